From an optimization exercise on the open Yosys and OpenROAD flow, aimed at small area and a short achievable clock period; shortcuts taken in it are not production practice.
Where RTL was checked, it was by simulation tests only, not by an equivalence proof against the original.
The runs stand in the order in which they began. Some may have run side by side, so a run need not build on the results above it, and the first need not be the original design.
The series may have gaps, and a smaller design here may also do less where the tests do not look.
The RTL of runs 1 and 2 was laid out without a check of its function.
Power figures rest on the tool's default switching activity, not on a simulated workload.

<file path="design/flow/design.v">
`timescale 1ns / 1ps
module cla_4bit_aug(
input [3:0]a,
input [3:0]b,
input cin,
output [3:0] sum,
output P,G);
wire [2:0]c;
wire [3:0]p,g;
assign p=a^b; 
assign g=a&b;  
assign c[0]= g[0]|(p[0]&cin);
assign c[1]= g[1] | (p[1]&g[0]) | p[1]&p[0]&cin;
assign c[2]= g[2] | (p[2]&g[1]) | p[2]&p[1]&g[0] | p[2]&p[1]&p[0]&cin;
assign P=p[0]&p[1]&p[2]&p[3];
assign G=g[3] | (p[3]&g[2]) | p[3]&p[2]&g[1] | p[3]&p[2]&p[1]&g[0];
xor x5(sum[0],p[0],cin),           
		 x6(sum[1],p[1],c[0]),
		 x7(sum[2],p[2],c[1]),
		 x8(sum[3],p[3],c[2]);
endmodule
`timescale 1ns / 1ps
module LCU(
input [3:0]p,
input [3:0]g,
input cin,
output [3:0]c
    );
assign c[0]= g[0]|(p[0]&cin);
assign c[1]= g[1] | (p[1]&g[0]) | p[1]&p[0]&cin;
assign c[2]= g[2] | (p[2]&g[1]) | p[2]&p[1]&g[0] | p[2]&p[1]&p[0]&cin;
assign c[3]=g[3] | (p[3]&g[2]) | p[3]&p[2]&g[1] | p[3]&p[2]&p[1]&g[0] | p[3]&p[2]&p[1]&p[0]&cin;
endmodule
`timescale 1ns / 1ps
module cla_16_bit(
    input [15:0] a,
    input [15:0] b,
    input cin,
    output [15:0] sum,
    output cout
    );
	wire [3:0]P,G;                            
	wire [3:0]c;
	LCU l1(P,G,cin,c);
	cla_4bit_aug c0(a[3:0],b[3:0],cin,sum[3:0],P[0],G[0]),
	 c1(a[7:4],b[7:4],c[0],sum[7:4],P[1],G[1]),
	 c2(a[11:8],b[11:8],c[1],sum[11:8],P[2],G[2]),
	 c3(a[15:12],b[15:12],c[2],sum[15:12],P[3],G[3]);
	assign cout=c[3];
endmodule
`timescale 1ns / 1ps
module cla_32_bit(
	 input [31:0] a,
    input [31:0] b,
    input cin,
    output [31:0] sum,
    output cout
    );
	wire carry1;
	cla_16_bit c1(a[15:0],b[15:0],cin,sum[15:0],carry1),
	c2(a[31:16],b[31:16],carry1,sum[31:16],cout);
endmodule
module ALU(
		input signed[31:0]reg1,
		input signed[31:0]reg2,
		input [2:0]x,
		input branch,
		input rst,
		input clk,
		output reg [1:0]sign,
		output reg cout,
		output reg [31:0]result
    );
	 wire [31:0]sum;
	 wire carry;
	 cla_32_bit add(reg1,reg2,1'b0,sum,carry);
	 always@(posedge rst or posedge clk)
		 begin
			if(rst) begin cout<=0;
			end
			else begin
				if(((~x[1])&(~x[0])&(~branch))) 
					begin 
					cout <=carry;
					end
			end
		 end
	 always@* begin
	 	if(~x[2]) begin
			if((~x[1])&(~x[0]))begin
				if(~branch) 
				begin
					result = sum;
				end else result=reg2;
				sign[1]=(reg1==0);
				sign[0]=(reg1[31]==1);
			end else if((~x[1])&(x[0]))
			begin
				result = ~reg2+1;
				sign[1]=(reg1==0);
				sign[0]=(reg1[31]==1);
			end else if((x[1])&(~x[0]))
			begin
				result = reg1&reg2;
				sign[1]=(reg1==0);
				sign[0]=(reg1[31]==1);
			end else
			begin
				 result=reg1^reg2;
				sign[1]=(reg1==0);
				sign[0]=(reg1[31]==1);
			end 
		end else begin 
			if((~x[1])&(x[0])) begin
				result = (reg1<<reg2);
				sign[1]=(reg1==0);
				sign[0]=(reg1[31]==1);
			end else if((x[1])&(x[0])) begin
				result = (reg1>>reg2);
				sign[1]=(reg1==0);
				sign[0]=(reg1[31]==1);
			end else begin
				result = (reg1>>>reg2);
				sign[1]=(reg1==0);
				sign[0]=(reg1[31]==1);
			end
		end
	end
endmodule
`timescale 1ns / 1ps
module alucontrol(
		input [3:0]funcode,
		input [3:0] aluop,
		output reg [5:0]control
    );
	 	 always@(*)
	 begin
		case(aluop)
				4'b0000:
				begin
						if(funcode==4'b0000) begin
								control=6'b000000;
						end else if (funcode==4'b0001)begin
								control=6'b001000;
						end else if(funcode==4'b0010) begin
								control=6'b010000;
						end else if(funcode==4'b0011) begin
								control=6'b011000;
						end else if(funcode==4'b0100) begin
									control=6'b101000;
						end else if(funcode==4'b0101) begin
									control=6'b111000;
						end else begin
									control=6'b110000;
							end
				end
				4'b0001:
				begin
						if(funcode==4'b0000) begin
								control=6'b000000;
						end else if (funcode==4'b0001) begin
								control=6'b001000;
						end else if (funcode==4'b0010) begin
								control=6'b101000;
						end else if (funcode==4'b0011) begin
								control=6'b111000;
						end else begin
									control=6'b110000;
							end
				end
				4'b0100:
				begin
						if(funcode==4'b0000) begin
								control=6'b000110;
						end else if(funcode==4'b0001) begin
								control=6'b000110;
						end else if(funcode==4'b0011) begin
								control=6'b000010;
						end else begin
								control=6'b000001;
							end
				end
				4'b0101:
				begin
						control=6'b000110;
				end
				4'b0110:
				begin
						if(funcode==4'b0000) begin
								control=6'b000011;
						end else if(funcode==4'b0001) begin
								control=6'b000100;
						end else if(funcode==4'b0010)	begin
								control=6'b000101;
						end else begin
								control=6'b000000;
							end
				end
				default:control=6'b000000;
			endcase
	 end
	endmodule
`timescale 1ns / 1ps
module branchlogic(
	input	[2:0]x,
	input carry,
	input [1:0]sign,
	output reg branch
    );
	 always @*
	 begin
			if(x==3'b110)
	 		begin
	 		branch=1;
			end else if(x==3'b001 &carry==1)
			begin
			branch=1;
			end else if(x==3'b010 &carry==0)
			begin
			branch=1;
			end else if(x==3'b011 &sign==2'b01)
			begin
			branch=1;
			end else if(x==3'b100 &sign==2'b10)
			begin
			branch=1;
			end else if(x==3'b101 & ~(sign==2'b10))
			begin
			branch=1;
			end else 
			begin
			branch=0;
			end
	 end
endmodule
`timescale 1ns / 1ps
module control(
	 input [3:0] opcode,
    output reg RegWrite, 
    output reg MemRead, 
    output reg MemWrite,
    output reg MemtoReg,  
	 output reg regbranch,
	 output reg AluSrc,
    output reg RegDst
    );
	 always@(*)
		begin
			MemWrite=((~opcode[2])&opcode[1]&opcode[0]);
			MemRead = (~opcode[2]) & (opcode[1]) & (~opcode[0])&(~opcode[3]);
			RegWrite = (~opcode[2]) & (~opcode[1] | (~opcode[0]));
			MemtoReg = (~opcode[2]) & (opcode[1]) & (~opcode[0]);
			RegDst = (~opcode[0])&opcode[1]&(~opcode[2]);
			regbranch = opcode[2];
			AluSrc = (opcode[2] | opcode[1] | opcode[0]);
		end
endmodule
`timescale 1ns / 1ps
module datamemory(
		input  memread,
		input  memwrite,
		input  clk,
		input  rst,
		input	 [31:0]writedata,
		input	 [31:0]address,
		output [31:0]readdata
    );
	integer i;
	reg[31:0]memreg[0:63];
assign readdata=memread?memreg[address[5:0]]:32'b0;	
always @(posedge clk or posedge rst) 
	begin
		if(rst)
		begin
			for(i=0;i<64;i=i+1)
				begin
					memreg[i]<=0;
				end
		end else begin 
			if(memwrite)
			begin
				memreg[address[5:0]]<=writedata;
			end
		end
	end
endmodule
`timescale 1ns / 1ps
module instructiondec(
		input [31:0]instr,
		output reg [3:0]opcode,
		output reg [4:0]reg1,
		output reg [4:0]reg2,
		output reg [15:0]imm,
		output reg [3:0]funcode
    );
	 wire [3:0]opc;
	 assign opc=instr[31:28];
	 always @*
	 begin
		if(opc==0000)
		begin
			reg1=instr[27:23];
			reg2=instr[22:18];
			 opcode=instr[31:28];
			funcode=instr[17:14];
			imm=0;
		end else if(opc==4'b0001)
		begin
			reg1=instr[27:23];
			reg2=0;
			 opcode=instr[31:28];
			imm=instr[22:7];
			funcode=instr[6:3];
		end else if(opc==4'b0010)
		begin
			reg2=instr[27:23];
			reg1=instr[22:18];
			imm=instr[17:2];
			 opcode=instr[31:28];
			funcode=0;
		end else if(opc==4'b0011)
		begin
			reg2=instr[27:23];
			reg1=instr[22:18];		
			imm=instr[17:2];
			 opcode=instr[31:28];
			funcode=0;
		end else if(opc==4'b0100)
		begin
			imm=instr[27:12];
			reg1=0;
			reg2=0;
			 opcode=instr[31:28];
			funcode=instr[11:8];
		end else if(opc==4'b0101)
		begin
			reg1=instr[27:23];
			imm=0;
			reg2=0;
			 opcode=instr[31:28];
			funcode=0;
		end else if(opc==4'b0110)
		begin
			reg1=instr[27:23];
			reg2=0;
			imm=instr[22:7];
			 opcode=instr[31:28];
			funcode=instr[6:3];
		end
		else 
		begin
			reg1=0;
			imm=0;
			reg2=0;
			funcode=0;
			 opcode=instr[31:28];
		end
	end
endmodule
`timescale 1ns / 1ps
module linker(
	input [3:0]opcode,
	input [3:0]funcode,
	output flag
    );
 assign flag=(opcode==4'b0100 & (funcode==0001));
endmodule
`timescale 1ns / 1ps
module mux_2_1_32bit(
	input switch,
	input [31:0]A, 
	input [31:0]B,
	output [31:0]out
    );
assign out=switch?B:A;
endmodule
`timescale 1ns / 1ps
module mux_2_1_5bit(
	input regdst,
	input [4:0]addreg1, 
	input [4:0]addreg2,
	output [4:0]writeaddress
    );
assign writeaddress=regdst?addreg2:addreg1;
endmodule
`timescale 1ns / 1ps
module program_counter(
    input clk,
    input rst,
    input Branch,
    input [31:0] L,
    output reg [31:0] pc
    );
	always @(posedge clk or posedge rst) 
	begin
		if(rst) begin
			pc<=32'd0;
		end
		else begin
			if(Branch)
				pc<=L; 
			else
				pc<=pc+4'b0100; 
		end
	end
endmodule
`timescale 1ns / 1ps
module reg_file(
  input clk,
  input write,
  input rst,
  input [4:0]writeaddress,
  input [4:0]addreg1,
  input [4:0]addreg2,
  input [31:0]dinreg,
  output [31:0]doutreg1,
  output [31:0]doutreg2
);
reg signed [31:0]register[31:0];
integer i;
	assign doutreg1=rst?32'b0:register[addreg1];
	assign doutreg2=rst?32'b0:register[addreg2];
	always @(posedge clk or posedge rst) 
	begin
		if(rst)
		begin
			for(i=0;i<32;i=i+1)
				begin
					register[i]<=0;
				end
		end else begin 
			if(write)
			begin
			register[writeaddress]<=dinreg;
			end 
		end
	end
endmodule
`timescale 1ns / 1ps
module sign16extn(
	input [15:0] imm,
	output [31:0]eimm
    );
assign eimm={{16{imm[15]}},imm};
endmodule
`timescale 1ns / 1ps
module Datapath(
	input clk,
	input rst,
	input [31:0]instr_in,
	output [31:0]pc_out,
	output MemRead,
	output MemWrite,
	output MemtoReg,
	output [3:0]opcode,
	output regwrite,
	output branchfinal,
	output [4:0]reg1,
	output [4:0]reg2,
	output [3:0]funcode,
	output [31:0]instru,
	output [31:0]doutreg1,
	output [31:0]doutreg2,
	output [31:0]result
    );
	 wire [1:0]sign;
	 wire cout;
	 wire [31:0]dinreg;
	 wire branch;
	 wire [5:0] control;
	 wire [31:0]pc;
	 wire [2:0]AluOp;
	 wire RegDst;
	 wire flag;
	 wire [4:0]finalwriteaddress;
	 wire [31:0]out;
	 wire [31:0]extimm;
	 wire [15:0]imm;
	 wire finalregwrite;
	 wire [31:0]readdata;
	 wire [31:0]writedata;
	 wire [4:0]writeaddress;
	program_counter p1(.clk(clk),.rst(rst),.Branch(branchfinal),.L(dinreg),.pc(pc));
	assign instru=instr_in;
	assign pc_out=pc;
	instructiondec dec1(instru,opcode,reg1,reg2,imm,funcode);
	mux_2_1_32bit m4(flag,dinreg,pc+4,writedata);
	mux_2_1_5bit m5(flag,writeaddress,5'b11111,finalwriteaddress);
	linker l1(opcode,funcode,flag);
	sign16extn ext1(imm,extimm);
	or(finalregwrite,regwrite,flag);
	control c1(opcode, regwrite, MemRead,  MemWrite,MemtoReg,branch,AluSrc, RegDst);
	alucontrol aluc1(funcode,opcode,control);
	mux_2_1_5bit m1(RegDst,reg1,reg2,writeaddress);
	mux_2_1_32bit m2(	AluSrc,doutreg2,extimm,out);
	mux_2_1_32bit m3(MemtoReg,result,readdata,dinreg);
	reg_file r1(clk,finalregwrite,rst,finalwriteaddress,reg1,reg2,writedata,doutreg1,doutreg2);
	ALU alu1(doutreg1,out,control[5:3],branch,rst,clk,sign,cout,result);
	branchlogic bl1(control[2:0],cout,sign,branchfinal);
	datamemory dm1(MemRead,MemWrite,clk,rst,doutreg2,result,readdata);
endmodule
</file>
<file path="design/flow/run.sh">
#!/bin/bash
# synth_recipe.tcl (not shown) runs the flow's synth.tcl, then flattens the netlist and writes it again
# the make line also repeats each setting of config.mk as NAME=value (left out here)
make -C /OpenROAD-flow-scripts/flow DESIGN_CONFIG=/design/flow/config.mk WORK_HOME=/design/flow/orfs CLKGATE_MAP_FILE= SYNTH_SCRIPT=/design/flow/synth_recipe.tcl finish
</file>
<file path="design/flow/config.mk">
export PLATFORM = sky130hd
export DESIGN_NAME = Datapath
export DESIGN_NICKNAME = Datapath
export VERILOG_FILES = /design/flow/design.v
export SDC_FILE = /design/flow/constraint.sdc
export NUM_CORES = 4
export LEC_CHECK = 0
export CAP_MARGIN = 20
export CORE_MARGIN = 2
export CORE_UTILIZATION = 25
export PLACE_DENSITY = 0.45
export SETUP_SLACK_MARGIN = 0.5
export SLEW_MARGIN = 20
</file>
<file path="design/flow/constraint.sdc">
create_clock -name core_clock -period 16.0 [get_ports {clk}]
set_input_delay 3.2000 -clock core_clock [delete_from_list [all_inputs] [get_ports {clk}]]
set_output_delay 3.2000 -clock core_clock [all_outputs]
set_load 0.01 [all_outputs]
</file>
==> metrics.md, run 1 <==
| Metric | Value |
|---|---|
| ANT nets after route | 0 |
| Sw power | 0.00827 W |
| First-pass GRT wire length | 1510 mm |
| Max frequency | 64.5 MHz |
| Async set-or-reset flop fraction in the synthesized netlist | 1.00 |
| Vias after detailed routing | 154694 |
| Final-report max-slew violation count | 0 |
| Via-per-instance ratio | 5.92 |
| Clk buf depth | 4 |
| Endpoints failing setup | 0 |
| Initial core utilization | 0.251 |
| #FFs+latches synth | 3105 |
| P per Cell Area | 122 mW/mm² |
| Most Crowded Layer GR | met2 |
| Seq pwr share | 0.413 |
| H-tree depth | 5 |
| Grt total ovfl | 0 |
| Syn_area_per_cell | 8.98 µm² |
| Worst Path Buf+Inv | 9 |
| Comb pwr share | 0.202 |
| Max_cap viols | 0 |
| Crit-path max FO | 22 |
| Share of layout cells above drive strength 1 | 0.177 |
| Post-layout util | 0.313 |
| CP arrival | 12.30 ns |
| Minimum clock period | 15.50 ns |
| Status | no timing/DRC/antenna violations |
| Fin crit share | 0.969 |
| Clock Skew | 0.0809 ns |
| Delay of the slowest critical-path stage | 1.00 ns |
| Worst min path class | register to register |
| Initial drt markers | 21899 |
| Placeable Area | 0.606 mm² |
| Largest net degree at the start of global routing | 160 |
| Fillers | 63915 |
| TritonCTS Buffers | 366 |
| Gr usage total | 0.369 |
| Crit start category | input port |
| Overall Power | 0.0231 W |
| DP Area | 0.177 mm² |
| Mapped Area | 0.152 mm² |
| Fin. Hold Viols | 0 |
| Leak | 82.1 nW |
| Area grow syn2layout | 24.9% |
| Final instance area | 0.190 mm² |
| Max VDD drop | 0.0915 mV |
| Height of the chip | 783 µm |
| Wire per inst | 44.6 µm |
| Ys Warns | 11 |
| Nets | 17767 |
| Vias in the first global route | 143101 |
| Slowest stage cell on the critical path | a2111oi_1 |
| HPWL Detailed | 859 mm |
| Worst Setup Slack post-DPL | -0.659 ns |
| Rows | 286 |
| WP data required | 12.80 ns |
| Clk pwr share | 0.385 |
| I/O pin total | 217 |
| Chip Width | 783 µm |
| Slew @ Worst Pin | 1.33 ns |
| Port bufs | 212 |
| Met1 Use GR | 0.472 |
| Number of synthesized flops with an enable pin | 0 |
| Synth unique cells | 129 |
| Register area share after synthesis | 0.512 |
| Grt met3 use | 0.0952 |
| Detailed Routing Iterations Pass 1 | 7 |
| Root buf cell | clkbuf_16 |
| Cells after synthesis | 16907 |
| Synthesized net count | 16983 |
| Worst setup margin | 0.499 ns |
| Clock edge transition at the registers on the reported setup and hold paths | 0.06 ns |
| Skew-Pair Late Insertion Delay | 1.08 ns |
| Final GP Congestion | 1.09 |
| Sink count of the clock tree | 3105 |
| CP Class | input port to primary output |
| CTS tree | done |
| Critical path's top delay family | compound AO/OA/AOI/OAI gates |
| Crit. End Element | primary output |
| CP dominant cell by count | buf_4 |
| Total internal power | 0.0148 W |
| Routed wire length | 1170 mm |
| RSZ-0062 raised after global routing | false |
| Initial antenna violation count | 173 |
| Sw Share | 0.358 |
| CTS Hold Buffers Added | 0 |
| Met2 usage | 0.542 |
| Die area | 0.613 mm² |
| Slew headroom | 0.107 |
| Final routed DRC violation total | 0 |
| Main synth FF type | dfrtp_1 |
-- kinds of logic (layout without fill, tap and decap cells) --
logic type / count (synthesis) / after routing / share of synthesized area
AND/OR/NAND/NOR: 6008 / 6008 / 0.182
AO/OA/AOI/OAI: 5434 / 5434 / 0.223
flip-flops: 3105 / 3105 / 0.512
buffers and inverters: 1962 / 3037 / 0.0549
multiplexers: 281 / 281 / 0.0200
XOR/XNOR: 75 / 75 / 0.00433
adder cells (fa/ha/maj): 42 / 42 / 0.00386
other: 0 / 94 / 0
-- cell usage after synthesis (238+ instances only) --
| cell | instances | share of area |
|---|---|---|
| nand2_1 | 3505 | 0.087 |
| dfrtp_1 | 3105 | 0.51 |
| o21ai_0 | 2878 | 0.095 |
| clkbuf_1 | 1183 | 0.029 |
| a22oi_1 | 784 | 0.039 |
| nand3_1 | 684 | 0.023 |
| nand4_1 | 540 | 0.022 |
| and3_1 | 340 | 0.014 |
| buf_2 | 296 | 0.0098 |
| nor2_1 | 296 | 0.0073 |
| a21oi_1 | 274 | 0.0090 |
| o21ai_1 | 261 | 0.0086 |
| inv_1 | 238 | 0.0059 |
-- worst paths after layout --
| path | startpoint | end | slack (ns) | depth (start not counted) |
|---|---|---|---|---|
| min in group asynchronous | rst | p1.pc[18] | 2.21 | 2 |
| min reg2reg | dm1.memreg[8][0] | dm1.memreg[8][0] | 0.47 | 2 |
| max | instr_in[24] | result[22] | 0.50 | 27 |
| max reg2reg | r1.register[5][23] | r1.register[26][19] | 5.39 | 33 |
| max in group asynchronous | rst | dm1.memreg[38][23] | 7.34 | 11 |
| min | dm1.memreg[8][0] | dm1.memreg[8][0] | 0.47 | 2 |
-- registers in the layout (all words and copies together), names as in the netlist --
signal,flops
dm1.memreg,2048
r1.register,1024
p1.pc,32
alu1.cout,1
-- layer usage --
| metal | share of wire | wire length (µm) |
|---|---|---|
| met1 | 0.40 | 469000 |
| met2 | 0.42 | 489000 |
| met3 | 0.092 | 107000 |
| met4 | 0.087 | 101000 |
| met5 | 0.00034 | 400 |
-- cells in the final DEF (no fill, tap or decap), types with 78 or more instances in the layout --
cell type	n
nand3_1	667
nor2_1	279
nor4_1	115
a22o_1	186
and3_1	325
dfrtp_1	3105
a221oi_1	111
o2111ai_1	176
buf_12	259
nand2_1	3407
clkdlybuf4s50_1	199
clkbuf_8	88
inv_1	233
o21ai_0	2872
nor3_1	100
mux2_2	178
clkbuf_1	78
a22oi_1	781
nand4_1	540
clkbuf_16	370
mux2i_1	101
diode_2	94
o21ai_1	260
a21oi_1	259
buf_4	1644
-- power groups by stage --
stage | combinational, W | clock (W) | sequential (W)
floorplan | 0.00178 | 0 | 0.00896
global placement | 0.00445 | 0 | 0.00959
detailed placement | 0.00446 | 0 | 0.00957
CTS | 0.00448 | 0.00898 | 0.00944
global route | 0.00473 | 0.00928 | 0.00950
finish | 0.00466 | 0.00889 | 0.00954
-- stage by stage --
step           setup TNS (ns)  hold WS (ns)  instances
5_1_grt                     0         0.492      26075
2_1_floorplan               0         0.442      16907
3_3_place_gp            -3.38         0.453      25369
6_report                    0         0.471      26140
3_5_place_dp            -2.36         0.462      25374
4_1_cts                     0         0.475      26044
-- final cells by class --
type | instances | area [µm²] | share of cell area
inverter | 257 | 1020 | 0.00537
tap | 8064 | 10100 | 0.0532
antenna | 94 | 235 | 0.00124
multi-input combinational | 11840 | 68400 | 0.361
sequential | 3105 | 77700 | 0.410
timing repair buffer | 2121 | 19700 | 0.104
clock inverter | 123 | 1680 | 0.00887
clock buffer | 536 | 10800 | 0.0568
-- worst min-delay path: cells and delay by family, from the launching register on --
kind	cells	cell delay (ns)
AOI/OAI and AO/OA	1	0.06
DFF	1	0.33
and+or+nand+nor	1	0.04
-- repair_timing --
item,4_1_cts,5_1_grt
setup buffers,11,0
pin swaps,11,0
endpoints found under the setup margin,13,5
resized for setup,45,8
==> run 2: changes to the inputs <==
==> design/flow/design.v (replaced) <==
`timescale 1ns / 1ps
module Datapath(
	input clk,
	input rst,
	input [31:0]instr_in,
	output [31:0]pc_out,
	output MemRead,
	output MemWrite,
	output MemtoReg,
	output [3:0]opcode,
	output regwrite,
	output branchfinal,
	output [4:0]reg1,
	output [4:0]reg2,
	output [3:0]funcode,
	output [31:0]instru,
	output [31:0]doutreg1,
	output [31:0]doutreg2,
	output [31:0]result
    );
	wire [31:0] i = instr_in;
	wire [3:0] op = i[31:28];
	wire op0 = (op == 4'd0);
	wire op1 = (op == 4'd1);
	wire op2 = (op == 4'd2);
	wire op3 = (op == 4'd3);
	wire op4 = (op == 4'd4);
	wire op5 = (op == 4'd5);
	wire op6 = (op == 4'd6);
	wire op8 = (op == 4'd8);
	wire op11 = (op == 4'd11);
	wire op23 = op2 | op3;
	assign instru = i;
	assign opcode = op;
	assign MemRead = op2;
	assign MemWrite = ~op[2] & op[1] & op[0];
	assign MemtoReg = ~op[2] & op[1] & ~op[0];
	assign regwrite = ~op[2] & ~(op[1] & op[0]);
	wire rsel_a = op0 | op1 | op5 | op6;      
	assign reg1 = rsel_a ? i[27:23] : op23 ? i[22:18] : 5'd0;
	assign reg2 = op0 ? i[22:18] : op23 ? i[27:23] : 5'd0;
	assign funcode = op0 ? i[17:14] : (op1 | op6) ? i[6:3] : op4 ? i[11:8] : 4'd0;
	reg [31:0] pc;
	reg carry;
	reg [31:0] rf [0:31];
	reg [31:0] rf_v;
	reg [31:0] dm [0:63];
	reg [63:0] dm_v;
	assign pc_out = pc;
	wire [4:0] ra = i[27:23];
	wire [4:0] rb = i[22:18];
	reg [31:0] A, B;
	integer k;
	always @* begin
		A = 32'd0;
		B = 32'd0;
		for (k = 0; k < 32; k = k + 1) begin
			A = A | ({32{(ra == k) & rf_v[k]}} & rf[k]);
			B = B | ({32{(rb == k) & rf_v[k]}} & rf[k]);
		end
	end
	wire [31:0] R0 = {32{rf_v[0]}} & rf[0];
	assign doutreg1 = rsel_a ? A : op23 ? B : R0;
	assign doutreg2 = op0 ? B : op23 ? A : R0;
	wire [31:0] imm1 = {{16{i[22]}}, i[22:7]};    
	wire [31:0] imm2 = {{16{i[17]}}, i[17:2]};    
	wire [31:0] imm4 = {{16{i[27]}}, i[27:12]};   
	wire [31:0] extimm = (op1 | op6) ? imm1 : op23 ? imm2 : op4 ? imm4 : 32'd0;
	wire [31:0] opa = doutreg1;
	wire [31:0] opb = (op0 | op8) ? doutreg2 : extimm;
	wire [32:0] sum = {1'b0, opa} + {1'b0, opb};
	wire [3:0] f = op0 ? i[17:14] : i[6:3];
	reg [2:0] fn;
	always @* begin
		if (op0) begin
			case (f)
				4'd0: fn = 3'd0;
				4'd1: fn = 3'd1;
				4'd2: fn = 3'd2;
				4'd3: fn = 3'd3;
				4'd4: fn = 3'd4;
				4'd5: fn = 3'd5;
				default: fn = 3'd6;
			endcase
		end else if (op1) begin
			case (f)
				4'd0: fn = 3'd0;
				4'd1: fn = 3'd1;
				4'd2: fn = 3'd4;
				4'd3: fn = 3'd5;
				default: fn = 3'd6;
			endcase
		end else
			fn = 3'd0;
	end
	reg [31:0] alu;
	always @* begin
		case (fn)
			3'd0: alu = sum[31:0];
			3'd1: alu = ~opb + 32'd1;
			3'd2: alu = opa & opb;
			3'd3: alu = opa ^ opb;
			3'd4: alu = opa << opb;
			3'd5: alu = opa >> opb;
			default: alu = $signed(opa) >>> opb;
		endcase
	end
	assign result = op[2] ? extimm : alu;
	wire carry_we = ~op[2] & (fn == 3'd0);
	wire [3:0] bf4 = i[11:8];
	wire [3:0] bf6 = i[6:3];
	assign branchfinal =
		(op4 & ((bf4 == 4'd0) | (bf4 == 4'd1) | ((bf4 == 4'd3) ? ~carry : carry))) |
		op5 |
		(op6 & (((bf6 == 4'd0) & A[31]) | ((bf6 == 4'd1) & (A == 32'd0)) | ((bf6 == 4'd2) & (A != 32'd0))));
	wire [31:0] pc4 = pc + 32'd4;
	wire [5:0] maddr = result[5:0];
	reg [31:0] rdata;
	always @* begin
		rdata = 32'd0;
		for (k = 0; k < 64; k = k + 1)
			rdata = rdata | ({32{(maddr == k) & dm_v[k]}} & dm[k]);
	end
	wire mwe = MemWrite;
	wire link = op4 & (bf4 == 4'd1);
	wire rwe = regwrite | link;
	wire [4:0] wa = link ? 5'd31 : (op0 | op1 | op2) ? i[27:23] : 5'd0;
	wire [31:0] wd = link ? pc4 : op2 ? rdata : MemtoReg ? 32'd0 : result;
	always @(posedge clk or posedge rst) begin
		if (rst) begin
			pc <= 32'd0;
			carry <= 1'b0;
			rf_v <= 32'd0;
			dm_v <= 64'd0;
		end else begin
			pc <= branchfinal ? result : pc4;
			if (carry_we) carry <= sum[32];
			if (rwe) rf_v[wa] <= 1'b1;
			if (mwe) dm_v[maddr] <= 1'b1;
		end
	end
	always @(posedge clk) begin
		if (rwe) rf[wa] <= wd;
		if (mwe) dm[maddr] <= doutreg2;
	end
endmodule
--- a/design/flow/config.mk
+++ b/design/flow/config.mk
@@ -7,7 +7,7 @@
 export LEC_CHECK = 0
 export CAP_MARGIN = 20
 export CORE_MARGIN = 2
-export CORE_UTILIZATION = 25
-export PLACE_DENSITY = 0.45
-export SETUP_SLACK_MARGIN = 0.5
+export CORE_UTILIZATION = 45
+export PLACE_DENSITY = 0.6
+export SETUP_SLACK_MARGIN = 4
 export SLEW_MARGIN = 20
==> metrics.md, run 2 <==
| Metric | Value |
|---|---|
| Status | no timing/DRC/antenna violations |
| Rows | 205 |
| Critical path's top delay family | compound AO/OA/AOI/OAI gates |
| Endpoints failing setup | 0 |
| Clock edge transition at the registers on the reported setup and hold paths | 0.06 ns |
| Initial antenna violation count | 155 |
| Post-layout util | 0.582 |
| Final-report max-slew violation count | 0 |
| Leak | 61.4 nW |
| Area share of the largest cell type after synthesis | 0.655 |
| Synth unique cells | 107 |
| Vias after detailed routing | 142752 |
| Initial core utilization | 0.452 |
| ANT nets after route | 0 |
| Synth Area in XOR/XNOR | 0.00460 |
| Root buf cell | clkbuf_16 |
| Final routed DRC violation total | 0 |
| Top flop regs | dm (2048), rf (1024), dm_v (64) |
| Area grow syn2layout | 28.9% |
| Largest family of logic cells by synthesized area | compound AO/OA/AOI/OAI gates |
| Multi-input logic area | 0.0461 mm² |
| Overall Power | 0.0221 W |
| Nets | 12401 |
| HPWL Detailed | 648 mm |
| Skew-Pair Late Insertion Delay | 1.05 ns |
| Largest register by flop count | dm |
| Slowest stage cell on the critical path | a22oi_2 |
| H-tree depth | 5 |
| Clock Skew | 0.149 ns |
| Most frequent cells after synthesis | edfxtp_1 (3072), nand2_1 (1216), nand4_1 (674) |
| Cells after synthesis | 10727 |
| Slew headroom | 0.0327 |
| Largest net degree at the start of global routing | 70 |
| Wire per inst | 58.2 µm |
| Commonest cells after routing, fill and taps aside | edfxtp_1 (3072), buf_4 (1406), nand2_1 (1156) |
| First-pass GRT wire length | 1240 mm |
| Crit-path max FO | 31 |
| Minimum clock period | 12.86 ns |
| #FFs+latches synth | 3201 |
| Number of synthesized flops with an enable pin | 3072 |
| Gr usage total | 0.602 |
| Area leader, netlist | edfxtp_1 |
| Port bufs | 212 |
| Crit start category | input port |
| RSZ-0062 raised after global routing | true |
| CP arrival | 9.66 ns |
| Grt total ovfl | 0 |
| Register area | 0.0955 mm² |
| Area share of fa/ha/maj cells after synthesis | 0.00388 |
| WP data required | 12.80 ns |
| I/O pin total | 217 |
| Worst setup margin | 3.14 ns |
| Worst Path Buf+Inv | 7 |
| Max VDD drop | 0.158 mV |
| Detailed Routing Iterations Pass 1 | 15 |
| Max_cap viols | 0 |
| Syn_area_per_cell | 13.1 µm² |
| CTS tree | done |
| Max FFs per register | 2048 |
| TritonCTS Buffers | 336 |
| CP dominant cell by count | o21ai_2 |
| Clk buf depth | 4 |
| Async set-or-reset flop fraction in the synthesized netlist | 0.0403 |
| Register area share after synthesis | 0.678 |
| Synth area leaders | edfxtp_1 (66%), nand2_1 (3.2%), nand4_1 (3.0%), dfrtp_1 (2.3%), a22oi_1 (2.2%) |
| Mapped Area | 0.141 mm² |
| Synth Area in Compound Gates | 0.142 |
| Final GP Congestion | 1.16 |
| Most frequent cell after synthesis | edfxtp_1 |
| P per Cell Area | 122 mW/mm² |
| CP Class | input port to primary output |
| Commonest non-fill, non-tap cell in the layout | edfxtp_1 |
| Slew @ Worst Pin | 1.45 ns |
| Worst Setup Slack post-DPL | 0.970 ns |
| Main synth FF type | edfxtp_1 |
| Crit. End Element | primary output |
| Fin. Hold Viols | 0 |
| Synthesized net count | 10804 |
| Chip Width | 563 µm |
| Via-per-instance ratio | 8.42 |
| Initial drt markers | 35827 |
| Fillers | 24508 |
| Hold Worst Slack | 0.453 ns |
| Share of layout cells above drive strength 1 | 0.263 |
| Delay of the slowest critical-path stage | 0.51 ns |
| Post-Synth Simple-Gate Area | 0.135 |
| Ys Warns | 1 |
| Height of the chip | 563 µm |
| Routed wire length | 988 mm |
| Vias in the first global route | 124374 |
| Fin crit share | 0.804 |
| Worst min path class | register to register |
| Post-synthesis mux area share | 0.00540 |
| Die area | 0.317 mm² |
| Placeable Area | 0.312 mm² |
| Sink count of the clock tree | 3201 |
| Max frequency | 77.7 MHz |
run 2: cell types whose count changed after synthesis, sizes merged, moves of 191 or more:
cell    delta
nor3     +191
a22oi    -375
nand2   -2287
dfrtp   -2976
nand3    -411
and3     -255
clkbuf   -675
or3      +246
edfxtp  +3072
o22ai    +256
o21ai   -2947
run 2: timing repair:
| action | CTS | global route |
|---|---|---|
| resized for setup | 798 | 318 |
| setup endpoints to repair | 1639 | 948 |
| cloned | 14 | 7 |
| hold endpoints to repair | 0 | 0 |
| pin swaps | 139 | 125 |
| hold buffers | 0 | 0 |
| buffers inserted | 230 | 124 |
run 2: path summary, 6_finish.rpt:
kind | start | to | slack [ns] | cells past startpoint
hold reg to reg | dm_v[48] | dm_v[48] | 0.45 | 1
setup reg to reg | rf_v[6] | rf[26][15] | 5.14 | 34
hold / removal | dm_v[48] | dm_v[48] | 0.45 | 1
max in group asynchronous | rst | rf_v[2] | 11.44 | 3
min in group asynchronous | rst | dm_v[36] | 2.85 | 2
setup / recovery | instr_in[18] | result[30] | 3.14 | 31
run 2: layout make-up:
type | count | share of cell area
sequential | 3201 | 0.527
multi-input combinational | 6517 | 0.254
antenna | 219 | 0.00302
timing repair buffer | 2153 | 0.124
inverter | 115 | 0.00252
tap | 4140 | 0.0286
clock inverter | 190 | 0.0118
clock buffer | 424 | 0.0499
run 2: where the power goes:
group / internal, W / switching (W) / total (W)
logic: 0.00115 / 0.00307 / 0.00421
registers: 0.00953 / 0.000192 / 0.00973
clock network: 0.00460 / 0.00357 / 0.00817
run 2: cell families after synthesis:
family | count (synthesis)
buffers and inverters | 1014
and+or+nand+nor | 3684
DFF | 3201
muxes | 75
xor gates and xnor gates | 73
adders and majority gates | 43
AOI/OAI and AO/OA | 2637
run 2: per-layer routing:
metal | global-route usage | wire length, µm
met5 | 0.0890 | 5940
met1 | 0.698 | 316000
met3 | 0.425 | 207000
met4 | 0.483 | 107000
met2 | 0.734 | 351000
run 2: stage by stage:
step | std cells | setup TNS, ns | cell area, µm²
after floorplan | 10727 | 0 | 141000
after global placement | 15735 | -17.08 | 161000
after detailed placement | 15746 | 0 | 162000
after CTS | 16604 | 0 | 178000
after global routing | 16787 | 0 | 181000
final | 16959 | 0 | 181000
==> run 3: changes to the inputs <==
==> design/flow/design.v (replaced) <==
`timescale 1ns / 1ps
module Datapath(
	input clk,
	input rst,
	input [31:0]instr_in,
	output [31:0]pc_out,
	output MemRead,
	output MemWrite,
	output MemtoReg,
	output [3:0]opcode,
	output regwrite,
	output branchfinal,
	output [4:0]reg1,
	output [4:0]reg2,
	output [3:0]funcode,
	output [31:0]instru,
	output [31:0]doutreg1,
	output [31:0]doutreg2,
	output [31:0]result
    );
	wire [31:0] i = instr_in;
	wire [3:0] op = i[31:28];
	wire op0 = (op == 4'd0);
	wire op1 = (op == 4'd1);
	wire op2 = (op == 4'd2);
	wire op3 = (op == 4'd3);
	wire op4 = (op == 4'd4);
	wire op5 = (op == 4'd5);
	wire op6 = (op == 4'd6);
	wire op8 = (op == 4'd8);
	wire op10 = (op == 4'd10);
	wire op23 = op2 | op3;
	assign instru = i;
	assign opcode = op;
	assign MemRead = op2;
	assign MemWrite = ~op[2] & op[1] & op[0];
	assign MemtoReg = ~op[2] & op[1] & ~op[0];
	assign regwrite = ~op[2] & ~(op[1] & op[0]);
	wire rsel_a = op0 | op1 | op5 | op6;      
	assign reg1 = rsel_a ? i[27:23] : op23 ? i[22:18] : 5'd0;
	assign reg2 = op0 ? i[22:18] : op23 ? i[27:23] : 5'd0;
	assign funcode = op0 ? i[17:14] : (op1 | op6) ? i[6:3] : op4 ? i[11:8] : 4'd0;
	reg [31:0] pc;
	reg carry;
	reg [31:0] rf_v;
	reg [63:0] dm_v;
	wire [1023:0] rf;     
	wire [2047:0] dm;
	assign pc_out = pc;
	function [31:0] rd32;
		input [4:0] a;
		input [1023:0] m;
		reg [511:0] l1;
		reg [255:0] l2;
		reg [127:0] l3;
		reg [63:0] l4;
		integer j;
		begin
			for (j = 0; j < 16; j = j + 1) l1[j*32 +: 32] = a[0] ? m[(2*j+1)*32 +: 32] : m[(2*j)*32 +: 32];
			for (j = 0; j < 8; j = j + 1) l2[j*32 +: 32] = a[1] ? l1[(2*j+1)*32 +: 32] : l1[(2*j)*32 +: 32];
			for (j = 0; j < 4; j = j + 1) l3[j*32 +: 32] = a[2] ? l2[(2*j+1)*32 +: 32] : l2[(2*j)*32 +: 32];
			for (j = 0; j < 2; j = j + 1) l4[j*32 +: 32] = a[3] ? l3[(2*j+1)*32 +: 32] : l3[(2*j)*32 +: 32];
			rd32 = a[4] ? l4[63:32] : l4[31:0];
		end
	endfunction
	wire [4:0] ra = i[27:23];
	wire [4:0] rb = i[22:18];
	wire [31:0] A = rd32(ra, rf) & {32{rf_v[ra]}};
	wire [31:0] B = rd32(rb, rf) & {32{rf_v[rb]}};
	wire [31:0] R0 = rf[31:0] & {32{rf_v[0]}};
	assign doutreg1 = rsel_a ? A : op23 ? B : R0;
	assign doutreg2 = op0 ? B : op23 ? A : R0;
	wire [31:0] imm1 = {{16{i[22]}}, i[22:7]};    
	wire [31:0] imm2 = {{16{i[17]}}, i[17:2]};    
	wire [31:0] imm4 = {{16{i[27]}}, i[27:12]};   
	wire [31:0] extimm = (op1 | op6) ? imm1 : op23 ? imm2 : op4 ? imm4 : 32'd0;
	wire [3:0] f0 = i[17:14];
	wire [3:0] f1 = i[6:3];
	wire fn_add = (op0 & (f0 == 4'd0)) | (op1 & (f1 == 4'd0)) | (~op[2] & ~op0 & ~op1);
	wire fn_neg = (op0 & (f0 == 4'd1)) | (op1 & (f1 == 4'd1));
	wire fn_and = op0 & (f0 == 4'd2);
	wire fn_xor = op0 & (f0 == 4'd3);
	wire fn_shl = (op0 & (f0 == 4'd4)) | (op1 & (f1 == 4'd2));
	wire fn_shr = (op0 & (f0 == 4'd5)) | (op1 & (f1 == 4'd3));
	wire fn_sra = (op0 & (f0 > 4'd5)) | (op1 & (f1 > 4'd3));
	wire fn_sh = fn_shl | fn_shr | fn_sra;
	wire fn_imm = op[2];
	wire [31:0] ax = op23 ? B : (op0 | op1) ? A : R0;
	wire [31:0] ay = op0 ? B : op8 ? R0 : op1 ? imm1 : op23 ? imm2 : 32'd0;
	wire [32:0] sum;
	ks_add32 add0(.a(ax), .b(ay), .s(sum));
	wire [31:0] sb = op0 ? B : imm1;
	wire [31:0] neg = ~sb + 32'd1;
	reg [31:0] a_r;
	integer n;
	always @* for (n = 0; n < 32; n = n + 1) a_r[n] = A[31 - n];
	wire [31:0] s0 = fn_shl ? a_r : A;
	wire fill = fn_sra & A[31];
	wire big = op0 ? (|B[31:5]) : (|i[22:12]);
	wire [31:0] s1 = sb[0] ? {fill, s0[31:1]} : s0;
	wire [31:0] s2 = sb[1] ? {{2{fill}}, s1[31:2]} : s1;
	wire [31:0] s3 = sb[2] ? {{4{fill}}, s2[31:4]} : s2;
	wire [31:0] s4 = sb[3] ? {{8{fill}}, s3[31:8]} : s3;
	wire [31:0] s5 = sb[4] ? {{16{fill}}, s4[31:16]} : s4;
	wire [31:0] s6 = big ? {32{fill}} : s5;
	reg [31:0] s6_r;
	always @* for (n = 0; n < 32; n = n + 1) s6_r[n] = s6[31 - n];
	wire [31:0] shres = fn_shl ? s6_r : s6;
	assign result = ({32{fn_add}} & sum[31:0]) |
	                ({32{fn_neg}} & neg) |
	                ({32{fn_and}} & (A & B)) |
	                ({32{fn_xor}} & (A ^ B)) |
	                ({32{fn_sh}}  & shres) |
	                ({32{fn_imm}} & extimm);
	wire [3:0] bf4 = i[11:8];
	wire [3:0] bf6 = i[6:3];
	assign branchfinal =
		(op4 & ((bf4 == 4'd0) | (bf4 == 4'd1) | ((bf4 == 4'd3) ? ~carry : carry))) |
		op5 |
		(op6 & (((bf6 == 4'd0) & A[31]) | ((bf6 == 4'd1) & (A == 32'd0)) | ((bf6 == 4'd2) & (A != 32'd0))));
	wire [31:0] pc4 = pc + 32'd4;
	wire [5:0] maddr = op[3] ? R0[5:0] : (B[5:0] + i[7:2]);
	wire [31:0] mwd = op[3] ? R0 : A;
	wire mwe = MemWrite;
	reg [31:0] rdata;
	integer k;
	always @* begin
		rdata = 32'd0;
		for (k = 0; k < 64; k = k + 1)
			rdata = rdata | ({32{maddr == k}} & dm[k*32 +: 32]);
		rdata = rdata & {32{dm_v[maddr]}};
	end
	wire link = op4 & (bf4 == 4'd1);
	wire rwe = regwrite | link;
	wire [4:0] wa = link ? 5'd31 : (op0 | op1 | op2) ? i[27:23] : 5'd0;
	wire [31:0] wd = link ? pc4 : op2 ? rdata : op10 ? 32'd0 : result;
	always @(posedge clk or posedge rst) begin
		if (rst) begin
			pc <= 32'd0;
			carry <= 1'b0;
			rf_v <= 32'd0;
			dm_v <= 64'd0;
		end else begin
			pc <= branchfinal ? extimm : pc4;
			if (fn_add) carry <= sum[32];
			if (rwe) rf_v[wa] <= 1'b1;
			if (mwe) dm_v[maddr] <= 1'b1;
		end
	end
	genvar g;
	generate
		for (g = 0; g < 32; g = g + 1) begin : rfw
			reg [31:0] q;
			always @(posedge clk) if (rwe & (wa == g)) q <= wd;
			assign rf[g*32 +: 32] = q;
		end
		for (g = 0; g < 64; g = g + 1) begin : dmw
			reg [31:0] q;
			always @(posedge clk) if (mwe & (maddr == g)) q <= mwd;
			assign dm[g*32 +: 32] = q;
		end
	endgenerate
endmodule
module ks_add32(
	input [31:0] a,
	input [31:0] b,
	output [32:0] s
    );
	wire [31:0] p0 = a ^ b;
	wire [31:0] g0 = a & b;
	wire [31:0] g1, p1, g2, p2, g3, p3, g4, p4, g5;
	genvar n;
	generate
		for (n = 0; n < 32; n = n + 1) begin : lv
			if (n >= 1) begin
				assign g1[n] = g0[n] | (p0[n] & g0[n-1]);
				assign p1[n] = p0[n] & p0[n-1];
			end else begin
				assign g1[n] = g0[n];
				assign p1[n] = p0[n];
			end
			if (n >= 2) begin
				assign g2[n] = g1[n] | (p1[n] & g1[n-2]);
				assign p2[n] = p1[n] & p1[n-2];
			end else begin
				assign g2[n] = g1[n];
				assign p2[n] = p1[n];
			end
			if (n >= 4) begin
				assign g3[n] = g2[n] | (p2[n] & g2[n-4]);
				assign p3[n] = p2[n] & p2[n-4];
			end else begin
				assign g3[n] = g2[n];
				assign p3[n] = p2[n];
			end
			if (n >= 8) begin
				assign g4[n] = g3[n] | (p3[n] & g3[n-8]);
				assign p4[n] = p3[n] & p3[n-8];
			end else begin
				assign g4[n] = g3[n];
				assign p4[n] = p3[n];
			end
			if (n >= 16)
				assign g5[n] = g4[n] | (p4[n] & g4[n-16]);
			else
				assign g5[n] = g4[n];
		end
	endgenerate
	assign s[0] = p0[0];
	assign s[31:1] = p0[31:1] ^ g5[30:0];
	assign s[32] = g5[31];
endmodule
--- a/design/flow/config.mk
+++ b/design/flow/config.mk
@@ -7,7 +7,10 @@
 export LEC_CHECK = 0
 export CAP_MARGIN = 20
 export CORE_MARGIN = 2
-export CORE_UTILIZATION = 45
-export PLACE_DENSITY = 0.6
+export CORE_UTILIZATION = 30
+export CTS_BUF_LIST = sky130_fd_sc_hd__clkbuf_8 sky130_fd_sc_hd__clkbuf_16
+export CTS_CLUSTER_DIAMETER = 80
+export CTS_CLUSTER_SIZE = 20
+export PLACE_DENSITY = 0.5
 export SETUP_SLACK_MARGIN = 4
 export SLEW_MARGIN = 20
==> metrics.md, run 3 <==
| Metric | Value |
|---|---|
| Status | no timing/DRC/antenna violations |
| Mapped Area | 0.141 mm² |
| CTS Hold Buffers Added | 0 |
| Slew headroom | 0.136 |
| Setup_tns | 0 ns |
| Fin. Hold Viols | 0 |
| CTS tree | done |
| Routed wire length | 718 mm |
| Hold_sp | dm_v[24] |
| First-pass GRT wire length | 933 mm |
| Launching element of the worst setup path | instr_in[25] |
| Vias after detailed routing | 103992 |
| Height of the chip | 689 µm |
| Port bufs | 212 |
| Largest net degree at the start of global routing | 92 |
| Nets | 9969 |
| Vias in the first global route | 97125 |
| Final GP Congestion | 1.01 |
| Routed length on met2 | 307 mm |
| Max VDD drop | 0.100 mV |
| Synth unique cells | 108 |
| Max FFs per register | 2048 |
| I/O pin total | 217 |
| Synth area leaders | edfxtp_1 (65%), mux2i_1 (4.9%), mux4_2 (3.9%), a22oi_1 (3.8%), dfrtp_1 (2.3%) |
| Root buf cell | clkbuf_16 |
| Metal-1 WL | 276 mm |
| Max layer used | met5 |
| Grt total ovfl | 0 |
| Max_cap viols | 0 |
| Worst R2R Setup Slack | 6.25 ns |
| Final-report max-slew violation count | 0 |
| Main synth FF type | edfxtp_1 |
| Worst Setup Slack post-DPL | 1.63 ns |
| Most frequent cell after synthesis | edfxtp_1 |
| Area grow syn2layout | 15.9% |
| Number of synthesized flops with an enable pin | 3072 |
| H-tree depth | 4 |
| Most frequent cells after synthesis | edfxtp_1 (3072), a22oi_1 (714), nand2_1 (701) |
| #FFs+latches synth | 3201 |
| Commonest non-fill, non-tap cell in the layout | edfxtp_1 |
| Initial antenna violation count | 65 |
| Via-per-instance ratio | 6.43 |
| Share of layout cells above drive strength 1 | 0.176 |
| Clock edge transition at the registers on the reported setup and hold paths | 0.09 ns |
| Clock Skew | 0.151 ns |
| CP dominant cell by count | o22ai_1 |
| Crit. End Element | primary output |
| P per Cell Area | 111 mW/mm² |
| Top flop regs | dmw.q (2048), rfw.q (1024), dm_v (64) |
| CP Class | input port to primary output |
| Delay of the slowest critical-path stage | 0.90 ns |
| Worst setup margin | 3.79 ns |
| Critical path, cell by cell | buf_8, buf_12, nand4b_1, buf_4, buf_4, buf_12, o22ai_1, nor4_2, nand3_1, o22ai_1, o32ai_1, a22oi_1, o22ai_1, nor2_1, nor2_1, o22a_1, a221o_1, clkdlybuf4s50_1 |
| Die area | 0.475 mm² |
| Wire per inst | 44.4 µm |
| Syn_area_per_cell | 14.8 µm² |
| TritonCTS Buffers | 194 |
| Async set-or-reset flop fraction in the synthesized netlist | 0.0403 |
| Slew @ Worst Pin | 1.29 ns |
| Leak | 53.7 nW |
| Metal3 WL | 83.3 mm |
| HPWL Detailed | 435 mm |
| Final routed DRC violation total | 0 |
| Skew-Pair Late Insertion Delay | 1.06 ns |
| Chip Width | 689 µm |
| Cells after synthesis | 9497 |
| Crit-path max FO | 15 |
| RSZ-0062 raised after global routing | true |
| Sink count of the clock tree | 3201 |
| Rows | 251 |
| Area share of the largest cell type after synthesis | 0.655 |
| Fillers | 44380 |
| Gr usage total | 0.292 |
| Register area share after synthesis | 0.677 |
| Minimum clock period | 12.21 ns |
| Overall Power | 0.0182 W |
| Worst r2r src | rf_v[0] |
| Placeable Area | 0.468 mm² |
| Ys Warns | 1 |
| Clk buf depth | 4 |
| Synthesized net count | 9608 |
| CP arrival | 9.01 ns |
| Largest register by flop count | dmw.q |
| Detailed Routing Iterations Pass 1 | 9 |
| WP data required | 12.80 ns |
| Area leader, netlist | edfxtp_1 |
| Fin crit share | 0.763 |
| Initial core utilization | 0.301 |
| Max frequency | 81.9 MHz |
| Hold Worst Slack | 0.478 ns |
| Slowest stage cell on the critical path | o22ai_1 |
| Crit start category | input port |
| Initial drt markers | 19126 |
| Worst min path class | register to register |
| ANT nets after route | 0 |
| Endpoints failing setup | 0 |
| Commonest cells after routing, fill and taps aside | edfxtp_1 (3072), a22oi_1 (704), nand2_1 (676), mux2i_1 (676), buf_4 (533) |
run 3: changes by cell type after synthesis, moves of 160 or more:
cell / previous run / this run
a22o_1: 292 / 132
mux4_2: 0 / 245
nor3_1: 321 / 94
a22oi_1: 409 / 714
mux2i_1: 67 / 684
o2111ai_1: 179 / 10
nand2_1: 1216 / 701
or3_1: 261 / 17
nand4_1: 674 / 111
run 3: worst paths after layout:
kind                       cells past startpoint       endpoint
max                                           18      result[0]
min                                            1       dm_v[24]
max reg2reg                                   25  rfw[31].q[27]
min reg2reg                                    1       dm_v[24]
max in group asynchronous                      3       dm_v[28]
min in group asynchronous                      2          carry
run 3: kinds of logic after synthesis:
family | synth area share
buf+inv | 0.0256
mux | 0.0906
fa+ha+maj | 0.00697
flops | 0.677
compound gates | 0.134
xor+xnor | 0.00497
simple gates | 0.0606
run 3: what timing repair did:
action / CTS / global route
pin swaps: 53 / 42
setup endpoints to repair: 33 / 29
gates resized for setup: 357 / 112
buffers inserted: 119 / 29
gates cloned: 25 / 7
run 3: power breakdown:
| group | leakage (nW) | switching, W | internal (W) |
|---|---|---|---|
| Sequential | 29.8 | 0.000134 | 0.00951 |
| Clock | 2.86 | 0.00296 | 0.00232 |
| Combinational | 21.0 | 0.00232 | 0.000958 |
| Total | 53.7 | 0.00541 | 0.0128 |
run 3: layer usage:
| layer | vias up | global-route usage |
|---|---|---|
| met5 | - | 0 |
| met3 | 1640 | 0.0729 |
| met1 | 55077 | 0.387 |
| met4 | 16 | 0.165 |
| met2 | 7885 | 0.435 |
| li1 | 39374 | - |
run 3: stage by stage:
step                      utilization  instance area (µm²)  cells
final                           0.349               163000  16161
after floorplan                     -               141000   9497
after CTS                       0.347               162000  16097
after global routing            0.349               163000  16137
after global placement          0.327               153000  15669
after detailed placement        0.328               153000  15678
run 3: critical path: cells and delay by family:
family / cells / cell delay, ns
AOI/OAI and AO/OA: 7 / 2.70
and+or+nand+nor: 5 / 1.51
buffers and inverters: 6 / 1.47
run 3: final cells by class:
type                       instances  area, µm²  area share
clock buffer                     197       4910      0.0300
antenna                           26       65.1    0.000398
sequential                      3201      95500       0.585
timing repair buffer             895       9250      0.0566
clock inverter                    78        772     0.00473
multi-input combinational       5494      44800       0.274
tap                             6198       7750      0.0475
inverter                          72        283     0.00173
==> run 4: changes to the inputs <==
==> design/flow/flow/run.sh (new file) <==
#!/bin/bash
set -euo pipefail
export BUFFER_PORTS_ARGS="-buffer_cell sky130_fd_sc_hd__buf_4"
bash standard.sh > standard_flow.log 2>&1
grep -h "input buffers\|output buffers" orfs/logs/*/Datapath/base/3_3_place_gp.log > port_buffers.log || true
==> design/flow/standard.sh (new file) <==
#!/bin/bash
# synth_recipe.tcl (not shown) runs the flow's synth.tcl, then flattens the netlist and writes it again
# the make line also repeats each setting of config.mk as NAME=value (left out here)
make -C /OpenROAD-flow-scripts/flow DESIGN_CONFIG=/design/flow/config.mk WORK_HOME=/design/flow/orfs CLKGATE_MAP_FILE= SYNTH_SCRIPT=/design/flow/synth_recipe.tcl "${@:-finish}"
removed: design/flow/run.sh
==> metrics.md, run 4 <==
| Metric | Value |
|---|---|
| Register area share after synthesis | 0.677 |
| Top flop regs | dmw.q (2048), rfw.q (1024), dm_v (64) |
| Cells after synthesis | 9497 |
| Area grow syn2layout | 15.3% |
| Number of synthesized flops with an enable pin | 3072 |
| Main synth FF type | edfxtp_1 |
| HPWL Detailed | 434 mm |
| Max VDD drop | 0.0903 mV |
| CP arrival | 8.95 ns |
| Gr usage total | 0.292 |
| Via-per-instance ratio | 6.44 |
| Vias in the first global route | 96351 |
| Final-report max-slew violation count | 0 |
| I/O pin total | 217 |
| Commonest cells after routing, fill and taps aside | edfxtp_1 (3072), a22oi_1 (705), mux2i_1 (678) |
| Ys Warns | 1 |
| Nets | 9914 |
| Setup_tns | 0 ns |
| Worst min path class | register to register |
| Synthesized net count | 9608 |
| H-tree depth | 4 |
| Initial core utilization | 0.301 |
| P per Cell Area | 112 mW/mm² |
| Max FFs per register | 2048 |
| Rows | 251 |
| Chip Width | 689 µm |
| TritonCTS Buffers | 191 |
| ANT nets after route | 0 |
| Minimum clock period | 12.15 ns |
| Crit-path max FO | 14 |
| Max frequency | 82.3 MHz |
| Grt total ovfl | 0 |
| Slew @ Worst Pin | 1.31 ns |
| Largest net degree at the start of global routing | 87 |
| Most frequent cell after synthesis | edfxtp_1 |
| Slew headroom | 0.125 |
| Final instance area | 0.162 mm² |
| Crit. End Element | primary output |
| Detailed Routing Iterations Pass 1 | 9 |
| Sink count of the clock tree | 3201 |
| Fin crit share | 0.759 |
| Share of layout cells above drive strength 1 | 0.189 |
| Vias after detailed routing | 103754 |
| Area leader, netlist | edfxtp_1 |
| RSZ-0062 raised after global routing | true |
| Final GP Congestion | 1.02 |
| Syn_area_per_cell | 14.8 µm² |
| Final routed DRC violation total | 0 |
| Area share of the largest cell type after synthesis | 0.655 |
| CTS tree | done |
| Die area | 0.475 mm² |
| Mapped Area | 0.141 mm² |
| DP Area | 0.153 mm² |
| Wire per inst | 44.8 µm |
| Crit start category | input port |
| Clock edge transition at the registers on the reported setup and hold paths | 0.09 ns |
| Routed wire length | 722 mm |
| Async set-or-reset flop fraction in the synthesized netlist | 0.0403 |
| Skew-Pair Late Insertion Delay | 0.99 ns |
| Placeable Area | 0.468 mm² |
| Commonest non-fill, non-tap cell in the layout | edfxtp_1 |
| Root buf cell | clkbuf_16 |
| Clock Skew | 0.106 ns |
| Synth unique cells | 108 |
| Initial drt markers | 18907 |
| Port bufs | 212 |
| Fin. Hold Viols | 0 |
| #FFs+latches synth | 3201 |
| First-pass GRT wire length | 933 mm |
| Status | no timing/DRC/antenna violations |
| Max_cap viols | 0 |
| CP Class | input port to primary output |
| Initial antenna violation count | 50 |
| Clk buf depth | 4 |
| Most frequent cells after synthesis | edfxtp_1 (3072), a22oi_1 (714), nand2_1 (701) |
| Height of the chip | 689 µm |
| Leak | 53.6 nW |
| WP data required | 12.80 ns |
| Endpoints failing setup | 0 |
| Synth area leaders | edfxtp_1 (65%), mux2i_1 (4.9%), mux4_2 (3.9%), a22oi_1 (3.8%), dfrtp_1 (2.3%) |
| Largest register by flop count | dmw.q |
==> run 4: cell counts after synthesis <==
Identical to the previous run, type by type.
==> run 4: cells by family after synthesis <==
family,synth area share
XOR/XNOR,0.00497
multiplexers,0.0906
AND/OR/NAND/NOR,0.0606
adder cells (fa/ha/maj),0.00697
buffers and inverters,0.0256
flip-flops,0.677
AO/OA/AOI/OAI,0.134
==> run 4: power by group <==
part	total (W)	internal [W]	switching, W
Clock	0.00525	0.00234	0.00291
Sequential	0.00966	0.00951	0.000144
Combinational	0.00325	0.000923	0.00232
Total	0.0182	0.0128	0.00538
==> run 4: final cells by class <==
type,instances,area [µm²]
fill,44550,305000
sequential,3201,95500
multi-input combinational,5492,44700
timing repair buffer,845,8570
tap,6198,7750
clock buffer,204,5060
clock inverter,75,574
inverter,72,284
antenna,18,45.0
==> run 4: metrics by stage <==
step                      setup WS, ns  power (W)  hold WS [ns]  utilization  instances
after detailed placement          1.58     0.0128         0.446        0.326      15636
after global placement            1.36     0.0128         0.442        0.326      15625
final                             3.85     0.0182         0.465        0.347      16105
after floorplan                   4.02     0.0112         0.428            -       9497
after CTS                         3.89     0.0180         0.466        0.344      16012
after global routing              3.90     0.0185         0.481        0.347      16088
==> run 4: final timing paths <==
kind | start | to | slack (ns) | cells past startpoint
max in group asynchronous | rst | dm_v[21] | 12.10 | 3
min | dm_v[56] | dm_v[56] | 0.46 | 1
max reg2reg | rf_v[0] | rfw[23].q[13] | 6.10 | 25
max | instr_in[18] | result[9] | 3.85 | 18
min reg2reg | dm_v[56] | dm_v[56] | 0.46 | 1
min in group asynchronous | rst | rf_v[4] | 2.49 | 2
==> run 4: metal layers <==
layer | track usage | vias up | part of all wire
met5 | 0 | - | 0.000096
met4 | 0.158 | 10 | 0.068
met1 | 0.391 | 54854 | 0.39
met3 | 0.0661 | 1586 | 0.11
li1 | - | 39258 | -
met2 | 0.440 | 8046 | 0.43
==> run 4: repair_timing <==
item	in CTS	in global routing
setup buffers	71	56
pin swaps	42	59
endpoints found under the setup margin	288	30
hold endpoints to repair	0	0
hold buffers	0	0
gates cloned	26	16
gates resized for setup	263	176
==> run 4: worst max-delay path, stage by stage <==
cell	delay, ns
buf_16	0.15
buf_12	0.17
buf_16	0.18
mux4_2	0.51
a22o_2	0.34
a211o_1	0.35
a222oi_1	1.13
nand4_1	0.32
or4_4	0.67
nor2_4	0.18
nor2_4	0.11
buf_6	0.21
a21oi_1	0.14
o22ai_1	0.15
a32oi_2	0.51
o211ai_1	0.17
buf_6	0.22
buf_4	0.17
==> run 5: changes to the inputs <==
--- a/design/flow/design.v
+++ b/design/flow/design.v
@@ -166,7 +166,7 @@
 	input [31:0] b,
 	output [32:0] s
     );
-	wire [31:0] p0 = a ^ b;
+	wire [31:0] p0 = a | b;
 	wire [31:0] g0 = a & b;
 	wire [31:0] g1, p1, g2, p2, g3, p3, g4, p4, g5;
 	genvar n;
@@ -206,7 +206,7 @@
 				assign g5[n] = g4[n];
 		end
 	endgenerate
-	assign s[0] = p0[0];
-	assign s[31:1] = p0[31:1] ^ g5[30:0];
+	assign s[0] = a[0] ^ b[0];
+	assign s[31:1] = a[31:1] ^ (b[31:1] ^ g5[30:0]);
 	assign s[32] = g5[31];
 endmodule
--- a/design/flow/config.mk
+++ b/design/flow/config.mk
@@ -12,5 +12,5 @@
 export CTS_CLUSTER_DIAMETER = 80
 export CTS_CLUSTER_SIZE = 20
 export PLACE_DENSITY = 0.5
-export SETUP_SLACK_MARGIN = 4
+export SETUP_SLACK_MARGIN = 5
 export SLEW_MARGIN = 20
==> metrics.md, run 5 <==
| Metric | Value |
|---|---|
| Max_cap viols | 0 |
| Hold path cells | 1 |
| Largest net degree at the start of global routing | 66 |
| Synthesized net count | 8787 |
| Main synth FF type | edfxtp_1 |
| Worst Setup Slack post-DPL | 2.51 ns |
| Fillers | 44004 |
| Seq pwr share | 0.539 |
| Async set-or-reset flop fraction in the synthesized netlist | 0.0403 |
| Comb pwr share | 0.176 |
| Leak | 52.6 nW |
| Fin. Hold Viols | 0 |
| Crit path capture | result[11] |
| Cells after synthesis | 8701 |
| Worst setup margin | 4.72 ns |
| Mapped Area | 0.139 mm² |
| CP arrival | 8.08 ns |
| Grt total ovfl | 0 |
| Critical path's top delay family | simple AND/OR/NAND/NOR gates |
| Vias in the first global route | 91654 |
| Wire per inst | 44.1 µm |
| Setup_tns | 0 ns |
| Area share of the largest cell type after synthesis | 0.663 |
| Max frequency | 88.7 MHz |
| Root buf cell | clkbuf_16 |
| Worst R2R Setup Slack | 7.17 ns |
| Register area share after synthesis | 0.686 |
| Syn_area_per_cell | 16.0 µm² |
| Fin crit share | 0.705 |
| Clk buf depth | 4 |
| Status | no timing/DRC/antenna violations |
| RSZ-0062 raised after global routing | true |
| Max FFs per register | 2048 |
| First-pass GRT wire length | 886 mm |
| ANT nets after route | 0 |
| Worst min path class | register to register |
| Total internal power | 0.0128 W |
| Final-report max-slew violation count | 0 |
| Number of synthesized flops with an enable pin | 3072 |
| Sink count of the clock tree | 3201 |
| Crit-path max FO | 7 |
| Worst r2r src | rf_v[0] |
| Most frequent cell after synthesis | edfxtp_1 |
| Nets | 9301 |
| Critical path, cell by cell | buf_16, buf_16, buf_4, buf_16, mux4_2, mux4_2, nand2_1, nand3_4, or2_2, a211o_1, nor2_1, nand2_1, nor2_1, xor2_2, nor2_1, a2111oi_2, nand3_2, buf_4 |
| CTS tree | done |
| Sw power | 0.00522 W |
| Commonest cells after routing, fill and taps aside | edfxtp_1 (3072), buf_4 (797), nand2_1 (602) |
| Crit. End Element | primary output |
| Clock edge transition at the registers on the reported setup and hold paths | 0.08 ns |
| Area leader, netlist | edfxtp_1 |
| Initial core utilization | 0.301 |
| Top flop regs | dmw.q (2048), rfw.q (1024), dm_v (64) |
| Max VDD drop | 0.101 mV |
| Slowest stage cell on the critical path | mux4_2 |
| Synth unique cells | 99 |
| Share of layout cells above drive strength 1 | 0.258 |
| Delay of the slowest critical-path stage | 0.49 ns |
| P per Cell Area | 111 mW/mm² |
| Commonest non-fill, non-tap cell in the layout | edfxtp_1 |
| Final GP Congestion | 0.995 |
| Gr usage total | 0.280 |
| Clock Skew | 0.118 ns |
| Ys Warns | 1 |
| Initial antenna violation count | 38 |
| TritonCTS Buffers | 190 |
| Slew @ Worst Pin | 1.25 ns |
| Routed wire length | 682 mm |
| H-tree depth | 4 |
| Die area | 0.469 mm² |
| Height of the chip | 685 µm |
| Launching element of the worst setup path | instr_in[18] |
| Initial drt markers | 16930 |
| Worst Path Buf+Inv | 5 |
| Most frequent cells after synthesis | edfxtp_1 (3072), nand2_1 (632), a22oi_1 (568) |
| Port bufs | 212 |
| Largest register by flop count | dmw.q |
| Rows | 250 |
| WP data required | 12.80 ns |
| Sw Share | 0.290 |
| Area grow syn2layout | 16.9% |
| Reg-to-Reg End | rfw[11].q[22] |
| Placeable Area | 0.463 mm² |
| CP Class | input port to primary output |
| Chip Width | 685 µm |
| Clk pwr share | 0.285 |
| Minimum clock period | 11.28 ns |
| Endpoints failing setup | 0 |
| FF-to-FF path depth | 23 |
| Final routed DRC violation total | 0 |
| Crit start category | input port |
| Slew headroom | 0.164 |
| Post-layout util | 0.351 |
| Synth area leaders | edfxtp_1 (66%), mux4_2 (9.0%), a22oi_1 (3.1%), dfrtp_1 (2.3%), mux2i_1 (2.1%) |
| Detailed Routing Iterations Pass 1 | 7 |
| Via-per-instance ratio | 6.30 |
| #FFs+latches synth | 3201 |
| CTS Hold Buffers Added | 0 |
| Stages on the worst setup path | 18 |
| Skew-Pair Late Insertion Delay | 0.99 ns |
| I/O pin total | 217 |
| Vias after detailed routing | 97460 |
| HPWL Detailed | 416 mm |
run 5: through the flow:
stage / instance area (µm²) / std cells / total power, W / hold slack, ns
3_3_place_gp: 151000 / 14956 / 0.0127 / 0.443
4_1_cts: 161000 / 15356 / 0.0178 / 0.465
6_report: 163000 / 15468 / 0.0180 / 0.464
2_1_floorplan: 139000 / 8701 / 0.0112 / 0.428
5_1_grt: 163000 / 15451 / 0.0183 / 0.482
3_5_place_dp: 151000 / 14960 / 0.0127 / 0.444
run 5: area by class of cell:
type,instances,area [µm²],share of cell area
clock buffer,195,4880,0.0300
antenna,18,45.0,0.000277
tap,6174,7720,0.0475
timing repair inverter,1,5.00,0.0000308
sequential,3201,95500,0.587
inverter,87,403,0.00248
timing repair buffer,950,9250,0.0569
multi-input combinational,4784,44400,0.273
clock inverter,58,520,0.00320
run 5: layer usage:
metal / up-vias / share of wire / track usage
li1: 36803 / - / -
met1: 51944 / 0.37 / 0.359
met2: 7167 / 0.47 / 0.452
met3: 1534 / 0.099 / 0.0495
met4: 12 / 0.067 / 0.155
met5: - / 0.00012 / 0
run 5: cells by family (layout without fill, tap and decap cells):
kind of cell	count (synthesis)	in the layout	share of synthesized area
AOI/OAI and AO/OA	1974	1974	0.105
xor gates and xnor gates	100	100	0.00639
adders and majority gates	73	73	0.00629
buffers and inverters	717	1291	0.0232
DFF	3201	3201	0.686
muxes	891	891	0.114
other	0	18	0
and+or+nand+nor	1745	1746	0.0587
run 5: power groups by stage:
stage / clock, W / sequential, W / combinational [W]
after floorplan: 0 / 0.00985 / 0.00132
after detailed placement: 0 / 0.00987 / 0.00281
after global placement: 0 / 0.00987 / 0.00279
after global routing: 0.00540 / 0.00970 / 0.00322
after CTS: 0.00515 / 0.00968 / 0.00300
final: 0.00512 / 0.00969 / 0.00317
run 5: worst min-delay path by stage:
stage | slack (ns) | endpoint | startpoint
final | 0.46 | dm_v[18] | dm_v[18]
after global routing | 0.48 | dm_v[6] | dm_v[6]
after CTS | 0.46 | dm_v[50] | dm_v[50]
after detailed placement | 0.44 | dm_v[18] | dm_v[18]
after global placement | 0.44 | dm_v[48] | dm_v[48]
after floorplan | 0.43 | dm_v[10] | dm_v[10]
run 5: what timing repair did:
item                                   in CTS  in global routing
setup endpoints to repair                1060                522
pin swaps                                  40                 67
resized for setup                         447                176
gates cloned                               36                  9
buffers inserted                          107                 84
endpoints found under the hold margin       0                  0
==> run 6: changes to the inputs <==
--- a/design/flow/design.v
+++ b/design/flow/design.v
@@ -119,7 +119,27 @@
 		op5 |
 		(op6 & (((bf6 == 4'd0) & A[31]) | ((bf6 == 4'd1) & (A == 32'd0)) | ((bf6 == 4'd2) & (A != 32'd0))));
 	wire [31:0] pc4 = pc + 32'd4;
-	wire [5:0] maddr = op[3] ? R0[5:0] : (B[5:0] + i[7:2]);
+	wire [5:0] ma = B[5:0];
+	wire [5:0] mb = i[7:2];
+	wire [5:0] mg = ma & mb;
+	wire [5:0] mp = ma | mb;
+	wire [5:0] mc;
+	assign mc[0] = 1'b0;
+	assign mc[1] = mg[0];
+	assign mc[2] = mg[1] | (mp[1] & mg[0]);
+	assign mc[3] = mg[2] | (mp[2] & mg[1]) | (mp[2] & mp[1] & mg[0]);
+	assign mc[4] = mg[3] | (mp[3] & mc[3]);
+	assign mc[5] = mg[4] | (mp[4] & mg[3]) | (mp[4] & mp[3] & mc[3]);
+	wire [5:0] msum = ma ^ (mb ^ mc);
+	wire [5:0] maddr = op[3] ? R0[5:0] : msum;
+	wire [7:0] mlo, mhi;
+	genvar d;
+	generate
+		for (d = 0; d < 8; d = d + 1) begin : mdec
+			assign mlo[d] = (maddr[2:0] == d);
+			assign mhi[d] = (maddr[5:3] == d);
+		end
+	endgenerate
 	wire [31:0] mwd = op[3] ? R0 : A;
 	wire mwe = MemWrite;
 	reg [31:0] rdata;
@@ -127,13 +147,13 @@
 	always @* begin
 		rdata = 32'd0;
 		for (k = 0; k < 64; k = k + 1)
-			rdata = rdata | ({32{maddr == k}} & dm[k*32 +: 32]);
-		rdata = rdata & {32{dm_v[maddr]}};
+			rdata = rdata | ({32{mhi[k/8] & mlo[k%8] & dm_v[k]}} & dm[k*32 +: 32]);
 	end
 	wire link = op4 & (bf4 == 4'd1);
 	wire rwe = regwrite | link;
 	wire [4:0] wa = link ? 5'd31 : (op0 | op1 | op2) ? i[27:23] : 5'd0;
-	wire [31:0] wd = link ? pc4 : op2 ? rdata : op10 ? 32'd0 : result;
+	wire wd_res = ~link & ~op2 & ~op10;
+	wire [31:0] wd = ({32{link}} & pc4) | ({32{op2}} & rdata) | ({32{wd_res}} & result);
 	always @(posedge clk or posedge rst) begin
 		if (rst) begin
 			pc <= 32'd0;
@@ -144,7 +164,8 @@
 			pc <= branchfinal ? extimm : pc4;
 			if (fn_add) carry <= sum[32];
 			if (rwe) rf_v[wa] <= 1'b1;
-			if (mwe) dm_v[maddr] <= 1'b1;
+			for (k = 0; k < 64; k = k + 1)
+				if (mwe & mhi[k/8] & mlo[k%8]) dm_v[k] <= 1'b1;
 		end
 	end
 	genvar g;
@@ -156,7 +177,7 @@
 		end
 		for (g = 0; g < 64; g = g + 1) begin : dmw
 			reg [31:0] q;
-			always @(posedge clk) if (mwe & (maddr == g)) q <= mwd;
+			always @(posedge clk) if (mwe & mhi[g/8] & mlo[g%8]) q <= mwd;
 			assign dm[g*32 +: 32] = q;
 		end
 	endgenerate
@@ -172,41 +193,56 @@
 	genvar n;
 	generate
 		for (n = 0; n < 32; n = n + 1) begin : lv
-			if (n >= 1) begin
+			if (n == 1) begin
+				assign g1[n] = g0[n] | ((p0[n] & a[0]) & b[0]);
+				assign p1[n] = p0[n] & p0[n-1];
+			end else if (n >= 2) begin
 				assign g1[n] = g0[n] | (p0[n] & g0[n-1]);
 				assign p1[n] = p0[n] & p0[n-1];
 			end else begin
 				assign g1[n] = g0[n];
 				assign p1[n] = p0[n];
 			end
-			if (n >= 2) begin
+			if (n == 2) begin
+				assign g2[n] = g1[n] | ((p1[n] & a[0]) & b[0]);
+				assign p2[n] = p1[n] & p1[n-2];
+			end else if (n >= 2) begin
 				assign g2[n] = g1[n] | (p1[n] & g1[n-2]);
 				assign p2[n] = p1[n] & p1[n-2];
 			end else begin
 				assign g2[n] = g1[n];
 				assign p2[n] = p1[n];
 			end
-			if (n >= 4) begin
+			if (n == 4) begin
+				assign g3[n] = g2[n] | ((p2[n] & a[0]) & b[0]);
+				assign p3[n] = p2[n] & p2[n-4];
+			end else if (n >= 4) begin
 				assign g3[n] = g2[n] | (p2[n] & g2[n-4]);
 				assign p3[n] = p2[n] & p2[n-4];
 			end else begin
 				assign g3[n] = g2[n];
 				assign p3[n] = p2[n];
 			end
-			if (n >= 8) begin
+			if (n == 8) begin
+				assign g4[n] = g3[n] | ((p3[n] & a[0]) & b[0]);
+				assign p4[n] = p3[n] & p3[n-8];
+			end else if (n >= 8) begin
 				assign g4[n] = g3[n] | (p3[n] & g3[n-8]);
 				assign p4[n] = p3[n] & p3[n-8];
 			end else begin
 				assign g4[n] = g3[n];
 				assign p4[n] = p3[n];
 			end
-			if (n >= 16)
+			if (n == 16)
+				assign g5[n] = g4[n] | ((p4[n] & a[0]) & b[0]);
+			else if (n >= 16)
 				assign g5[n] = g4[n] | (p4[n] & g4[n-16]);
 			else
 				assign g5[n] = g4[n];
 		end
 	endgenerate
 	assign s[0] = a[0] ^ b[0];
-	assign s[31:1] = a[31:1] ^ (b[31:1] ^ g5[30:0]);
+	assign s[1] = a[1] ^ (b[1] ^ (a[0] & b[0]));
+	assign s[31:2] = a[31:2] ^ (b[31:2] ^ g5[30:1]);
 	assign s[32] = g5[31];
 endmodule
==> metrics.md, run 6 <==
| Metric | Value |
|---|---|
| First-pass GRT wire length | 861 mm |
| Setup_tns | 0 ns |
| Height of the chip | 683 µm |
| Synth area leaders | edfxtp_1 (67%), mux4_2 (9.1%), a22oi_1 (2.9%), dfrtp_1 (2.3%), a221oi_1 (1.8%) |
| Ys Warns | 1 |
| Fin crit share | 0.704 |
| CP Class | input port to primary output |
| Max VDD drop | 0.0827 mV |
| Max frequency | 88.8 MHz |
| Routed wire length | 664 mm |
| Commonest non-fill, non-tap cell in the layout | edfxtp_1 |
| Placeable Area | 0.459 mm² |
| Fin. Hold Viols | 0 |
| Detailed Routing Iterations Pass 1 | 10 |
| Commonest cells after routing, fill and taps aside | edfxtp_1 (3072), buf_4 (771), mux4_2 (564) |
| Clk buf depth | 4 |
| Rows | 249 |
| Mapped Area | 0.138 mm² |
| Worst setup margin | 4.73 ns |
| P per Cell Area | 107 mW/mm² |
| Final instance area | 0.162 mm² |
| Comb pwr share | 0.146 |
| Via-per-instance ratio | 6.34 |
| ANT nets after route | 0 |
| WP data required | 12.80 ns |
| Critical path, cell by cell | buf_8, clkinvlp_4, nor2_1, buf_4, and4_1, nor4_4, bufbuf_16, nor3_4, o22a_1, nor2_1, a2111o_1, o2111ai_2, nand3_4, o211a_4, maj3_2, o21ba_4, a221o_1, a221o_1, buf_6 |
| Worst Setup Slack post-DPL | 2.16 ns |
| Non-filler instance count after layout | 15002 |
| Nets | 8868 |
| Sw Share | 0.272 |
| Chip Width | 683 µm |
| Skew-Pair Late Insertion Delay | 0.99 ns |
| Seq pwr share | 0.556 |
| Initial core utilization | 0.301 |
| Hold Worst Slack | 0.462 ns |
| Clock edge transition at the registers on the reported setup and hold paths | 0.08 ns |
| Worst min path class | register to register |
| Synth unique cells | 106 |
| Sink count of the clock tree | 3201 |
| HPWL Detailed | 385 mm |
| CP arrival | 8.07 ns |
| Initial drt markers | 17009 |
| Delay of the slowest critical-path stage | 0.47 ns |
| Crit-path max FO | 14 |
| Slew @ Worst Pin | 1.29 ns |
| Dpl cells | 14440 |
| TritonCTS Buffers | 190 |
| Register area | 0.0955 mm² |
| Total internal power | 0.0126 W |
| Minimum clock period | 11.27 ns |
| Die area | 0.466 mm² |
| Root buf cell | clkbuf_16 |
| Most frequent cell after synthesis | edfxtp_1 |
| Slowest stage cell on the critical path | a221o_1 |
| Initial antenna violation count | 44 |
| Status | no timing/DRC/antenna violations |
| Wire per inst | 44.2 µm |
| Max_cap viols | 0 |
| Clk pwr share | 0.297 |
| Async set-or-reset flop fraction in the synthesized netlist | 0.0403 |
| Cells after synthesis | 8240 |
| Gr usage total | 0.275 |
| DP Area | 0.150 mm² |
| Top flop regs | dmw.q (2048), rfw.q (1024), dm_v (64) |
| Final routed DRC violation total | 0 |
| Area share of the largest cell type after synthesis | 0.668 |
| Final-report max-slew violation count | 0 |
| Share of layout cells above drive strength 1 | 0.279 |
| I/O pin total | 217 |
| Register area share after synthesis | 0.691 |
| CTS tree | done |
| Clock Skew | 0.106 ns |
| Most frequent cells after synthesis | edfxtp_1 (3072), mux4_2 (557), a22oi_1 (529) |
| Multi-input logic area | 0.0432 mm² |
| H-tree depth | 4 |
| Port bufs | 212 |
| #FFs+latches synth | 3201 |
| Fillers | 43303 |
| Main synth FF type | edfxtp_1 |
| CTS Hold Buffers Added | 0 |
| Leak | 52.5 nW |
| Vias after detailed routing | 95129 |
| Sw power | 0.00470 W |
| Number of synthesized flops with an enable pin | 3072 |
| Slew headroom | 0.143 |
| Vias in the first global route | 89526 |
| Syn_area_per_cell | 16.8 µm² |
| Endpoints failing setup | 0 |
| Final GP Congestion | 0.969 |
| Largest net degree at the start of global routing | 84 |
| Crit start category | input port |
| Grt total ovfl | 0 |
| Crit. End Element | primary output |
| Synthesized net count | 8318 |
| Area leader, netlist | edfxtp_1 |
| Max FFs per register | 2048 |
| Area grow syn2layout | 17.3% |
| RSZ-0062 raised after global routing | true |
| Largest register by flop count | dmw.q |
==> run 6: final cells by class <==
cell class | instances | share of cell area
sequential | 3201 | 0.589
multi-input combinational | 4379 | 0.266
timing repair buffer | 964 | 0.0621
tap | 6149 | 0.0475
clock buffer | 194 | 0.0299
clock inverter | 44 | 0.00300
inverter | 52 | 0.00164
antenna | 17 | 0.000262
timing repair inverter | 2 | 0.000108
==> run 6: timing repair <==
item / in CTS / in global routing
resized for setup: 500 / 160
cloned: 63 / 11
setup buffers: 151 / 80
pin swaps: 76 / 72
setup endpoints to repair: 917 / 80
==> run 6: critical path: cells and delay by family <==
family                   cells  cell delay [ns]
AO/OA/AOI/OAI                7             2.26
adder cells (fa/ha/maj)      1             0.34
buffers and inverters        5             1.08
AND/OR/NAND/NOR              6             1.09
==> run 6: final timing paths <==
check                                end  cells after the start  slack, ns          from
setup / recovery              result[24]                     19       4.73  instr_in[21]
hold reg to reg                 dm_v[48]                      1       0.46      dm_v[48]
max in group asynchronous         pc[30]                      3      12.14           rst
setup reg to reg           rfw[17].q[24]                     22       7.35   rfw[0].q[1]
hold / removal                  dm_v[48]                      1       0.46      dm_v[48]
min in group asynchronous        rf_v[9]                      2       2.45           rst
==> run 6: logic make-up (layout without fill, tap and decap cells) <==
kind of cell,Yosys count,after routing,share of synthesized area
fa+ha+maj,61,61,0.00538
flops,3201,3201,0.691
xor+xnor,94,94,0.00596
compound gates,1824,1825,0.0998
simple gates,1509,1510,0.0531
buf+inv,662,1256,0.0232
mux,889,889,0.121
other cells,0,17,0
==> run 6: through the flow <==
stage / total power, W / util
after floorplan: 0.0108 / -
after global placement: 0.0119 / 0.326
after detailed placement: 0.0120 / 0.326
after CTS: 0.0172 / 0.350
after global routing: 0.0176 / 0.353
final: 0.0173 / 0.353
==> run 6: power groups by stage <==
stage / Clock, W / Sequential (W) / Combinational [W]
4_1_cts: 0.00516 / 0.00961 / 0.00240
3_3_place_gp: 0 / 0.00980 / 0.00213
3_5_place_dp: 0 / 0.00980 / 0.00215
6_report: 0.00514 / 0.00962 / 0.00253
5_1_grt: 0.00541 / 0.00962 / 0.00259
2_1_floorplan: 0 / 0.00980 / 0.00104
==> run 6: per-layer routing <==
metal,track usage,part of all wire,vias to the layer above
li1,-,-,35297
met1,0.355,0.36,50953
met2,0.435,0.46,7345
met3,0.0702,0.12,1504
met4,0.127,0.058,30
met5,0,0.00029,-
==> run 7: changes to the inputs <==
==> design/flow/config.mk (replaced) <==
export PLATFORM = sky130hd
export DESIGN_NAME = Datapath
export DESIGN_NICKNAME = Datapath
export VERILOG_FILES = /design/flow/design.v
export SDC_FILE = /design/flow/constraint.sdc
export NUM_CORES = 4
export LEC_CHECK = 0
export CAP_MARGIN = 20
export CORE_MARGIN = 2
export CORE_UTILIZATION = 35
export CTS_BUF_LIST = sky130_fd_sc_hd__clkbuf_16
export CTS_CLUSTER_DIAMETER = 100
export CTS_CLUSTER_SIZE = 25
export PLACE_DENSITY = 0.55
export SETUP_SLACK_MARGIN = 5
export SLEW_MARGIN = 20
==> metrics.md, run 7 <==
| Metric | Value |
|---|---|
| Largest register by flop count | dmw.q |
| Commonest cells after routing, fill and taps aside | edfxtp_1 (3072), buf_4 (727), mux4_2 (558) |
| Sw power | 0.00445 W |
| Crit. End Element | primary output |
| DP Area | 0.149 mm² |
| Max VDD drop | 0.0938 mV |
| Area leader, netlist | edfxtp_1 |
| Top flop regs | dmw.q (2048), rfw.q (1024), dm_v (64) |
| First-pass GRT wire length | 833 mm |
| Leak | 51.9 nW |
| I/O pin total | 217 |
| Root buf cell | clkbuf_16 |
| Synth unique cells | 106 |
| Overall Power | 0.0166 W |
| Worst Path Buf+Inv | 8 |
| CP dominant cell by count | buf_6 |
| Via-per-instance ratio | 6.78 |
| Non-filler instance count after layout | 14001 |
| Worst min path class | register to register |
| Critical path's top delay family | compound AO/OA/AOI/OAI gates |
| H-tree depth | 4 |
| Area grow syn2layout | 15.7% |
| Crit path capture | result[28] |
| Async set-or-reset flop fraction in the synthesized netlist | 0.0403 |
| Die area | 0.400 mm² |
| Clk buf depth | 4 |
| Slew @ Worst Pin | 1.32 ns |
| Stages on the worst setup path | 22 |
| TritonCTS Buffers | 158 |
| Area share of the largest cell type after synthesis | 0.668 |
| Clock Skew | 0.101 ns |
| Synth area leaders | edfxtp_1 (67%), mux4_2 (9.1%), a22oi_1 (2.9%), dfrtp_1 (2.3%), a221oi_1 (1.8%) |
| FF-to-FF path depth | 21 |
| Cells after synthesis | 8240 |
| Synthesized net count | 8318 |
| Worst r2r src | rfw[0].q[0] |
| #FFs+latches synth | 3201 |
| Seq pwr share | 0.579 |
| CP arrival | 7.96 ns |
| Slew headroom | 0.123 |
| Final instance area | 0.160 mm² |
| Minimum clock period | 11.16 ns |
| Wire per inst | 45.4 µm |
| Metal3 WL | 81.1 mm |
| Mapped Area | 0.138 mm² |
| Most frequent cells after synthesis | edfxtp_1 (3072), mux4_2 (557), a22oi_1 (529) |
| WP data required | 12.80 ns |
| Initial core utilization | 0.352 |
| Detailed Routing Iterations Pass 1 | 9 |
| Slowest stage cell on the critical path | or4_4 |
| Number of synthesized flops with an enable pin | 3072 |
| Clock edge transition at the registers on the reported setup and hold paths | 0.11 ns |
| Initial drt markers | 17145 |
| Height of the chip | 632 µm |
| Worst R2R Setup Slack | 7.34 ns |
| Ys Warns | 1 |
| CP Class | input port to primary output |
| Max FFs per register | 2048 |
| CTS tree | done |
| Largest net degree at the start of global routing | 67 |
| Status | no timing/DRC/antenna violations |
| Syn_area_per_cell | 16.8 µm² |
| Fin. Hold Viols | 0 |
| RSZ-0062 raised after global routing | true |
| P per Cell Area | 104 mW/mm² |
| Metal-1 WL | 224 mm |
| Skew-Pair Late Insertion Delay | 0.96 ns |
| Setup_tns | 0 ns |
| Most frequent cell after synthesis | edfxtp_1 |
| Max_cap viols | 0 |
| Final-report max-slew violation count | 0 |
| Total internal power | 0.0122 W |
| Register area share after synthesis | 0.691 |
| Launching element of the worst setup path | instr_in[23] |
| Reg-to-Reg End | rfw[24].q[25] |
| Final GP Congestion | 0.961 |
| Grt total ovfl | 0 |
| Final routed DRC violation total | 0 |
| Delay of the slowest critical-path stage | 0.56 ns |
| Clk pwr share | 0.275 |
| ANT nets after route | 0 |
| Nets | 8801 |
| HPWL Detailed | 371 mm |
| Routed length on met2 | 288 mm |
| Fin crit share | 0.697 |
| Rows | 230 |
| Chip Width | 632 µm |
| Main synth FF type | edfxtp_1 |
| Port bufs | 212 |
| CTS Hold Buffers Added | 0 |
| Commonest non-fill, non-tap cell in the layout | edfxtp_1 |
| Vias in the first global route | 88564 |
| Initial antenna violation count | 28 |
| Endpoints failing setup | 0 |
| Max layer used | met5 |
| Share of layout cells above drive strength 1 | 0.273 |
| Vias after detailed routing | 94915 |
| Crit-path max FO | 7 |
| Fillers | 35117 |
| Routed wire length | 636 mm |
| Placeable Area | 0.393 mm² |
| Sink count of the clock tree | 3201 |
| Gr usage total | 0.310 |
| Critical path, cell by cell | buf_16, buf_6, buf_16, mux2i_1, nand2_1, nand4_1, buf_12, a41oi_4, buf_6, buf_4, a32oi_1, o211a_1, a2111o_1, buf_4, o211a_4, o31ai_4, a311oi_4, nor2_2, nor3_1, a41o_1, or4_4, buf_6 |
| Hold Worst Slack | 0.468 ns |
| Sw Share | 0.268 |
| Max frequency | 89.6 MHz |
| Comb pwr share | 0.147 |
| Dpl cells | 13495 |
| Crit start category | input port |
[run 7: timing repair]
action                     in CTS  in global routing
pin swaps                      71                 88
setup endpoints to repair    1162                 65
cloned                         57                  9
setup buffers                 132                 86
resized for setup             524                176
[run 7: power by group through the flow]
stage | registers [W] | logic (W) | clock network [W]
after global routing | 0.00963 | 0.00250 | 0.00482
after global placement | 0.00981 | 0.00206 | 0
final | 0.00963 | 0.00244 | 0.00457
after CTS | 0.00962 | 0.00230 | 0.00457
after detailed placement | 0.00981 | 0.00208 | 0
after floorplan | 0.00980 | 0.00104 | 0
[run 7: how the worst min path moves through the flow]
stage | from | endpoint | slack, ns | depth (start not counted)
floorplan | dm_v[33] | dm_v[33] | 0.43 | 2
global placement | dm_v[54] | dm_v[54] | 0.44 | 1
detailed placement | dm_v[52] | dm_v[52] | 0.44 | 1
CTS | dm_v[52] | dm_v[52] | 0.47 | 1
global route | dm_v[52] | dm_v[52] | 0.47 | 1
finish | dm_v[52] | dm_v[52] | 0.47 | 1
[run 7: cell type report]
class,instances,area (µm²),share of cell area
well taps,5220,6530,0.0409
multi-input cells,4380,43300,0.271
repair buffers,929,9770,0.0611
clock inverters,40,292,0.00182
repair inverters,1,8.76,0.0000548
diodes,15,37.5,0.000235
flip-flops and latches,3201,95500,0.598
inverters,52,269,0.00168
clock buffers,163,4080,0.0255
[run 7: per-stage QoR]
step | setup WS [ns] | utilization
3_3_place_gp | 2.53 | 0.378
4_1_cts | 4.87 | 0.402
5_1_grt | 4.84 | 0.407
6_report | 4.84 | 0.407
3_5_place_dp | 2.49 | 0.378
2_1_floorplan | 4.96 | -
[run 7: logic make-up after synthesis]
| group | count (synthesis) | synth area share |
|---|---|---|
| flip-flops | 3201 | 0.691 |
| AND/OR/NAND/NOR | 1509 | 0.0531 |
| adder cells (fa/ha/maj) | 61 | 0.00538 |
| XOR/XNOR | 94 | 0.00596 |
| multiplexers | 889 | 0.121 |
| AO/OA/AOI/OAI | 1824 | 0.0998 |
| buffers and inverters | 662 | 0.0232 |
[run 7: metal layers]
metal  track usage  up-vias
met5       0.00229        -
li1              -    35104
met2         0.487     7777
met3        0.0807     1563
met1         0.396    50447
met4         0.157       24

==> afterwards: timing with drivers on the ports <==
Ports are ideal in the flow. The routed layouts listed here were re-timed in OpenROAD. Step 1 assumes that a clkbuf_16 drives the clock port and a buf_2 every other input. Step 2 also shifts input and output timing later by t, the mid clock arrival at the registers, as if the neighbouring blocks saw the same clock. Slacks: ideal / step 1 / step 2; pairs: ideal / step 1.
| run | t (ns) | setup WS [ns] | worst setup path after step 2 | worst slew at a driven data input, ns | pins driven straight from the clock port |
|---|---|---|---|---|---|
| run 1 | 1.184 | 0.499 / 0.473 / 0.473 | input to output | 0.08 | 1 |
| run 2 | 1.087 | 3.138 / 3.022 / 2.387 | input to register | 0.35 | 1 |
| run 3 | 1.114 | 3.788 / 3.514 / 3.058 | input to register | 0.46 | 1 |
| run 4 | 1.046 | 3.850 / 3.445 / 2.844 | input to register | 0.47 | 1 |
| run 5 | 1.056 | 4.721 / 4.370 / 3.640 | input to register | 0.39 | 1 |
| run 6 | 1.043 | 4.733 / 4.228 / 3.651 | input to register | 0.74 | 1 |
| run 7 | 1.026 | 4.843 / 4.409 / 3.745 | input to register | 0.57 | 1 |
After both steps setup and hold are still met in every run listed. For run 7, which loses most, drivers alone change the setup slack by -0.434 ns; drivers and shift together by -1.098 ns.
